This is an optimization exercise on Yosys and OpenROAD, whose aim is small area, not a production implementation.
RTL that was checked went through simulation tests only; none was proved equivalent to the original.
The runs stand in the order in which they began. Some may have run side by side, so a run need not build on the results above it, and the first need not be the original design.
Some runs may be left out. An edit can pass the tests and still lose a function that they never use.
Function not checked in runs 3 and 4: the RTL went through the layout flow alone.
Power and IR drop assume default switching activity.

$ cat design/flow/run.sh
#!/bin/bash
# synth_recipe.tcl (not shown) runs the flow's synth.tcl, then flattens the netlist and writes it again
# the make line also repeats each setting of config.mk as NAME=value (left out here)
make -C /OpenROAD-flow-scripts/flow DESIGN_CONFIG=/design/flow/config.mk WORK_HOME=/design/flow/orfs CLKGATE_MAP_FILE= SYNTH_SCRIPT=/design/flow/synth_recipe.tcl finish
$ cat design/flow/config.mk
export PLATFORM = sky130hd
export DESIGN_NAME = top_module_x3
export DESIGN_NICKNAME = top_module_x3
export VERILOG_FILES = /design/flow/design.v
export SDC_FILE = /design/flow/constraint.sdc
export NUM_CORES = 4
export LEC_CHECK = 0
export CAP_MARGIN = 20
export CORE_MARGIN = 2
export CORE_UTILIZATION = 40
export SLEW_MARGIN = 20
$ cat design/flow/design.v
module i2c_ina219_x3 #(
    parameter [7:0] SENSOR_ADDR = 8'h80  
)(
    input wire clk,
    input wire reset,
    input wire sda_i,
    output reg sda_o,
    output reg sda_oe,
    output reg scl,
    output reg [15:0] data_out
);
    localparam TICK_DIV  = 2;    
    localparam IDLE_WAIT = 20;   
    reg [1:0] clk_div;
    reg tick;
    always @(posedge clk or negedge reset) begin
        if (!reset) begin tick <= 0; clk_div <= 0; end
        else if (clk_div == TICK_DIV) begin tick <= 1; clk_div <= 0; end
        else begin tick <= 0; clk_div <= clk_div + 1; end
    end
    reg [1:0] phase;
    reg [7:0] current_byte;
    localparam IDLE=0, START1=1, START2=2,
               WRITE_BIT=3, READ_ACK=4,
               READ_BIT=5, SEND_ACK=6, SEND_NACK=7,
               STOP1=8, STOP2=9, STOP3=10,
               WAIT_STEP=11, NEXT_PHASE=12;
    reg [4:0] state;
    reg [3:0] bit_cnt;
    reg [2:0] sub_step;
    reg [1:0] byte_idx;
    reg [15:0] read_buffer;
    reg [4:0] long_timer;
    always @(posedge clk or negedge reset) begin
        if (!reset) begin
            state <= IDLE; scl <= 1; sda_oe <= 0; sda_o <= 1;
            phase <= 0; byte_idx <= 0; data_out <= 0;
            current_byte <= 0; bit_cnt <= 0; sub_step <= 0;
            read_buffer <= 0; long_timer <= 0;
        end else if (tick) begin
            case (state)
                IDLE: begin
                    scl <= 1; sda_oe <= 1; sda_o <= 1;
                    if (long_timer == IDLE_WAIT) begin
                        long_timer <= 0;
                        state <= START1;
                    end else long_timer <= long_timer + 1;
                end
                START1: begin scl <= 1; sda_o <= 0; state <= START2; end
                START2: begin
                    scl <= 0;
                    state <= WRITE_BIT;
                    bit_cnt <= 7;
                    sub_step <= 0;
                    if (phase == 0) begin  
                        if (byte_idx == 0) current_byte <= SENSOR_ADDR;
                        else if (byte_idx == 1) current_byte <= 8'h05;
                        else if (byte_idx == 2) current_byte <= 8'h10;
                        else current_byte <= 8'h00;
                    end else if (phase == 1) begin  
                        if (byte_idx == 0) current_byte <= SENSOR_ADDR;
                        else current_byte <= 8'h04;
                    end else begin  
                        current_byte <= SENSOR_ADDR | 8'h01;
                    end
                end
                WRITE_BIT: begin
                    case (sub_step)
                        0: begin scl<=0; sda_oe<=1; sda_o<=current_byte[bit_cnt]; sub_step<=1; end
                        1: begin scl<=1; sub_step<=2; end
                        2: begin scl<=1; sub_step<=3; end
                        3: begin
                            scl<=0;
                            if (bit_cnt==0) begin state<=READ_ACK; sub_step<=0; end
                            else begin bit_cnt<=bit_cnt-1; sub_step<=0; end
                        end
                    endcase
                end
                READ_ACK: begin
                    case (sub_step)
                        0: begin scl<=0; sda_oe<=0; sub_step<=1; end  
                        1: begin scl<=1; sub_step<=2; end
                        2: begin scl<=1; sub_step<=3; end
                        3: begin
                            scl<=0;
                            if (phase == 2 && byte_idx == 0) begin
                                state <= READ_BIT; bit_cnt <= 7; byte_idx <= 1; sub_step <= 0;
                            end else begin
                                if (phase == 0 && byte_idx < 3) begin
                                    byte_idx <= byte_idx + 1;
                                    state <= WRITE_BIT;
                                    bit_cnt <= 7;
                                    if (byte_idx == 0) current_byte <= 8'h05;
                                    else if (byte_idx == 1) current_byte <= 8'h10;
                                    else current_byte <= 8'h00;
                                end else if (phase == 1 && byte_idx < 1) begin
                                    byte_idx <= byte_idx + 1;
                                    state <= WRITE_BIT;
                                    bit_cnt <= 7;
                                    current_byte <= 8'h04;
                                end else begin
                                    state <= STOP1;
                                end
                            end
                        end
                    endcase
                end
                READ_BIT: begin
                    case (sub_step)
                        0: begin scl<=0; sda_oe<=0; sub_step<=1; end
                        1: begin scl<=1; sub_step<=2; end
                        2: begin
                            scl<=1;
                            if (byte_idx == 1) read_buffer[bit_cnt + 8] <= sda_i;  
                            else read_buffer[bit_cnt] <= sda_i;  
                            sub_step<=3;
                        end
                        3: begin
                            scl<=0;
                            if (bit_cnt==0) begin
                                if (byte_idx == 1) state<=SEND_ACK;
                                else state<=SEND_NACK;
                                sub_step<=0;
                            end else begin bit_cnt<=bit_cnt-1; sub_step<=0; end
                        end
                    endcase
                end
                SEND_ACK: begin
                    case (sub_step)
                        0: begin scl<=0; sda_oe<=1; sda_o<=0; sub_step<=1; end
                        1: begin scl<=1; sub_step<=2; end
                        2: begin scl<=1; sub_step<=3; end
                        3: begin
                            scl<=0;
                            byte_idx <= 2;
                            state <= READ_BIT; bit_cnt <= 7; sub_step <= 0;
                        end
                    endcase
                end
                SEND_NACK: begin
                    case (sub_step)
                        0: begin scl<=0; sda_oe<=1; sda_o<=1; sub_step<=1; end
                        1: begin scl<=1; sub_step<=2; end
                        2: begin scl<=1; sub_step<=3; end
                        3: begin scl<=0; state <= STOP1; end
                    endcase
                end
                STOP1: begin scl<=0; sda_oe<=1; sda_o<=0; state<=STOP2; end
                STOP2: begin scl<=1; state<=STOP3; end
                STOP3: begin
                    sda_o<=1;
                    state <= NEXT_PHASE;
                end
                NEXT_PHASE: begin
                    if (phase == 0) phase <= 1;       
                    else if (phase == 1) phase <= 2;  
                    else begin
                        phase <= 1;  
                        data_out <= read_buffer;  
                    end
                    byte_idx <= 0;
                    state <= IDLE;
                end
            endcase
        end
    end
endmodule
module lcd_controller_x3 (
    input clk,
    input reset,
    input [15:0] val1,  
    input [15:0] val2,  
    input [15:0] val3,  
    output reg rs,
    output reg rw,
    output reg enable,
    output reg [7:0] data
);
    localparam TICK_DIV = 9;  
    reg [3:0] count_tick;
    reg lcd_tick;  
    always @(posedge clk or negedge reset) begin
        if (!reset) begin
            lcd_tick <= 0;
            count_tick <= 0;
        end else if (count_tick == TICK_DIV) begin  
            lcd_tick <= 1;
            count_tick <= 0;
        end else begin
            lcd_tick <= 0;
            count_tick <= count_tick + 1;
        end
    end
    localparam PWR_ON = 0,
               FUNC_SET1 = 1, FUNC_SET2 = 2, FUNC_SET3 = 3,
               DISP_ON = 4, CLEAR = 5, ENTRY_MODE = 6,
               WR_S1_LABEL = 7, WR_S1_VAL = 8,
               WR_SPACE = 9,
               WR_S2_LABEL = 10, WR_S2_VAL = 11,
               NEXT_LINE = 12,
               WR_S3_LABEL = 13, WR_S3_VAL = 14,
               FINISH = 15;
    reg [4:0] state;
    reg [3:0] char_idx;
    reg [3:0] char_idx1;
    reg [2:0] sub_step;  
    always @(posedge clk or negedge reset) begin
        if (!reset) begin
            state <= PWR_ON; enable <= 0; rs <= 0; rw <= 0;
            data <= 0; char_idx <= 0; char_idx1 <= 0; sub_step <= 0;
        end else if (lcd_tick) begin
            case (sub_step)
                0: begin  
                    enable <= 0;
                    rw <= 0;  
                    case (state)
                        PWR_ON: begin rs<=0; data<=8'h38; end
                        FUNC_SET1: begin rs<=0; data<=8'h38; end
                        FUNC_SET2: begin rs<=0; data<=8'h38; end
                        FUNC_SET3: begin rs<=0; data<=8'h38; end
                        DISP_ON:   begin rs<=0; data<=8'h0C; end
                        CLEAR:     begin rs<=0; data<=8'h01; end
                        ENTRY_MODE:begin rs<=0; data<=8'h06; end
                        WR_S1_LABEL: begin 
                            rs<=1; 
                            case(char_idx) 0:data<="S"; 1:data<="1"; 2:data<=":"; endcase 
                        end
                        WR_S1_VAL: begin
                            rs<=1;
                            case(char_idx1)
                                0:data<=8'h30 + ((val1/100)%10);  
                                1:data<=8'h30 + ((val1/10)%10);   
										  2:data<=8'h2E;   
                                3:data<=8'h30 + (val1%10);        
                            endcase
                        end
                        WR_SPACE: begin rs<=1; data<=" "; end
                        WR_S2_LABEL: begin 
                            rs<=1; 
                            case(char_idx) 0:data<="S"; 1:data<="2"; 2:data<=":"; endcase 
                        end
                        WR_S2_VAL: begin
                            rs<=1;
                            case(char_idx1)
                                0:data<=8'h30 + ((val2/100)%10);
                                1:data<=8'h30 + ((val2/10)%10);
										  2:data<=8'h2E;   
                                3:data<=8'h30 + (val2%10);
                            endcase
                        end
                        NEXT_LINE: begin rs<=0; data<=8'hC0; end  
                        WR_S3_LABEL: begin 
                            rs<=1; 
                            case(char_idx) 0:data<="S"; 1:data<="3"; 2:data<=":"; endcase 
                        end
                        WR_S3_VAL: begin
                            rs<=1;
                            case(char_idx1)
                                0:data<=8'h30 + ((val3/100)%10);
                                1:data<=8'h30 + ((val3/10)%10);
										  2:data<=8'h2E;   
                                3:data<=8'h30 + (val3%10);
                            endcase
                        end
                        FINISH: begin rs<=0; data<=8'h80; end  
                    endcase
                    sub_step <= 1;
                end
                1: begin enable <= 1; sub_step <= 2; end  
                2: begin 
                    enable <= 0; sub_step <= 0;  
                    case (state)
                        PWR_ON: state <= FUNC_SET1;
                        FUNC_SET1: state <= FUNC_SET2;
                        FUNC_SET2: state <= FUNC_SET3;
                        FUNC_SET3: state <= DISP_ON;
                        DISP_ON: state <= CLEAR;
                        CLEAR: state <= ENTRY_MODE;
                        ENTRY_MODE: begin state <= WR_S1_LABEL; char_idx <= 0; char_idx1 <= 0; end
                        WR_S1_LABEL: if(char_idx==2) begin state<=WR_S1_VAL; char_idx<=0; end else char_idx<=char_idx+1;
                        WR_S1_VAL:   if(char_idx1==3) begin state<=WR_SPACE; char_idx1<=0; end else char_idx1<=char_idx1+1;
                        WR_SPACE:    begin state<=WR_S2_LABEL; char_idx<=0; char_idx1<=0; end
                        WR_S2_LABEL: if(char_idx==2) begin state<=WR_S2_VAL; char_idx<=0; end else char_idx<=char_idx+1;
                        WR_S2_VAL:   if(char_idx1==3) begin state<=NEXT_LINE; char_idx1<=0; end else char_idx1<=char_idx1+1;
                        NEXT_LINE:   begin state<=WR_S3_LABEL; char_idx<=0; char_idx1<=0; end
                        WR_S3_LABEL: if(char_idx==2) begin state<=WR_S3_VAL; char_idx<=0; end else char_idx<=char_idx+1;
                        WR_S3_VAL:   if(char_idx1==3) begin state<=FINISH; end else char_idx1<=char_idx1+1;
                        FINISH: begin state<=WR_S1_LABEL; char_idx<=0; char_idx1 <= 0; end  
                    endcase
                end
            endcase
        end
    end
endmodule
module top_module_x3 (
    input wire clk,
    input wire rst_n,
    output reg buzzer,
    input  wire sda1_i, output wire sda1_o, output wire sda1_oe, output wire scl1,
    input  wire sda2_i, output wire sda2_o, output wire sda2_oe, output wire scl2,
    input  wire sda3_i, output wire sda3_o, output wire sda3_oe, output wire scl3,
    output wire lcd_rs,
    output wire lcd_rw,
    output wire lcd_en,
    output wire [7:0] lcd_d,
    output reg relay1,
    output reg relay2,
    output reg relay3
);
    localparam STARTUP_CYCLES = 4000;
    localparam FILTER_CYCLES  = 1000;
    wire [15:0] w_s1;
    wire [15:0] w_s2;
    wire [15:0] w_s3;
    i2c_ina219_x3 #(.SENSOR_ADDR(8'h80)) U_SENSOR1 (.clk(clk),.reset(rst_n),.sda_i(sda1_i),.sda_o(sda1_o),.sda_oe(sda1_oe),.scl(scl1),.data_out(w_s1));
    i2c_ina219_x3 #(.SENSOR_ADDR(8'h82)) U_SENSOR2 (.clk(clk),.reset(rst_n),.sda_i(sda2_i),.sda_o(sda2_o),.sda_oe(sda2_oe),.scl(scl2),.data_out(w_s2));
    i2c_ina219_x3 #(.SENSOR_ADDR(8'h88)) U_SENSOR3 (.clk(clk),.reset(rst_n),.sda_i(sda3_i),.sda_o(sda3_o),.sda_oe(sda3_oe),.scl(scl3),.data_out(w_s3));
    reg [11:0] startup_timer;
    reg [10:0] f1;
    reg [10:0] f2;
    reg [10:0] f3;
    always @(posedge clk or negedge rst_n) begin
        if (!rst_n) begin
            relay1 <= 1;
            relay2 <= 1;
            relay3 <= 1;
            buzzer <= 1'b1;
            startup_timer <= 0;
            f1<=0; f2<=0; f3<=0;
        end else begin
            if (startup_timer < STARTUP_CYCLES) begin
                startup_timer <= startup_timer + 1;
                relay1 <= 1; relay2 <= 1; relay3 <= 1;  
            end
            else begin
                if (w_s1 > 16'd500 && w_s1 < 16'd32000) begin
                    buzzer <= 1'b0;
                    if (f1 < FILTER_CYCLES) f1 <= f1 + 1;
                    else relay1 <= 0;  
                end else begin
                    f1 <= 0;
                end
                if (w_s2 > 16'd500 && w_s2 < 16'd32000) begin
                    buzzer <= 1'b0;
                    if (f2 < FILTER_CYCLES) f2 <= f2 + 1;
                    else relay2 <= 0;
                end else f2 <= 0;
                if (w_s3 > 16'd500 && w_s3 < 16'd32000) begin
                    buzzer <= 1'b0;
                    if (f3 < FILTER_CYCLES) f3 <= f3 + 1;
                    else relay3 <= 0;
                end else f3 <= 0;
            end
        end
    end
    lcd_controller_x3 U_LCD (
        .clk(clk), .reset(rst_n),
        .val1(w_s1), .val2(w_s2), .val3(w_s3),
        .rs(lcd_rs), .rw(lcd_rw), .enable(lcd_en), .data(lcd_d)
    );
endmodule
$ cat design/flow/constraint.sdc
create_clock -name core_clock -period 20.0 [get_ports {clk}]
set_input_delay 4.0000 -clock core_clock [delete_from_list [all_inputs] [get_ports {clk}]]
set_output_delay 4.0000 -clock core_clock [all_outputs]
set_load 0.01 [all_outputs]
==> run summary, run 1 <==
most frequent cells in the layout nand2_1, nor2_1, o21ai_0; final WL 127000 um; Critical Path RT 20420 ps; H-tree depth 2; vias in the first global route 41100; Seq/Total Area, Yosys 15.8%; GPL Wtd Cong 0.915; Buf/Inv on CP 1; MaxCap Viol Count 0; Setup Viol. Count Final 0; Vias 45200; WP data arrival 14130 ps; CP dominant cell by count nor2_1; Final Hold Fails 0; initial core utilization 40.5%; Clk pin slew, worst setup/hold paths 60 ps; post-synthesis cell count 5937; Worst path slowest cell nor2_1; largest family of logic cells by synthesized area compound AO/OA/AOI/OAI gates; width of the chip 326 um; first-pass GRT wire length 210000 um; Routed Antenna Nets 0; DRT iter0 DRCs 4571; Root Driver clkbuf_16; worst slew pin tran 1140 ps; worst-case clock buffer depth 3; commonest non-fill, non-tap cell in the layout nand2_1; Net Count, Synth 6033; xor/xnor share of the synthesized area 5.60%; # clock sinks 261; Setup TNS Final 0 ps; Total Routing Usage GR 22.7%; vias per cell 6.37; number of synthesized register bits 261; Ys Warns 5; ys async rst share 100%; fmax 72.9 MHz; # DRC 0; I/O pin cnt 29; PortBufs 27; area grow syn2layout 4.94%; status complete, no violations; library cells used by synthesis 139; crit path launch type register; Worst Setup End Kind register; largest net degree at the start of global routing 88; cell family with most CP delay simple AND/OR/NAND/NOR gates; detailed placement HPWL 93900 um; drt pass-1 iters 9; cts bufs inserted 34; row count 117; Antenna Cells 0; area share of fa/ha/maj cells after synthesis 3.72%; clk_skew 32.8 ps; CTS Hold Bufs 0; crit path time final 13710 ps; Slew Limit Fails 0; critical path type register to register; post-cts sizing count 0; die height 326 um; setup bufs post-CTS 0; Most used DFF post-synth dfrtp_1; layout cells sized above 1 7.05%; synthesized cell area 0.0414 sq mm; Die Area 0.106 sq mm; syn_area_per_cell 6.97 sq um; CTS tree built; initial antenna violation count 0; Final nets 5786; RSZ-0062 raised after global routing no; crit share post-route 68.6%; post-synthesis mux area share 4.32%; wire per inst 18.0 um; CORE AREA 0.102 sq mm; Post-synth EDFFs 0; worst-skew pair later-pin latency 570 ps; Simple-Gate Fraction of Synth Area 28.8%; post-synthesis compound-gate area fraction 36.3%; worst min path class register to register; slowest stage delay, CP 750 ps; relative slew slack 24.1%; Max Fanout on Critical Path 30; total global routing overflow 0
-- worst paths after layout --
check                                        from                      to  cells past startpoint  slack (ps)
min in group asynchronous                   rst_n   U_SENSOR3.sub_step[0]                      1        3470
min reg2reg                  U_SENSOR3.clk_div[0]    U_SENSOR3.clk_div[0]                      1         430
max reg2reg                U_SENSOR3.data_out[14]           U_LCD.data[5]                     42        6290
max in group asynchronous                   rst_n  U_SENSOR2.data_out[11]                      3       14660
min                          U_SENSOR3.clk_div[0]    U_SENSOR3.clk_div[0]                      1         430
max                        U_SENSOR3.data_out[14]           U_LCD.data[5]                     42        6290
-- through the flow --
step                instance area (sq um)  cells  setup WS (ps)  hold slack, ps  util [%]
global placement                    42300   7020           6800             423      41.4
detailed placement                  42300   7020           6490             428      41.4
finish                              43400   7083           6290             434      42.5
CTS                                 43400   7081           6460             439      42.5
global route                        43400   7083           5140             462      42.5
floorplan                           41400   5937           9670             411         -
-- synth_stat cells, types with 54 or more instances --
cell	n	area (sq um)
nand3_1	246	1230
mux2_2	78	878
or3_1	64	400
xor2_1	57	499
nor2b_1	59	369
and3_1	86	538
a21oi_1	423	2120
dfrtp_1	251	6280
o31ai_1	75	563
and2_1	85	532
o21a_1	72	541
nor2_1	593	2230
buf_2	71	355
nand4_1	79	494
nor4_1	74	463
mux2i_1	86	861
inv_1	158	593
a31oi_1	128	801
clkbuf_1	263	987
nor3_1	229	1150
xnor2_1	204	1790
a211oi_1	84	631
ha_1	91	1140
o22ai_1	54	338
nand2b_1	74	463
o21ai_0	424	2120
o211ai_1	116	871
nand2_1	602	2260
-- area by class of cell --
class | instances | area, sq um
clock buffers | 48 | 933
clock inverters | 13 | 169
fillers | 10600 | 58800
inverters | 176 | 661
multi-input cells | 5128 | 32700
flip-flops and latches | 261 | 6540
well taps | 1368 | 1710
repair buffers | 89 | 741
-- logic make-up after synthesis --
logic type | after synthesis
compound gates | 2150
xor+xnor | 263
fa+ha+maj | 131
buf+inv | 548
flops | 261
mux | 167
other cells | 1
simple gates | 2416
-- registers in the layout (all words and copies together) (netlist names), 5 cells and up --
register	flops
U_SENSOR1.data_out	16
U_SENSOR1.read_buffer	16
U_SENSOR2.data_out	16
U_SENSOR2.read_buffer	16
U_SENSOR3.data_out	16
U_SENSOR3.read_buffer	16
startup_timer	12
f1	11
f2	11
f3	11
U_LCD.data	8
U_SENSOR1.long_timer	5
U_SENSOR2.long_timer	5
U_SENSOR3.long_timer	5
-- metal layers --
layer	share of wire, %	track usage [%]
met2	45	36.5
met5	0	0
met3	5.8	2.81
met4	1.9	5.34
met1	47	32.3
Power of run 1 is not shown: the default activity estimate is doubtful for this run.
==> inputs of run 2 (changes only) <==
==> design/flow/design.v (replaced) <==
module ina_chan (
    input  wire        clk,
    input  wire        rst_n,
    input  wire        samp,     
    input  wire        first,    
    input  wire [3:0]  k,        
    input  wire        sda,
    input  wire        upd,
    output reg  [11:0] bcd,      
    output reg         inr       
);
    localparam HI = 2'd0,    
               LO = 2'd1,    
               IN = 2'd2,
               OUT = 2'd3;
    reg [11:0] acc;
    reg [1:0]  cs;
    wire c32 = (k == 4'd14) | (k == 4'd13) | (k == 4'd12) | (k == 4'd11) | (k == 4'd10) | (k == 4'd8);
    wire c5  = (k == 4'd8) | (k == 4'd7) | (k == 4'd6) | (k == 4'd5) | (k == 4'd4) | (k == 4'd2);
    wire [1:0] cs0 = first ? HI : cs;
    reg  [1:0] cs_n;
    always @(*) begin
        case (cs0)
            HI: cs_n = (sda == c32) ? HI : (sda ? OUT : ((k == 4'd14) ? LO : IN));
            LO: cs_n = (sda == c5)  ? LO : (sda ? IN : OUT);
            default: cs_n = cs0;
        endcase
    end
    wire [11:0] a0 = first ? 12'd0 : acc;
    wire [3:0] h = a0[11:8], t = a0[7:4], u = a0[3:0];
    wire cu = (u >= 4'd5), ct = (t >= 4'd5);
    wire [3:0] u2 = (cu ? u - 4'd5 : u);
    wire [3:0] t2 = (ct ? t - 4'd5 : t);
    wire [3:0] h2 = (h >= 4'd5) ? h - 4'd5 : h;
    wire [11:0] acc_n = {h2[2:0], ct, t2[2:0], cu, u2[2:0], sda};
    always @(posedge clk or negedge rst_n) begin
        if (!rst_n) begin
            acc <= 12'd0; cs <= OUT; bcd <= 12'd0; inr <= 1'b0;
        end else begin
            if (samp) begin acc <= acc_n; cs <= cs_n; end
            if (upd) begin bcd <= acc; inr <= (cs == IN); end
        end
    end
endmodule
module lcd_controller_x3 (
    input clk,
    input reset,
    input [11:0] val1,
    input [11:0] val2,
    input [11:0] val3,
    output rs,
    output rw,
    output enable,
    output [7:0] data
);
    reg [4:0] e;
    reg [4:0] p;
    reg [3:0] dlo;       
    wire setup = (e == 5'd20);
    wire [4:0] pn = (p == 5'd31) ? 5'd8 : p + 5'd1;
    wire [11:0] vsel = (pn[4:3] == 2'd1) ? val1 : (pn[4:3] == 2'd2) ? val2 : val3;
    reg [3:0] lo_n;
    always @(*) begin
        if (pn[4:3] == 2'd0) begin
            case (pn[2:0])
                3'd5: lo_n = 4'hC;
                3'd6: lo_n = 4'h1;
                3'd7: lo_n = 4'h6;
                default: lo_n = 4'h8;
            endcase
        end else begin
            case (pn[2:0])
                3'd0: lo_n = 4'h3;
                3'd1: lo_n = {2'b00, pn[4:3]};
                3'd2: lo_n = 4'hA;
                3'd3: lo_n = vsel[11:8];
                3'd4: lo_n = vsel[7:4];
                3'd5: lo_n = 4'hE;
                3'd6: lo_n = vsel[3:0];
                default: lo_n = 4'h0;
            endcase
        end
    end
    reg [3:0] hi;
    always @(*) begin
        if (p[4:3] == 2'd0) hi = (p == 5'd0 || p[2:0] >= 3'd5) ? 4'h0 : 4'h3;
        else case (p[2:0])
            3'd0: hi = 4'h5;
            3'd5: hi = 4'h2;
            3'd7: hi = (p[4:3] == 2'd1) ? 4'h2 : (p[4:3] == 2'd2) ? 4'hC : 4'h8;
            default: hi = 4'h3;
        endcase
    end
    always @(posedge clk or negedge reset) begin
        if (!reset) begin
            e <= 5'd30; p <= 5'd0; dlo <= 4'd0;
        end else begin
            e <= (e == 5'd0) ? 5'd29 : e - 5'd1;
            if (setup) begin p <= pn; dlo <= lo_n; end
        end
    end
    assign data = {hi, dlo};
    assign rs = (p[4:3] != 2'd0) & ~((p[2:0] == 3'd7) & p[4]);
    assign rw = 1'b0;
    assign enable = (e <= 5'd9);
endmodule
module top_module_x3 (
    input wire clk,
    input wire rst_n,
    output reg buzzer,
    input  wire sda1_i, output wire sda1_o, output wire sda1_oe, output wire scl1,
    input  wire sda2_i, output wire sda2_o, output wire sda2_oe, output wire scl2,
    input  wire sda3_i, output wire sda3_o, output wire sda3_oe, output wire scl3,
    output wire lcd_rs,
    output wire lcd_rw,
    output wire lcd_en,
    output wire [7:0] lcd_d,
    output reg relay1,
    output reg relay2,
    output reg relay3
);
    reg [1:0] q;
    wire tick = q[1] & q[0];
    reg       inbyte;
    reg [5:0] ss;
    reg [3:0] bidx;
    reg [3:0] ucnt;      
    wire [4:0] g    = ss[4:0];
    wire [3:0] slot = ss[5:2];
    wire [1:0] sub  = ss[1:0];
    wire b_last  = (bidx == 4'd3) | (bidx == 4'd5) | (bidx == 4'd8);
    wire b_read  = (bidx == 4'd7) | (bidx == 4'd8);
    wire gap4    = ~inbyte & (bidx == 4'd4);
    wire upd     = tick & gap4 & (g == 5'd31);    
    always @(posedge clk or negedge rst_n) begin
        if (!rst_n) begin
            q <= 2'd0;
            inbyte <= 1'b0; ss <= 6'd0; bidx <= 4'd0; ucnt <= 4'd0;
        end else begin
            q <= {q[0] ^ q[1], ~q[0] | q[1]};
            if (tick) begin
                if (!inbyte) begin
                    if (g == 5'd23) begin inbyte <= 1'b1; ss <= 6'd0; end
                    else ss <= {1'b0, g + 5'd1};
                    if (g == 5'd31 && bidx == 4'd4 && !ucnt[3]) ucnt <= ucnt + 4'd1;
                end else if (ss == 6'd35) begin
                    if (b_last) begin
                        inbyte <= 1'b0; ss <= 6'd29;
                        bidx <= (bidx == 4'd8) ? 4'd4 : bidx + 4'd1;
                    end else begin
                        bidx <= bidx + 4'd1;
                        ss <= (bidx == 4'd6 || bidx == 4'd7) ? 6'd0 : 6'd3;
                    end
                end else ss <= ss + 6'd1;
            end
        end
    end
    wire scl_c = inbyte ? (sub[1] ^ sub[0]) : ~(g == 5'd29 || g == 5'd23);
    wire oe_c  = inbyte ? ((slot == 4'd8) ? b_read
                                          : ~b_read & ~(slot == 4'd0 & ~(bidx == 4'd0 | bidx == 4'd4 | bidx == 4'd6)))
                        : ~(g == 5'd0 && bidx == 4'd0);
    wire [2:0] bitn = ~slot[2:0];             
    wire is_addr = (bidx == 4'd0) | (bidx == 4'd4) | (bidx == 4'd6);
    reg cbit;                                  
    always @(*) begin
        case (bidx)
            4'd1: cbit = (bitn == 3'd0) | (bitn == 3'd2);      
            4'd2: cbit = (bitn == 3'd4);                       
            4'd5: cbit = (bitn == 3'd2);                       
            4'd6: cbit = (bitn == 3'd7) | (bitn == 3'd0);      
            4'd8: cbit = 1'b1;                                 
            4'd0, 4'd4: cbit = (bitn == 3'd7);                 
            default: cbit = 1'b0;                              
        endcase
    end
    wire o_gap = ~(g == 5'd29 || g == 5'd30 || g == 5'd22 || g == 5'd23);
    wire o1 = inbyte ? cbit : o_gap;
    wire o2 = inbyte ? (cbit | (is_addr & bitn == 3'd1 & ~slot[3])) : o_gap;
    wire o3 = inbyte ? (cbit | (is_addr & bitn == 3'd3 & ~slot[3])) : o_gap;
    assign scl1 = scl_c; assign scl2 = scl_c; assign scl3 = scl_c;
    assign sda1_oe = oe_c; assign sda2_oe = oe_c; assign sda3_oe = oe_c;
    assign sda1_o = o1; assign sda2_o = o2; assign sda3_o = o3;
    wire samp  = tick & inbyte & b_read & ~slot[3] & (sub == 2'd1);
    wire first = (bidx == 4'd7) & (slot == 4'd0);
    wire [3:0] kbit = {~bidx[3], bitn};       
    wire [11:0] v1, v2, v3;
    wire c1, c2, c3;
    ina_chan U_C1 (.clk(clk), .rst_n(rst_n), .samp(samp), .first(first), .k(kbit), .sda(sda1_i), .upd(upd), .bcd(v1), .inr(c1));
    ina_chan U_C2 (.clk(clk), .rst_n(rst_n), .samp(samp), .first(first), .k(kbit), .sda(sda2_i), .upd(upd), .bcd(v2), .inr(c2));
    ina_chan U_C3 (.clk(clk), .rst_n(rst_n), .samp(samp), .first(first), .k(kbit), .sda(sda3_i), .upd(upd), .bcd(v3), .inr(c3));
    wire prot = ucnt[3] | (ucnt == 4'd7) | ((ucnt == 4'd6) & ~(gap4 & ~g[4]));
    wire rel_pt = (q == 2'd2) & ~inbyte & (bidx == 4'd6) &
                  ((ucnt == 4'd7) ? (g == 5'd22) : (g == 5'd6));
    reg a1, a2, a3;
    always @(posedge clk or negedge rst_n) begin
        if (!rst_n) begin
            relay1 <= 1'b1; relay2 <= 1'b1; relay3 <= 1'b1;
            buzzer <= 1'b1;
            a1 <= 1'b0; a2 <= 1'b0; a3 <= 1'b0;
        end else begin
            if (prot & (c1 | c2 | c3)) buzzer <= 1'b0;
            if (upd) begin a1 <= prot & c1; a2 <= prot & c2; a3 <= prot & c3; end
            if (rel_pt & a1 & c1) relay1 <= 1'b0;
            if (rel_pt & a2 & c2) relay2 <= 1'b0;
            if (rel_pt & a3 & c3) relay3 <= 1'b0;
        end
    end
    lcd_controller_x3 U_LCD (
        .clk(clk), .reset(rst_n),
        .val1(v1), .val2(v2), .val3(v3),
        .rs(lcd_rs), .rw(lcd_rw), .enable(lcd_en), .data(lcd_d)
    );
endmodule
==> run summary, run 2 <==
Worst Setup End Kind output port; Most used DFF post-synth dfrtp_1; detailed placement HPWL 11000 um; worst-case clock buffer depth 2; Antenna Cells 0; # DRC 0; post-synth top area share 36.7%; gr busiest metal met2; H-tree depth 4; commonest non-fill, non-tap cell in the layout nand2_1; fillcell total 1677; worst min path class register to register; initial antenna violation count 0; MaxCap Viol Count 0; clk_skew 15.1 ps; Reg-to-Reg End U_LCD.dlo[0]; critical path depth 7; crit share post-route 34.1%; WP data arrival 2820 ps; Net Count, Synth 859; Vias 5738; synthesized cell area 0.00715 sq mm; CTS Hold Bufs 0; most common cell in the netlist nand2_1; Post-synth EDFFs 0; cell family with most CP delay adder cells; total global routing overflow 0; syn_area_per_cell 8.87 sq um; status complete, no violations; DRT iter0 DRCs 290; Final Hold Fails 0; PortBufs 27; critical path type register to output port; initial core utilization 41.1%; row count 48; library cells used by synthesis 77; Setup TNS Final 0 ps; Post-synth top cells nand2_1, dfrtp_1, ha_1; number of synthesized register bits 119; largest cells by area after synthesis dfrtp_1, nand2_1, ha_1, dfstp_2, a21oi_1; GRT met2 Usage 28.7%; post-synth top area cell dfrtp_1; Die Area 0.0190 sq mm; Worst Setup EP lcd_d[5]; drt pass-1 iters 5; hold slack 419 ps; layout cells sized above 1 8.37%; largest net degree at the start of global routing 62; worst-skew pair later-pin latency 420 ps; crit path launch type register; Total Routing Usage GR 18.8%; Max Fanout on Critical Path 15; CP Cell Sequence ha_1 > ha_1 > inv_1 > a21oi_1 > o22ai_1 > o21ai_0 > clkdlybuf4s50_1; die height 138 um; relative slew slack 47.4%; Buf/Inv on CP 2; Setup Viol. Count Final 0; CP dominant cell by count ha_1; Seq/Total Area, Yosys 41.9%; post-cts sizing count 0; final WL 16500 um; most frequent cells in the layout nand2_1, dfrtp_1, ha_1; # clock sinks 119; setup bufs post-CTS 0; Worst path slowest cell ha_1; Setup crit start U_LCD.p[0]; Slew Limit Fails 0; I/O pin cnt 29; CTS tree built; met3 usage 4.42%; fmax 147 MHz; worst r2r src U_LCD.p[0]; first-pass GRT wire length 28000 um; worst reg2reg path depth 8; Critical Path RT 16000 ps; vias per cell 5.47; area grow syn2layout 12.0%; GPL Wtd Cong 0.847; Final nets 863; slowest stage delay, CP 560 ps; met1 Track Usage GR 26.7%; CORE AREA 0.0174 sq mm; crit path time final 6820 ps; width of the chip 138 um; wire per inst 15.7 um; RSZ-0062 raised after global routing no; Routed Antenna Nets 0; Clk pin slew, worst setup/hold paths 50 ps; fin util 46.0%; reg-to-reg slack, setup 16620 ps; Root Driver clkbuf_16; Ys Warns 3; ys async rst share 100%; worst slew pin tran 787 ps; cts bufs inserted 17; post-synthesis cell count 807; vias in the first global route 5393
run 2: logic make-up (layout without fill, tap and decap cells):
family	Yosys count	after routing	share of synthesized area (%)
buf+inv	91	108	6.19
other cells	1	1	0.0524
xor+xnor	16	16	1.96
compound gates	200	200	18.4
flops	119	119	41.9
mux	12	12	1.70
fa+ha+maj	47	47	8.22
simple gates	321	321	21.6
run 2: worst register-to-register path, delay by kind of cell (launching register included):
| family | cells | cell delay, ps |
|---|---|---|
| DFF | 1 | 500 |
| adders and majority gates | 2 | 800 |
| AOI/OAI and AO/OA | 4 | 1110 |
| and+or+nand+nor | 2 | 840 |
run 2: final cells by class:
class / count / area (sq um) / area share, %
Tap cell: 225 / 282 / 3.51
Multi-Input combinational cell: 597 / 3720 / 46.4
Inverter: 44 / 165 / 2.06
Clock inverter: 4 / 45.0 / 0.562
Clock buffer: 28 / 507 / 6.32
Timing Repair Buffer: 32 / 305 / 3.81
Sequential cell: 119 / 3000 / 37.4
run 2: how the worst min path moves through the flow:
stage	from	endpoint	cells after the start
6_report	a2	relay2	1
5_1_grt	a2	relay2	1
4_1_cts	a2	relay2	1
3_5_place_dp	a3	relay3	1
3_3_place_gp	a2	relay2	1
2_1_floorplan	a1	relay1	1
run 2: metal layers:
layer / share of wire (%) / vias up
li1: - / 2829
met1: 49 / 2770
met2: 45 / 120
met3: 4.4 / 19
met4: 1.2 / 0
met5: 0 / -
run 2: metrics by stage:
stage | cell area [sq um] | setup WS [ps] | cells
floorplan | 7150 | 14230 | 807
global placement | 7460 | 13650 | 1017
detailed placement | 7460 | 13640 | 1017
CTS | 8020 | 13180 | 1049
global route | 8020 | 12970 | 1049
finish | 8020 | 13180 | 1049
Power of run 2 is not shown: the default activity estimate is doubtful for this run.
==> inputs of run 3 (changes only) <==
==> design/flow/design.v (replaced) <==
module ina_chan (
    input  wire        clk,
    input  wire        rst_n,
    input  wire        samp,     
    input  wire        first,    
    input  wire        c32,      
    input  wire        c5,       
    input  wire        k14,      
    input  wire        sda,
    input  wire        upd,
    output reg  [11:0] bcd,      
    output reg         inr       
);
    reg [11:0] acc;
    reg [1:0]  cs;
    wire [1:0] c0 = first ? 2'b10 : cs;
    wire lim = c0[0] ? c5 : c32;
    wire [1:0] cs_n = (~c0[1] | (sda == lim)) ? c0 :
                      (c0[0] ? {1'b0, sda} : ((k14 & ~sda) ? 2'b11 : {1'b0, ~sda}));
    function [3:0] dbl;    
        input [3:0] d;
        dbl = {d[3] | d[2] & (d[1] | d[0]),
               d[3] & d[0] | d[2] & ~d[1] & ~d[0],
               ~d[3] & ~d[2] & d[1] | d[2] & d[1] & d[0] | d[3] & ~d[0],
               ~d[3] & ~d[2] & d[0] | d[2] & d[1] & ~d[0] | d[3] & ~d[0]};
    endfunction
    wire [11:0] a0 = first ? 12'd0 : acc;
    wire [3:0] dh = dbl(a0[11:8]), dt = dbl(a0[7:4]), du = dbl(a0[3:0]);
    wire [11:0] acc_n = {dh[2:0], dt[3], dt[2:0], du[3], du[2:0], sda};
    always @(posedge clk or negedge rst_n) begin
        if (!rst_n) begin
            acc <= 12'd0; cs <= 2'b00; bcd <= 12'd0; inr <= 1'b0;
        end else begin
            if (samp) begin acc <= acc_n; cs <= cs_n; end
            if (upd) begin bcd <= acc; inr <= ~cs[1] & cs[0]; end
        end
    end
endmodule
module lcd_controller_x3 (
    input clk,
    input reset,
    input [11:0] val1,
    input [11:0] val2,
    input [11:0] val3,
    output rs,
    output rw,
    output enable,
    output [7:0] data
);
    reg [4:0] e;
    reg [4:0] p;
    reg [3:0] dlo;       
    wire setup = (e == 5'd10);
    wire [4:0] pn = (&p) ? 5'd8 : p + 5'd1;
    wire [11:0] vsel = pn[4] ? (pn[3] ? val3 : val2) : val1;
    reg [3:0] lo_n;
    always @(*) begin
        if (pn[4:3] == 2'd0) begin
            case (pn[2:0])
                3'd5: lo_n = 4'hC;
                3'd6: lo_n = 4'h1;
                3'd7: lo_n = 4'h6;
                default: lo_n = 4'h8;
            endcase
        end else begin
            case (pn[2:0])
                3'd0: lo_n = 4'h3;
                3'd1: lo_n = {2'b00, pn[4:3]};
                3'd2: lo_n = 4'hA;
                3'd3: lo_n = vsel[11:8];
                3'd4: lo_n = vsel[7:4];
                3'd5: lo_n = 4'hE;
                3'd6: lo_n = vsel[3:0];
                default: lo_n = 4'h0;
            endcase
        end
    end
    reg [3:0] hi;
    always @(*) begin
        if (p[4:3] == 2'd0) hi = (p == 5'd0 || p[2:0] >= 3'd5) ? 4'h0 : 4'h3;
        else case (p[2:0])
            3'd0: hi = 4'h5;
            3'd5: hi = 4'h2;
            3'd7: hi = (p[4:3] == 2'd1) ? 4'h2 : (p[4:3] == 2'd2) ? 4'hC : 4'h8;
            default: hi = 4'h3;
        endcase
    end
    always @(posedge clk or negedge reset) begin
        if (!reset) begin
            e <= 5'd0; p <= 5'd0; dlo <= 4'd0;
        end else begin
            e <= (e == 5'd30) ? 5'd1 : e + 5'd1;
            if (setup) begin p <= pn; dlo <= lo_n; end
        end
    end
    assign data = {hi, dlo};
    assign rs = (p[4:3] != 2'd0) & ~((p[2:0] == 3'd7) & p[4]);
    assign rw = 1'b0;
    assign enable = e[4] & (e[3] | e[2] & (e[1] | e[0]));    
endmodule
module top_module_x3 (
    input wire clk,
    input wire rst_n,
    output reg buzzer,
    input  wire sda1_i, output wire sda1_o, output wire sda1_oe, output wire scl1,
    input  wire sda2_i, output wire sda2_o, output wire sda2_oe, output wire scl2,
    input  wire sda3_i, output wire sda3_o, output wire sda3_oe, output wire scl3,
    output wire lcd_rs,
    output wire lcd_rw,
    output wire lcd_en,
    output wire [7:0] lcd_d,
    output reg relay1,
    output reg relay2,
    output reg relay3
);
    reg [1:0] q;
    wire tick = q[1] & q[0];
    reg [5:0] ss;
    reg [3:0] bidx;
    reg [3:0] ucnt;      
    wire inbyte = ~(ss[5] & (ss[4] | ss[3] | ss[2]));
    wire [3:0] slot = ss[5:2];
    wire [1:0] sub  = ss[1:0];
    wire b_last  = (bidx == 4'd3) | (bidx == 4'd5) | bidx[3];
    wire b_read  = (bidx == 4'd7) | bidx[3];
    wire b4      = (bidx == 4'd4);
    wire upd     = tick & b4 & (ss == 6'd39);    
    always @(posedge clk or negedge rst_n) begin
        if (!rst_n) begin
            q <= 2'd0;
            ss <= 6'd40; bidx <= 4'd0; ucnt <= 4'd0;
        end else begin
            q <= {q[0] ^ q[1], ~q[0] | q[1]};
            if (tick) begin
                if (ss == 6'd35) begin
                    if (b_last) begin
                        ss <= 6'd37;
                        bidx <= bidx[3] ? 4'd4 : bidx + 4'd1;
                    end else begin
                        bidx <= bidx + 4'd1;
                        ss <= (bidx[2] & bidx[1]) ? 6'd0 : 6'd3;
                    end
                end else ss <= ss + 6'd1;
                if (ss == 6'd39 && b4 && !ucnt[3]) ucnt <= ucnt + 4'd1;
            end
        end
    end
    wire g_scl_lo = (ss == 6'd37) | (ss == 6'd63);
    wire g_o_lo   = g_scl_lo | (ss == 6'd38) | (ss == 6'd62);
    wire scl_c = inbyte ? (sub[1] ^ sub[0]) : ~g_scl_lo;
    wire is_addr = (bidx == 4'd0) | b4 | (bidx == 4'd6);
    wire oe_c  = inbyte ? (slot[3] ? b_read : ~b_read & ~(slot == 4'd0 & ~is_addr))
                        : ~(ss == 6'd40 && bidx == 4'd0);
    wire [2:0] bitn = ~slot[2:0];             
    reg cbit;                                  
    always @(*) begin
        case (bidx)
            4'd1: cbit = (bitn == 3'd0) | (bitn == 3'd2);      
            4'd2: cbit = (bitn == 3'd4);                       
            4'd5: cbit = (bitn == 3'd2);                       
            4'd6: cbit = (bitn == 3'd7) | (bitn == 3'd0);      
            4'd8: cbit = 1'b1;                                 
            4'd0, 4'd4: cbit = (bitn == 3'd7);                 
            default: cbit = 1'b0;                              
        endcase
    end
    wire o1 = inbyte ? cbit : ~g_o_lo;
    wire o2 = inbyte ? (cbit | (is_addr & bitn == 3'd1 & ~slot[3])) : ~g_o_lo;
    wire o3 = inbyte ? (cbit | (is_addr & bitn == 3'd3 & ~slot[3])) : ~g_o_lo;
    assign scl1 = scl_c; assign scl2 = scl_c; assign scl3 = scl_c;
    assign sda1_oe = oe_c; assign sda2_oe = oe_c; assign sda3_oe = oe_c;
    assign sda1_o = o1; assign sda2_o = o2; assign sda3_o = o3;
    wire samp  = tick & inbyte & b_read & ~slot[3] & ~sub[1] & sub[0];
    wire first = (bidx == 4'd7) & (slot[2:0] == 3'd0);
    wire msb = ~bidx[3];
    wire c32 = msb & (bitn == 3'd6 | bitn == 3'd5 | bitn == 3'd4 | bitn == 3'd3 | bitn == 3'd2 | bitn == 3'd0);
    wire c5  = msb ? (bitn == 3'd0) : (bitn == 3'd7 | bitn == 3'd6 | bitn == 3'd5 | bitn == 3'd4 | bitn == 3'd2);
    wire k14 = msb & (bitn == 3'd6);
    wire [11:0] v1, v2, v3;
    wire c1, c2, c3;
    ina_chan U_C1 (.clk(clk), .rst_n(rst_n), .samp(samp), .first(first), .c32(c32), .c5(c5), .k14(k14), .sda(sda1_i), .upd(upd), .bcd(v1), .inr(c1));
    ina_chan U_C2 (.clk(clk), .rst_n(rst_n), .samp(samp), .first(first), .c32(c32), .c5(c5), .k14(k14), .sda(sda2_i), .upd(upd), .bcd(v2), .inr(c2));
    ina_chan U_C3 (.clk(clk), .rst_n(rst_n), .samp(samp), .first(first), .c32(c32), .c5(c5), .k14(k14), .sda(sda3_i), .upd(upd), .bcd(v3), .inr(c3));
    wire u7 = (ucnt == 4'd7);
    wire prot = ucnt[3] | u7 | ((ucnt == 4'd6) & ~(b4 & ss[5] & (ss[4] ^ ss[3])));    
    wire rel_pt = q[1] & ~q[0] & (bidx == 4'd6) & (u7 ? (ss == 6'd62) : (ss == 6'd46));
    reg a1, a2, a3;
    always @(posedge clk or negedge rst_n) begin
        if (!rst_n) begin
            relay1 <= 1'b1; relay2 <= 1'b1; relay3 <= 1'b1;
            buzzer <= 1'b1;
            a1 <= 1'b0; a2 <= 1'b0; a3 <= 1'b0;
        end else begin
            if (prot & (c1 | c2 | c3)) buzzer <= 1'b0;
            if (upd) begin a1 <= prot & c1; a2 <= prot & c2; a3 <= prot & c3; end
            if (rel_pt & a1 & c1) relay1 <= 1'b0;
            if (rel_pt & a2 & c2) relay2 <= 1'b0;
            if (rel_pt & a3 & c3) relay3 <= 1'b0;
        end
    end
    lcd_controller_x3 U_LCD (
        .clk(clk), .reset(rst_n),
        .val1(v1), .val2(v2), .val3(v3),
        .rs(lcd_rs), .rw(lcd_rw), .enable(lcd_en), .data(lcd_d)
    );
endmodule
==> run summary, run 3 <==
setup bufs post-CTS 0; ys async rst share 100%; most frequent cells in the layout nand2_1, dfrtp_1, o21ai_0; first-pass GRT wire length 27200 um; xor/xnor share of the synthesized area 1.73%; I/O pin cnt 29; wire per inst 16.0 um; synthesized cell area 0.00659 sq mm; Routed Antenna Nets 0; Worst Setup End Kind output port; largest family of logic cells by synthesized area simple AND/OR/NAND/NOR gates; area share of fa/ha/maj cells after synthesis 4.75%; H-tree depth 4; initial antenna violation count 0; Clk pin slew, worst setup/hold paths 60 ps; DRT iter0 DRCs 363; slowest stage delay, CP 710 ps; relative slew slack 42.1%; area grow syn2layout 15.3%; total global routing overflow 0; worst slew pin tran 868 ps; status complete, no violations; Seq/Total Area, Yosys 45.0%; Critical Path RT 16000 ps; most common cell in the netlist nand2_1; vias per cell 5.61; Pleak 0.00345 uW; GPL Wtd Cong 0.904; fillcell total 1568; Vias 5662; largest net degree at the start of global routing 81; Most used DFF post-synth dfrtp_1; Final Hold Fails 0; Slew Limit Fails 0; CTS Hold Bufs 0; post-cts sizing count 0; worst min path class register to register; crit path time final 7050 ps; Post-synth EDFFs 0; post-synth top area share 42.6%; layout cells sized above 1 6.68%; Total Routing Usage GR 19.0%; Post-synth top cells nand2_1, dfrtp_1, o21ai_0; worst-case clock buffer depth 2; Root Driver clkbuf_16; CORE AREA 0.0160 sq mm; power density over the cells 77.6 mW/mm^2; crit share post-route 35.3%; Antenna Cells 0; pre-CTS setup slack 13410 ps; # clock sinks 118; Die Area 0.0175 sq mm; number of synthesized register bits 118; Net Count, Synth 812; Worst path slowest cell dfrtp_1; Ys Warns 3; clk_skew 14.4 ps; Final nets 811; reg-to-reg slack, setup 16620 ps; cts bufs inserted 17; fmax 142 MHz; library cells used by synthesis 59; PortBufs 27; final worst slack 12950 ps; post-synth top area cell dfrtp_1; vias in the first global route 5609; crit path launch type register; post-synthesis compound-gate area fraction 20.9%; total power 589 uW; WP data arrival 3050 ps; hold slack 422 ps; syn_area_per_cell 8.42 sq um; # DRC 0; post-synthesis mux area share 0.627%; die height 132 um; MaxCap Viol Count 0; Setup TNS Final 0 ps; RSZ-0062 raised after global routing no; critical path type register to output port; drt pass-1 iters 5; largest cells by area after synthesis dfrtp_1, nand2_1, o21ai_0, ha_1, a21oi_1; initial core utilization 41.2%; VDD IR max 0.0564 mV; CTS tree built; Max Fanout on Critical Path 16; post-synthesis cell count 782; commonest non-fill, non-tap cell in the layout nand2_1; Simple-Gate Fraction of Synth Area 21.2%; worst-skew pair later-pin latency 410 ps; detailed placement HPWL 10700 um; row count 46; CP Cell Sequence inv_1 > ha_1 > a21oi_1 > nor3_1 > a211oi_1 > a21o_1 > clkdlybuf4s50_1; final WL 16200 um; Setup Viol. Count Final 0; width of the chip 132 um
==> run 3: cells by family (layout without fill, tap and decap cells) <==
group / Yosys count / count (layout)
AND/OR/NAND/NOR: 316 / 316
AO/OA/AOI/OAI: 215 / 215
flip-flops: 118 / 118
buffers and inverters: 90 / 102
adder cells (fa/ha/maj): 25 / 25
XOR/XNOR: 13 / 13
multiplexers: 4 / 4
other: 1 / 1
==> run 3: final timing paths <==
check | start | endpoint | cells after the start
min in group asynchronous | rst_n | U_LCD.e[3] | 1
worst max register to register | U_LCD.p[0] | U_LCD.dlo[2] | 8
worst min-delay path | a3 | relay3 | 1
worst min register to register | a3 | relay3 | 1
worst max-delay path | ss[4] | sda2_o | 7
max in group asynchronous | rst_n | U_C1.acc[2] | 2
==> run 3: stage by stage <==
step | cells | cell area, sq um | utilization [%]
after floorplan | 782 | 6590 | -
after global placement | 978 | 6930 | 43.3
after detailed placement | 978 | 6930 | 43.3
after CTS | 1010 | 7590 | 47.4
after global routing | 1010 | 7590 | 47.5
final | 1010 | 7590 | 47.5
==> run 3: critical path, delay by kind of cell, from the launching register on <==
| family | cells | cell delay, ps |
|---|---|---|
| DFF | 1 | 710 |
| and+or+nand+nor | 1 | 80 |
| adders and majority gates | 1 | 290 |
| buffers and inverters | 2 | 750 |
| AOI/OAI and AO/OA | 3 | 810 |
==> run 3: cell type report <==
class	instances	area (sq um)	area share [%]
Clock buffer	18	439	5.78
Clock inverter	14	223	2.93
Inverter	37	139	1.83
Multi-Input combinational cell	574	3250	42.8
Sequential cell	118	2960	39.0
Tap cell	216	270	3.56
Timing Repair Buffer	33	317	4.17
==> run 3: per-layer routing <==
| metal | up-vias | GRT usage [%] | wire (um) |
|---|---|---|---|
| li1 | 2732 | - | - |
| met1 | 2754 | 25.1 | 7680 |
| met2 | 152 | 30.5 | 7560 |
| met3 | 24 | 4.92 | 752 |
| met4 | 0 | 6.33 | 195 |
| met5 | - | 0 | 0 |
==> run 3: power breakdown <==
part           internal, uW  switching [uW]  leakage (uW)
Clock                   226             116      0.000317
Sequential              239           0.673       0.00157
Combinational          1.87            6.05       0.00157
==> inputs of run 4 (changes only) <==
--- a/design/flow/config.mk
+++ b/design/flow/config.mk
@@ -5,7 +5,9 @@
 export SDC_FILE = /design/flow/constraint.sdc
 export NUM_CORES = 4
 export LEC_CHECK = 0
+export ABC_CLOCK_PERIOD_IN_PS = 20000
 export CAP_MARGIN = 20
 export CORE_MARGIN = 2
-export CORE_UTILIZATION = 40
+export CORE_UTILIZATION = 75
+export CTS_BUF_LIST = sky130_fd_sc_hd__clkbuf_4
 export SLEW_MARGIN = 20
==> run summary, run 4 <==
detailed placement HPWL 10300 um; Final nets 811; status complete, no violations; GPL Wtd Cong 0.952; wire per inst 17.0 um; first-pass GRT wire length 26400 um; Pleak 0.00328 uW; fmax 140 MHz; power density over the cells 60.2 mW/mm^2; Final Hold Fails 0; clk_skew 16.7 ps; Root Driver clkbuf_4; post-synth top area share 42.6%; CTS Hold Bufs 0; vias per cell 6.54; area grow syn2layout 7.64%; Max Fanout on Critical Path 17; drt pass-1 iters 6; # DRC 0; Post-synth top cells nand2_1, dfrtp_1, o21ai_0; die height 97.7 um; crit path time final 7150 ps; H-tree depth 4; CP Cell Sequence inv_1 > ha_1 > a21oi_1 > nor3_1 > a211oi_1 > a21o_1 > clkdlybuf4s50_1; Critical Path RT 16000 ps; worst-case clock buffer depth 2; worst-skew pair later-pin latency 550 ps; reg-to-reg slack, setup 16570 ps; most common cell in the netlist nand2_1; DR top layer met4; synthesized cell area 0.00659 sq mm; Total Routing Usage GR 34.2%; Seq/Total Area, Yosys 45.0%; Net Count, Synth 812; number of synthesized register bits 118; VDD IR max 0.0449 mV; WL met1 6250 um; Antenna Cells 0; Worst Setup End Kind output port; Routed Antenna Nets 0; final worst slack 12850 ps; total global routing overflow 0; Die Area 0.00955 sq mm; critical path type register to output port; commonest non-fill, non-tap cell in the layout nand2_1; row count 34; worst min path class register to register; post-synth top area cell dfrtp_1; initial antenna violation count 0; layout cells sized above 1 6.68%; area of the multi-input gates 0.00325 sq mm; Ys Warns 3; metal2 WL 7440 um; crit share post-route 35.8%; DRT iter0 DRCs 539; register area 0.00296 sq mm; Most used DFF post-synth dfrtp_1; # clock sinks 118; cts bufs inserted 17; fillcell total 554; largest cells by area after synthesis dfrtp_1, nand2_1, o21ai_0, ha_1, a21oi_1; post-cts sizing count 0; I/O pin cnt 29; Vias 5901; ys async rst share 100%; vias in the first global route 5670; RSZ-0062 raised after global routing no; pre-CTS setup slack 13440 ps; Post-synth EDFFs 0; setup bufs post-CTS 0; worst slew pin tran 815 ps; CORE AREA 0.00864 sq mm; library cells used by synthesis 59; Clk pin slew, worst setup/hold paths 120 ps; PortBufs 27; Setup TNS Final 0 ps; CTS tree built; largest net degree at the start of global routing 68; met3 WL 1310 um; initial core utilization 76.3%; WP data arrival 3150 ps; most frequent cells in the layout nand2_1, dfrtp_1, o21ai_0; Worst path slowest cell dfstp_2; crit path launch type register; MaxCap Viol Count 0; syn_area_per_cell 8.42 sq um; Setup Viol. Count Final 0; slowest stage delay, CP 730 ps; final WL 15400 um; width of the chip 97.7 um; Slew Limit Fails 0; post-synthesis cell count 782; relative slew slack 45.7%
## run 4: changes by cell type in the layout (fill, tap and decap cells not counted), sizes merged
| cell | previous run | this run |
|---|---|---|
| clkbuf | 18 | 17 |
| clkinv | 6 | 3 |
| inv | 38 | 44 |
| bufinv | 5 | 2 |
| clkinvlp | 2 | 3 |
## run 4: power breakdown
group	internal [uW]	switching, uW
Sequential	239	0.651
Clock	77.0	103
Combinational	1.80	5.76
## run 4: final timing paths
path	start	end	cells after the start
worst max register to register	U_LCD.p[0]	U_LCD.dlo[2]	8
max in group asynchronous	rst_n	U_C3.cs[1]	2
min in group asynchronous	rst_n	U_LCD.e[3]	1
worst max-delay path	ss[3]	sda2_o	7
worst min register to register	a2	relay2	1
worst min-delay path	a2	relay2	1
## run 4: per-stage QoR
stage | area, sq um | utilization [%] | hold slack (ps) | instances | total power [uW]
floorplan | 6590 | - | 399 | 782 | 246
global placement | 6790 | 78.7 | 408 | 870 | 252
detailed placement | 6790 | 78.7 | 419 | 870 | 252
CTS | 7090 | 82.1 | 435 | 902 | 428
global route | 7090 | 82.1 | 449 | 902 | 440
finish | 7090 | 82.1 | 429 | 902 | 427
## run 4: layout make-up
type	count	share of cell area, %
Clock buffer	17	1.80
Timing Repair Buffer	33	4.41
Multi-Input combinational cell	574	45.8
Inverter	37	1.96
Tap cell	108	1.91
Sequential cell	118	41.8
Clock inverter	15	2.35
## run 4: critical path: cells and delay by family, from the launching register on
family / cells / cell delay (ps)
AO/OA/AOI/OAI: 3 / 800
adder cells (fa/ha/maj): 1 / 290
buffers and inverters: 2 / 710
flip-flops: 1 / 730
AND/OR/NAND/NOR: 1 / 90
## run 4: kinds of logic (layout without fill, tap and decap cells)
| kind of cell | after synthesis | count (layout) | synth area share, % |
|---|---|---|---|
| buffers and inverters | 90 | 102 | 5.81 |
| and+or+nand+nor | 316 | 316 | 21.2 |
| other | 1 | 1 | 0.0569 |
| xor gates and xnor gates | 13 | 13 | 1.73 |
| muxes | 4 | 4 | 0.627 |
| AOI/OAI and AO/OA | 215 | 215 | 20.9 |
| DFF | 118 | 118 | 45.0 |
| adders and majority gates | 25 | 25 | 4.75 |
## run 4: routing by layer
layer	global-route usage (%)	vias up
met5	0	-
met4	13.6	0
met3	7.77	52
met2	54.2	316
met1	46.3	2803
li1	-	2730
==> inputs of run 5 (changes only) <==
--- a/design/flow/design.v
+++ b/design/flow/design.v
@@ -117,31 +117,33 @@
     wire tick = q[1] & q[0];
     reg [5:0] ss;
     reg [3:0] bidx;
-    reg [3:0] ucnt;      
+    reg [2:0] ucnt;      
     wire inbyte = ~(ss[5] & (ss[4] | ss[3] | ss[2]));
     wire [3:0] slot = ss[5:2];
     wire [1:0] sub  = ss[1:0];
     wire b_last  = (bidx == 4'd3) | (bidx == 4'd5) | bidx[3];
     wire b_read  = (bidx == 4'd7) | bidx[3];
     wire b4      = (bidx == 4'd4);
-    wire upd     = tick & b4 & (ss == 6'd39);    
+    wire nxt     = tick & (ss == 6'd39);
+    wire upd     = nxt & bidx[3];    
     always @(posedge clk or negedge rst_n) begin
         if (!rst_n) begin
             q <= 2'd0;
-            ss <= 6'd40; bidx <= 4'd0; ucnt <= 4'd0;
+            ss <= 6'd40; bidx <= 4'd0; ucnt <= 3'd0;
         end else begin
             q <= {q[0] ^ q[1], ~q[0] | q[1]};
             if (tick) begin
                 if (ss == 6'd35) begin
-                    if (b_last) begin
-                        ss <= 6'd37;
-                        bidx <= bidx[3] ? 4'd4 : bidx + 4'd1;
-                    end else begin
+                    if (b_last) ss <= 6'd37;
+                    else begin
                         bidx <= bidx + 4'd1;
                         ss <= (bidx[2] & bidx[1]) ? 6'd0 : 6'd3;
                     end
                 end else ss <= ss + 6'd1;
-                if (ss == 6'd39 && b4 && !ucnt[3]) ucnt <= ucnt + 4'd1;
+                if (ss == 6'd39) begin
+                    bidx <= bidx[3] ? 4'd4 : bidx + 4'd1;
+                    if (bidx[3] && !(&ucnt)) ucnt <= ucnt + 3'd1;
+                end
             end
         end
     end
@@ -181,9 +183,9 @@
     ina_chan U_C1 (.clk(clk), .rst_n(rst_n), .samp(samp), .first(first), .c32(c32), .c5(c5), .k14(k14), .sda(sda1_i), .upd(upd), .bcd(v1), .inr(c1));
     ina_chan U_C2 (.clk(clk), .rst_n(rst_n), .samp(samp), .first(first), .c32(c32), .c5(c5), .k14(k14), .sda(sda2_i), .upd(upd), .bcd(v2), .inr(c2));
     ina_chan U_C3 (.clk(clk), .rst_n(rst_n), .samp(samp), .first(first), .c32(c32), .c5(c5), .k14(k14), .sda(sda3_i), .upd(upd), .bcd(v3), .inr(c3));
-    wire u7 = (ucnt == 4'd7);
-    wire prot = ucnt[3] | u7 | ((ucnt == 4'd6) & ~(b4 & ss[5] & (ss[4] ^ ss[3])));    
-    wire rel_pt = q[1] & ~q[0] & (bidx == 4'd6) & (u7 ? (ss == 6'd62) : (ss == 6'd46));
+    wire u6 = (ucnt == 3'd6);
+    wire prot = (&ucnt) | u6 | ((ucnt == 3'd5) & ~(b4 & ss[5] & (ss[4] ^ ss[3])));    
+    wire rel_pt = q[1] & ~q[0] & (bidx == 4'd6) & (u6 ? (ss == 6'd62) : (ss == 6'd46));
     reg a1, a2, a3;
     always @(posedge clk or negedge rst_n) begin
         if (!rst_n) begin
==> design/flow/config.mk (replaced) <==
export PLATFORM = sky130hd
export DESIGN_NAME = top_module_x3
export DESIGN_NICKNAME = top_module_x3
export VERILOG_FILES = /design/flow/design.v
export SDC_FILE = /design/flow/constraint.sdc
export NUM_CORES = 4
export LEC_CHECK = 0
export CAP_MARGIN = 20
export CORE_MARGIN = 2
export CORE_UTILIZATION = 60
export CTS_BUF_LIST = sky130_fd_sc_hd__clkbuf_8
export SLEW_MARGIN = 20
==> run summary, run 5 <==
status complete, no violations; final WL 15300 um; Post-synth EDFFs 0; total global routing overflow 0; PortBufs 27; worst min path class register to register; cell family with most CP delay buffers and inverters; Logic pwr share 1.6%; Max Fanout on Critical Path 19; Net Count, Synth 758; setup bufs post-CTS 0; CORE AREA 0.0108 sq mm; syn_area_per_cell 9.15 sq um; Seq pwr share 52.7%; wire per inst 17.3 um; Final Cell Area 0.00725 sq mm; Post-synth top cells dfrtp_1, nand2_1, inv_1, o21ai_1, a21oi_1; CP Cell Sequence inv_1 > ha_1 > a21boi_0 > o21ai_0 > a21o_1 > o31ai_1 > clkdlybuf4s50_1; H-tree depth 4; post-synthesis cell count 727; vias per cell 6.18; vias in the first global route 5223; slowest stage delay, CP 750 ps; sw frac 24.0%; Area after DPL 0.00688 sq mm; Buf/Inv on CP 2; synthesized cell area 0.00665 sq mm; CTS tree built; drt pass-1 iters 5; number of synthesized register bits 117; Clk pin slew, worst setup/hold paths 70 ps; Root Driver clkbuf_8; largest cells by area after synthesis dfrtp_1, nand2_1, ha_1, mux2_1, o21ai_1; first-pass GRT wire length 25400 um; Worst path slowest cell dfstp_2; layout cells sized above 1 7.65%; row count 38; I/O pin cnt 29; Ys Warns 3; post-synth top area share 41.8%; cts bufs inserted 17; Critical Path RT 16000 ps; critical path depth 7; clock share of power 45.7%; library cells used by synthesis 75; critical path type register to output port; Routed Antenna Nets 0; relative slew slack 34.0%; worst-skew pair later-pin latency 450 ps; MaxCap Viol Count 0; crit path launch type register; worst reg2reg path depth 5; Setup Viol. Count Final 0; post-synth top area cell dfrtp_1; most frequent cells in the layout dfrtp_1, nand2_1, inv_1; Vias 5467; total power 449 uW; hold slack 423 ps; post-cts sizing count 0; worst slew pin tran 987 ps; Pleak 0.00328 uW; worst-case clock buffer depth 2; most common cell in the netlist dfrtp_1; fmax 145 MHz; width of the chip 109 um; crit share post-route 34.6%; Antenna Cells 0; die height 109 um; Slew Limit Fails 0; Final Hold Fails 0; initial core utilization 61.3%; power density over the cells 62.0 mW/mm^2; area grow syn2layout 9.01%; Most used DFF post-synth dfrtp_1; Final nets 763; ys async rst share 100%; hold depth 1; initial antenna violation count 0; crit path time final 6910 ps; sw power 108 uW; Die Area 0.0119 sq mm; Total Routing Usage GR 27.6%; Setup TNS Final 0 ps; WP data arrival 2910 ps; largest net degree at the start of global routing 77; Worst Setup End Kind output port; fillcell total 894; detailed placement HPWL 10300 um; Seq/Total Area, Yosys 44.1%; # clock sinks 117; internal power 342 uW; # DRC 0; clk_skew 9.77 ps; commonest non-fill, non-tap cell in the layout dfrtp_1; DRT iter0 DRCs 542; RSZ-0062 raised after global routing no; VDD IR max 0.0561 mV; CTS Hold Bufs 0; GPL Wtd Cong 0.905
run 5: cells by family after synthesis:
logic type	count (synthesis)	synth area share [%]
compound gates	225	21.5
flops	117	44.1
fa+ha+maj	26	4.89
mux	35	5.80
xor+xnor	11	1.45
simple gates	217	15.7
other cells	1	0.0564
buf+inv	95	6.49
run 5: metal layers:
layer | vias up | GRT usage [%] | share of wire [%]
met4 | 0 | 9.40 | 1.3
met5 | - | 0 | 0
met1 | 2701 | 38.4 | 47
li1 | 2610 | - | -
met2 | 134 | 42.2 | 47
met3 | 22 | 7.05 | 4.6
run 5: power groups by stage:
stage               clock [uW]  combinational (uW)  sequential [uW]
finish                     205                7.28              237
detailed placement           0                7.65              241
CTS                        207                7.65              237
global route               218                8.59              237
global placement             0                7.47              241
floorplan                    0                1.35              241
run 5: layout make-up:
class	count	area (sq um)	share of cell area, %
multi-input cells	515	3280	45.3
flip-flops and latches	117	2940	40.5
repair buffers	31	298	4.11
clock buffers	19	262	3.61
inverters	50	188	2.59
well taps	140	175	2.42
clock inverters	13	109	1.50
run 5: path summary, 6_finish.rpt:
check	start	to	slack, ps
setup reg to reg	q[0]	U_C3.acc[3]	16440
hold / removal	a1	relay1	420
hold reg to reg	a1	relay1	420
setup / recovery	ss[3]	sda3_o	13090
max in group asynchronous	rst_n	U_C1.inr	15070
min in group asynchronous	rst_n	U_LCD.e[3]	3540
run 5: per-stage QoR:
step           setup slack [ps]  util [%]  cells
2_1_floorplan             14220         -    727
3_3_place_gp              13640      63.4    853
3_5_place_dp              13590      63.4    853
4_1_cts                   13100      66.9    885
5_1_grt                   12920      66.9    885
6_report                  13090      66.9    885
==> inputs of run 6 (changes only) <==
==> design/flow/flow/run.sh (new file) <==
#!/bin/bash
# Own layout flow: the standard ORFS flow (standard.sh) with two changes
# to how the layout is made:
#  - the I/O port buffers are sky130_fd_sc_hd__buf_1 (the standard flow's
#    buffer_ports picks a larger cell; the ports see only 0.01 pF)
#  - clock tree synthesis uses clkbuf_8 and adds no dummy loads
# Everything else (synthesis, floorplan, placement, routing) is standard.sh.
set -e
cat >> config.mk <<'EOM'
export BUFFER_PORTS_ARGS = -buffer_cell sky130_fd_sc_hd__buf_1
export CTS_ARGS = -sink_clustering_enable -repair_clock_nets -dont_use_dummy_load -buf_list sky130_fd_sc_hd__clkbuf_8
EOM
bash standard.sh > standard.log 2>&1
==> design/flow/standard.sh (new file) <==
#!/bin/bash
# synth_recipe.tcl (not shown) runs the flow's synth.tcl, then flattens the netlist and writes it again
# the make line also repeats each setting of config.mk as NAME=value (left out here)
make -C /OpenROAD-flow-scripts/flow DESIGN_CONFIG=/design/flow/config.mk WORK_HOME=/design/flow/orfs CLKGATE_MAP_FILE= SYNTH_SCRIPT=/design/flow/synth_recipe.tcl "${@:-finish}"
--- a/design/flow/config.mk
+++ b/design/flow/config.mk
@@ -8,5 +8,6 @@
 export CAP_MARGIN = 20
 export CORE_MARGIN = 2
 export CORE_UTILIZATION = 60
-export CTS_BUF_LIST = sky130_fd_sc_hd__clkbuf_8
 export SLEW_MARGIN = 20
+export BUFFER_PORTS_ARGS = -buffer_cell sky130_fd_sc_hd__buf_1
+export CTS_ARGS = -sink_clustering_enable -repair_clock_nets -dont_use_dummy_load -buf_list sky130_fd_sc_hd__clkbuf_8
removed: design/flow/run.sh
==> run summary, run 6 <==
CP Cell Sequence inv_1 > ha_1 > a21boi_0 > o21ai_0 > a21o_1 > o31ai_1 > buf_1; Slew Limit Fails 0; Pleak 0.00316 uW; clk_skew 20.5 ps; GPL Wtd Cong 0.869; post-synth top area cell dfrtp_1; fmax 154 MHz; worst min path class register to register; CTS Hold Bufs 0; crit path time final 6510 ps; DRT iter0 DRCs 520; area grow syn2layout 4.52%; Setup crit start ss[3]; MaxCap Viol Count 0; cts bufs inserted 17; Clk pin slew, worst setup/hold paths 60 ps; Buf/Inv on CP 2; Worst Setup EP sda2_o; # DRC 0; relative slew slack 27.9%; power density over the cells 57.4 mW/mm^2; dpl cells 853; initial antenna violation count 0; Seq/Total Area, Yosys 44.1%; post-synthesis cell count 727; fin cells 870; critical path type register to output port; syn_area_per_cell 9.15 sq um; Net Count, Synth 758; worst-case clock buffer depth 2; Post-synth top cells dfrtp_1, nand2_1, inv_1, o21ai_1, a21oi_1; RSZ-0062 raised after global routing no; wire per inst 17.3 um; fillcell total 925; row count 38; layout cells sized above 1 5.89%; Antenna Cells 0; crit share post-route 32.5%; # clock sinks 117; pre-CTS setup slack 13920 ps; setup bufs post-CTS 0; most common cell in the netlist dfrtp_1; Post-synth EDFFs 0; most frequent cells in the layout dfrtp_1, nand2_1, inv_1, o21ai_1, a21oi_1; slowest stage delay, CP 750 ps; width of the chip 109 um; post-cts sizing count 0; Max Fanout on Critical Path 19; initial core utilization 61.3%; Worst Setup End Kind output port; Critical Path RT 16000 ps; crit path launch type register; Worst path slowest cell dfstp_2; largest cells by area after synthesis dfrtp_1, nand2_1, ha_1, mux2_1, o21ai_1; detailed placement HPWL 10200 um; Setup TNS Final 0 ps; status complete, no violations; vias per cell 6.21; CORE AREA 0.0108 sq mm; PortBufs 27; Die Area 0.0119 sq mm; H-tree depth 4; VDD IR max 0.0460 mV; worst reg2reg path depth 5; WP data arrival 2510 ps; reg-to-reg slack, setup 16330 ps; final WL 15100 um; Total Routing Usage GR 27.1%; commonest non-fill, non-tap cell in the layout dfrtp_1; synthesized cell area 0.00665 sq mm; Reg-to-Reg End U_C2.acc[7]; cell family with most CP delay flip-flops; worst-skew pair later-pin latency 420 ps; CTS tree built; hold slack 411 ps; total global routing overflow 0; drt pass-1 iters 6; Final nets 763; first-pass GRT wire length 24800 um; Final Hold Fails 0; final worst slack 13490 ps; Most used DFF post-synth dfrtp_1; die height 109 um; Vias 5405; number of synthesized register bits 117; Routed Antenna Nets 0; vias in the first global route 4966; I/O pin cnt 29; Ys Warns 3; library cells used by synthesis 75; Setup Viol. Count Final 0; critical path depth 7; worst slew pin tran 1080 ps; worst r2r src q[0]; largest net degree at the start of global routing 65; Root Driver clkbuf_8; ys async rst share 100%; post-synth top area share 41.8%
run 6: layer usage:
metal	GRT usage [%]	vias up	routed length, um
met3	6.04	16	945
li1	-	2598	-
met4	9.04	0	159
met2	40.9	174	6820
met5	0	-	0
met1	38.8	2617	7150
run 6: power breakdown:
part / leakage [uW] / switching (uW) / internal, uW / total, uW
sequential: 0.00155 / 0.0959 / 237 / 237
combinational: 0.00148 / 5.89 / 0.947 / 6.84
clock: 0.000122 / 80.4 / 74.5 / 155
total: 0.00316 / 86.4 / 312 / 399
run 6: worst min path at each step:
| stage | cells after the start | slack [ps] | endpoint | startpoint |
|---|---|---|---|---|
| 4_1_cts | 1 | 410 | relay2 | a2 |
| 3_3_place_gp | 1 | 410 | relay2 | a2 |
| 2_1_floorplan | 1 | 400 | relay1 | a1 |
| 3_5_place_dp | 1 | 410 | relay1 | a1 |
| 5_1_grt | 1 | 430 | relay2 | a2 |
| 6_report | 1 | 410 | relay2 | a2 |
run 6: cells by family (layout without fill, tap and decap cells):
logic type,after synthesis,count (layout),share of synthesized area [%]
mux,35,35,5.80
simple gates,217,217,15.7
flops,117,117,44.1
buf+inv,95,98,6.49
fa+ha+maj,26,26,4.89
xor+xnor,11,11,1.45
other cells,1,1,0.0564
compound gates,225,225,21.5
run 6: layout make-up:
class | count | area, sq um | share of cell area [%]
Inverter | 50 | 188 | 2.70
Multi-Input combinational cell | 515 | 3280 | 47.2
Clock buffer | 17 | 234 | 3.37
Timing Repair Buffer | 31 | 135 | 1.94
Sequential cell | 117 | 2940 | 42.2
Tap cell | 140 | 175 | 2.52
run 6: through the flow:
stage	utilization, %	power (uW)	instance area [sq um]
2_1_floorplan	-	243	6650
3_3_place_gp	61.9	248	6720
3_5_place_dp	61.9	248	6720
4_1_cts	64.1	403	6950
5_1_grt	64.1	416	6950
6_report	64.1	399	6950
==> inputs of run 7 (changes only) <==
--- a/design/flow/design.v
+++ b/design/flow/design.v
@@ -1,19 +1,13 @@
-module ina_chan (
-    input  wire        clk,
-    input  wire        rst_n,
-    input  wire        samp,     
+module ina_step (
+    input  wire [13:0] r,
     input  wire        first,    
     input  wire        c32,      
     input  wire        c5,       
     input  wire        k14,      
     input  wire        sda,
-    input  wire        upd,
-    output reg  [11:0] bcd,      
-    output reg         inr       
+    output wire [13:0] rn
 );
-    reg [11:0] acc;
-    reg [1:0]  cs;
-    wire [1:0] c0 = first ? 2'b10 : cs;
+    wire [1:0] c0 = first ? 2'b10 : r[1:0];
     wire lim = c0[0] ? c5 : c32;
     wire [1:0] cs_n = (~c0[1] | (sda == lim)) ? c0 :
                       (c0[0] ? {1'b0, sda} : ((k14 & ~sda) ? 2'b11 : {1'b0, ~sda}));
@@ -24,17 +18,9 @@
                ~d[3] & ~d[2] & d[1] | d[2] & d[1] & d[0] | d[3] & ~d[0],
                ~d[3] & ~d[2] & d[0] | d[2] & d[1] & ~d[0] | d[3] & ~d[0]};
     endfunction
-    wire [11:0] a0 = first ? 12'd0 : acc;
+    wire [11:0] a0 = first ? 12'd0 : r[13:2];
     wire [3:0] dh = dbl(a0[11:8]), dt = dbl(a0[7:4]), du = dbl(a0[3:0]);
-    wire [11:0] acc_n = {dh[2:0], dt[3], dt[2:0], du[3], du[2:0], sda};
-    always @(posedge clk or negedge rst_n) begin
-        if (!rst_n) begin
-            acc <= 12'd0; cs <= 2'b00; bcd <= 12'd0; inr <= 1'b0;
-        end else begin
-            if (samp) begin acc <= acc_n; cs <= cs_n; end
-            if (upd) begin bcd <= acc; inr <= ~cs[1] & cs[0]; end
-        end
-    end
+    assign rn = {dh[2:0], dt[3], dt[2:0], du[3], du[2:0], sda, cs_n};
 endmodule
 module lcd_controller_x3 (
     input clk,
@@ -51,27 +37,29 @@
     reg [4:0] p;
     reg [3:0] dlo;       
     wire setup = (e == 5'd10);
-    wire [4:0] pn = (&p) ? 5'd8 : p + 5'd1;
-    wire [11:0] vsel = pn[4] ? (pn[3] ? val3 : val2) : val1;
+    wire [1:0] ch = p[4:3];
+    wire [2:0] o  = p[2:0];
+    wire [11:0] vsel = ch[1] ? (ch[0] ? val3 : val2) : val1;
     reg [3:0] lo_n;
     always @(*) begin
-        if (pn[4:3] == 2'd0) begin
-            case (pn[2:0])
-                3'd5: lo_n = 4'hC;
-                3'd6: lo_n = 4'h1;
-                3'd7: lo_n = 4'h6;
-                default: lo_n = 4'h8;
+        if (ch == 2'd0) begin
+            case (o)
+                3'd4: lo_n = 4'hC;       
+                3'd5: lo_n = 4'h1;       
+                3'd6: lo_n = 4'h6;       
+                3'd7: lo_n = 4'h3;       
+                default: lo_n = 4'h8;    
             endcase
         end else begin
-            case (pn[2:0])
-                3'd0: lo_n = 4'h3;
-                3'd1: lo_n = {2'b00, pn[4:3]};
-                3'd2: lo_n = 4'hA;
-                3'd3: lo_n = vsel[11:8];
-                3'd4: lo_n = vsel[7:4];
-                3'd5: lo_n = 4'hE;
-                3'd6: lo_n = vsel[3:0];
-                default: lo_n = 4'h0;
+            case (o)
+                3'd0: lo_n = {2'b00, ch};        
+                3'd1: lo_n = 4'hA;               
+                3'd2: lo_n = vsel[11:8];         
+                3'd3: lo_n = vsel[7:4];          
+                3'd4: lo_n = 4'hE;               
+                3'd5: lo_n = vsel[3:0];          
+                3'd6: lo_n = 4'h0;               
+                default: lo_n = 4'h3;            
             endcase
         end
     end
@@ -90,7 +78,7 @@
             e <= 5'd0; p <= 5'd0; dlo <= 4'd0;
         end else begin
             e <= (e == 5'd30) ? 5'd1 : e + 5'd1;
-            if (setup) begin p <= pn; dlo <= lo_n; end
+            if (setup) begin p <= (&p) ? 5'd8 : p + 5'd1; dlo <= lo_n; end
         end
     end
     assign data = {hi, dlo};
@@ -172,17 +160,37 @@
     assign scl1 = scl_c; assign scl2 = scl_c; assign scl3 = scl_c;
     assign sda1_oe = oe_c; assign sda2_oe = oe_c; assign sda3_oe = oe_c;
     assign sda1_o = o1; assign sda2_o = o2; assign sda3_o = o3;
-    wire samp  = tick & inbyte & b_read & ~slot[3] & ~sub[1] & sub[0];
+    wire rd_slot = inbyte & b_read & ~slot[3];
+    wire proc  = rd_slot & (tick ? (~sub[1] & sub[0]) : ((q[1] ^ q[0]) & sub[1] & ~sub[0]));
     wire first = (bidx == 4'd7) & (slot[2:0] == 3'd0);
     wire msb = ~bidx[3];
     wire c32 = msb & (bitn == 3'd6 | bitn == 3'd5 | bitn == 3'd4 | bitn == 3'd3 | bitn == 3'd2 | bitn == 3'd0);
     wire c5  = msb ? (bitn == 3'd0) : (bitn == 3'd7 | bitn == 3'd6 | bitn == 3'd5 | bitn == 3'd4 | bitn == 3'd2);
     wire k14 = msb & (bitn == 3'd6);
-    wire [11:0] v1, v2, v3;
-    wire c1, c2, c3;
-    ina_chan U_C1 (.clk(clk), .rst_n(rst_n), .samp(samp), .first(first), .c32(c32), .c5(c5), .k14(k14), .sda(sda1_i), .upd(upd), .bcd(v1), .inr(c1));
-    ina_chan U_C2 (.clk(clk), .rst_n(rst_n), .samp(samp), .first(first), .c32(c32), .c5(c5), .k14(k14), .sda(sda2_i), .upd(upd), .bcd(v2), .inr(c2));
-    ina_chan U_C3 (.clk(clk), .rst_n(rst_n), .samp(samp), .first(first), .c32(c32), .c5(c5), .k14(k14), .sda(sda3_i), .upd(upd), .bcd(v3), .inr(c3));
+    reg d3, d2a, d2b;        
+    always @(posedge clk or negedge rst_n)
+        if (!rst_n) begin d3 <= 1'b0; d2a <= 1'b0; d2b <= 1'b0; end
+        else begin d3 <= sda3_i; d2a <= sda2_i; d2b <= d2a; end
+    wire sbit = tick ? sda1_i : (q[1] ? d2b : d3);
+    reg [13:0] ra, rb, rc;   
+    wire [13:0] rstep;
+    ina_step U_STEP (.r(ra), .first(first), .c32(c32), .c5(c5), .k14(k14), .sda(sbit), .rn(rstep));
+    always @(posedge clk or negedge rst_n)
+        if (!rst_n) begin ra <= 14'd0; rb <= 14'd0; rc <= 14'd0; end
+        else begin ra <= rc; rb <= proc ? rstep : ra; rc <= rb; end
+    wire dload = (ss == 6'd39) & bidx[3] & (q != 2'd0);
+    reg [11:0] da, db, dc;
+    always @(posedge clk or negedge rst_n)
+        if (!rst_n) begin da <= 12'd0; db <= 12'd0; dc <= 12'd0; end
+        else begin da <= dc; db <= dload ? ra[13:2] : da; dc <= db; end
+    wire [11:0] v1 = db, v2 = dc, v3 = da;
+    reg c1, c2, c3;
+    always @(posedge clk or negedge rst_n)
+        if (!rst_n) begin
+            c1 <= 1'b0; c2 <= 1'b0; c3 <= 1'b0;
+        end else if (upd) begin
+            c1 <= ~ra[1] & ra[0]; c2 <= ~rb[1] & rb[0]; c3 <= ~rc[1] & rc[0];
+        end
     wire u6 = (ucnt == 3'd6);
     wire prot = (&ucnt) | u6 | ((ucnt == 3'd5) & ~(b4 & ss[5] & (ss[4] ^ ss[3])));    
     wire rel_pt = q[1] & ~q[0] & (bidx == 4'd6) & (u6 ? (ss == 6'd62) : (ss == 6'd46));
==> run summary, run 7 <==
critical path type register to output port; area of the multi-input gates 0.00235 sq mm; final WL 11300 um; Largest regs ra: 14 flops, rb: 14 flops, rc: 14 flops; worst slew pin tran 841 ps; post-cts sizing count 0; slowest stage delay, CP 680 ps; setup bufs post-CTS 0; Post-synth EDFFs 0; relative slew slack 43.6%; largest cells by area after synthesis dfrtp_1, ha_1, dfstp_2, mux2_2, nand2_1; DRT iter0 DRCs 212; CP Cell Sequence inv_1 > ha_1 > a21boi_1 > nor3_1 > a41oi_1 > buf_1; Net Count, Synth 549; clock share of power 38.0%; synthesized cell area 0.00563 sq mm; ys async rst share 100%; # DRC 0; first-pass GRT wire length 19400 um; crit path launch type register; Routed Antenna Nets 0; worst-skew pair later-pin latency 410 ps; Antenna Cells 0; Ys Warns 3; post-synthesis cell count 515; clk_skew 24.7 ps; Seq/Total Area, Yosys 53.4%; GPL Wtd Cong 0.859; Total Routing Usage GR 24.7%; wire per inst 17.6 um; syn_area_per_cell 10.9 sq um; most common cell in the netlist dfrtp_1; Post-synth top cells dfrtp_1, nand2_1, inv_1; Worst Setup End Kind output port; layout cells sized above 1 9.04%; WP data arrival 2440 ps; width of the chip 101 um; area grow syn2layout 6.02%; Vias 3948; status complete, no violations; RSZ-0062 raised after global routing no; fmax 155 MHz; Setup Viol. Count Final 0; commonest non-fill, non-tap cell in the layout dfrtp_1; fillcell total 747; Critical Path RT 16000 ps; total global routing overflow 0; Final nets 567; worst-case clock buffer depth 2; sw power 82.5 uW; CTS tree built; worst min path class register to register; Root Driver clkbuf_8; Logic pwr share 1.3%; initial core utilization 61.3%; crit share post-route 32.2%; Clk pin slew, worst setup/hold paths 60 ps; post-synth top area cell dfrtp_1; I/O pin cnt 29; Final Hold Fails 0; die height 101 um; MaxCap Viol Count 0; register area 0.00301 sq mm; drt pass-1 iters 4; Die Area 0.0102 sq mm; crit path time final 6440 ps; PortBufs 27; Most used DFF post-synth dfrtp_1; Slew Limit Fails 0; CORE AREA 0.00920 sq mm; # clock sinks 120; detailed placement HPWL 7830 um; vias per cell 6.15; row count 35; CTS Hold Bufs 0; number of synthesized register bits 120; library cells used by synthesis 66; Setup TNS Final 0 ps; Pleak 0.00272 uW; largest net degree at the start of global routing 63; sw frac 20.6%; Worst path slowest cell dfstp_2; Seq pwr share 60.7%; initial antenna violation count 0; VDD IR max 0.0420 mV; power density over the cells 67.1 mW/mm^2; internal power 318 uW; most frequent cells in the layout dfrtp_1, nand2_1, inv_1; post-synth top area share 50.6%; vias in the first global route 3903; total power 401 uW; cts bufs inserted 17; H-tree depth 4; Max Fanout on Critical Path 14
run 7: cell count changes in the layout (fill, tap and decap cells not counted), moves of 8 or more:
cell	before	now
nand2_1	94	42
nor2_1	40	16
mux2_1	26	0
o21ai_1	49	0
inv_1	49	31
a21oi_1	46	21
mux2_2	2	14
o21ai_0	21	29
a31oi_1	23	10
run 7: critical path: cells and delay by family (launching register included):
kind / cells / cell delay [ps]
AO/OA/AOI/OAI: 2 / 700
flip-flops: 1 / 680
buffers and inverters: 2 / 320
adder cells (fa/ha/maj): 1 / 220
AND/OR/NAND/NOR: 1 / 120
run 7: metal layers:
metal / routed length, um / GRT usage [%]
met2: 5480 / 39.6
met1: 5360 / 34.0
met4: 127 / 8.42
met5: 0 / 0
met3: 333 / 4.99
run 7: final timing paths:
path                            startpoint  slack [ps]       to  depth (start not counted)
worst max-delay path                 ss[3]       13560  sda3_oe                          6
worst min-delay path                 rc[6]         340    ra[6]                          0
worst max register to register       ss[5]       17360    db[8]                          4
worst min register to register       rc[6]         340    ra[6]                          0
max in group asynchronous            rst_n       15040     q[0]                          2
min in group asynchronous            rst_n        3700    ra[8]                          1
run 7: cell families (layout without fill, tap and decap cells):
family	Yosys count	after routing	synth area share, %
AO/OA/AOI/OAI	141	141	17.5
XOR/XNOR	5	5	0.777
adder cells (fa/ha/maj)	29	29	6.44
buffers and inverters	61	77	4.80
flip-flops	120	120	53.4
multiplexers	23	23	4.40
other	1	1	0.0666
AND/OR/NAND/NOR	135	135	12.5
run 7: cell type report:
| cell class | instances | share of cell area, % |
|---|---|---|
| flip-flops and latches | 120 | 50.4 |
| multi-input cells | 334 | 39.4 |
| inverters | 31 | 1.95 |
| clock buffers | 17 | 3.92 |
| repair buffers | 29 | 2.01 |
| well taps | 111 | 2.33 |
run 7: power groups by stage:
stage / Clock (uW) / Sequential [uW] / Combinational, uW
6_report: 152 / 243 / 5.23
5_1_grt: 168 / 243 / 6.45
4_1_cts: 156 / 243 / 5.59
3_5_place_dp: 0 / 248 / 5.55
3_3_place_gp: 0 / 248 / 5.44
2_1_floorplan: 0 / 248 / 0.454
run 7: stage by stage:
step	cells	instance area (sq um)	util [%]	setup WS, ps	hold WS (ps)
2_1_floorplan	515	5630	-	14040	331
3_3_place_gp	625	5740	62.4	14030	331
3_5_place_dp	625	5740	62.4	14000	335
4_1_cts	642	5970	65.0	13550	338
5_1_grt	642	5970	65.0	13300	351
6_report	642	5970	65.0	13560	338
==> inputs of run 8 (changes only) <==
==> design/flow/flow/run.sh (replaced) <==
#!/bin/bash
# Own layout flow: the standard ORFS flow (standard.sh) with two changes
# to how the layout is made:
#  - the I/O port buffers are sky130_fd_sc_hd__buf_1 (the standard flow's
#    buffer_ports picks a larger cell; the ports see only 0.01 pF)
#  - clock tree synthesis uses clkbuf_4 and adds no dummy loads
# Everything else (synthesis, floorplan, placement, routing) is standard.sh.
set -e
cat >> config.mk <<'EOM'
export BUFFER_PORTS_ARGS = -buffer_cell sky130_fd_sc_hd__buf_1
export CTS_ARGS = -sink_clustering_enable -repair_clock_nets -dont_use_dummy_load -buf_list sky130_fd_sc_hd__clkbuf_4
EOM
bash standard.sh > standard.log 2>&1
--- a/design/flow/config.mk
+++ b/design/flow/config.mk
@@ -10,4 +10,4 @@
 export CORE_UTILIZATION = 60
 export SLEW_MARGIN = 20
 export BUFFER_PORTS_ARGS = -buffer_cell sky130_fd_sc_hd__buf_1
-export CTS_ARGS = -sink_clustering_enable -repair_clock_nets -dont_use_dummy_load -buf_list sky130_fd_sc_hd__clkbuf_8
+export CTS_ARGS = -sink_clustering_enable -repair_clock_nets -dont_use_dummy_load -buf_list sky130_fd_sc_hd__clkbuf_4
==> run summary, run 8 <==
status complete, no violations; worst-skew pair later-pin latency 510 ps; power density over the cells 61.4 mW/mm^2; Vias 3925; worst-case clock buffer depth 2; post-synth top area cell dfrtp_1; Ys Warns 3; Die Area 0.0102 sq mm; hold slack 333 ps; xor/xnor share of the synthesized area 0.777%; fin cells 642; Worst path slowest cell dfstp_2; CP Cell Sequence inv_1 > ha_1 > a21boi_1 > nand2_1 > o221ai_1 > buf_1; Final nets 567; largest net degree at the start of global routing 63; post-synthesis compound-gate area fraction 17.5%; width of the chip 101 um; # DRC 0; Setup TNS Final 0 ps; die height 101 um; Setup crit start ss[3]; first-pass GRT wire length 19300 um; CTS tree built; worst reg2reg path depth 4; initial antenna violation count 0; Setup Viol. Count Final 0; dpl cells 625; Net Count, Synth 549; Slew Limit Fails 0; GPL Wtd Cong 0.859; clock share of power 31.1%; I/O pin cnt 29; wire per inst 17.5 um; cell family with most CP delay flip-flops; syn_area_per_cell 10.9 sq um; min-delay src rc[6]; vias per cell 6.11; Simple-Gate Fraction of Synth Area 12.5%; fmax 153 MHz; post-cts sizing count 0; area grow syn2layout 4.13%; post-synthesis mux area share 4.40%; Buf/Inv on CP 2; H-tree depth 4; slowest stage delay, CP 690 ps; CORE AREA 0.00920 sq mm; Total Routing Usage GR 24.8%; area share of fa/ha/maj cells after synthesis 6.44%; crit share post-route 32.6%; Routed Antenna Nets 0; cts bufs inserted 17; most common cell in the netlist dfrtp_1; total power 360 uW; initial core utilization 61.3%; RSZ-0062 raised after global routing no; setup bufs post-CTS 0; sw power 78.0 uW; fillcell total 757; MaxCap Viol Count 0; layout cells sized above 1 9.04%; total global routing overflow 0; vias in the first global route 3886; WP data arrival 2530 ps; worst slew pin tran 838 ps; # clock sinks 120; library cells used by synthesis 66; Post-synth EDFFs 0; DRT iter0 DRCs 233; reg-to-reg slack, setup 17390 ps; Most used DFF post-synth dfrtp_1; final WL 11200 um; Post-synth top cells dfrtp_1, nand2_1, inv_1; Seq pwr share 67.4%; crit path time final 6530 ps; Largest regs ra: 14 flops, rb: 14 flops, rc: 14 flops; drt pass-1 iters 4; worst min path class register to register; sw frac 21.7%; post-synthesis cell count 515; crit path launch type register; ys async rst share 100%; Clk pin slew, worst setup/hold paths 100 ps; Pleak 0.00267 uW; detailed placement HPWL 7830 um; Critical Path RT 16000 ps; post-synth top area share 50.6%; relative slew slack 43.8%; Antenna Cells 0; Worst Setup End Kind output port; commonest non-fill, non-tap cell in the layout dfrtp_1; Root Driver clkbuf_4; Logic pwr share 1.5%; Reg-to-Reg End db[8]; worst r2r src ss[5]; Hold Path End ra[6]; Seq/Total Area, Yosys 53.4%; row count 35; Max Fanout on Critical Path 14; clk_skew 42.6 ps; critical path type register to output port; synthesized cell area 0.00563 sq mm; internal power 282 uW; largest family of logic cells by synthesized area compound AO/OA/AOI/OAI gates; PortBufs 27; number of synthesized register bits 120; Final Hold Fails 0; largest cells by area after synthesis dfrtp_1, ha_1, dfstp_2, mux2_2, nand2_1; hold depth 0; CTS Hold Bufs 0; most frequent cells in the layout dfrtp_1, nand2_1, inv_1; VDD IR max 0.0391 mV
## run 8: cell counts after synthesis
No cell type changed its count.
## run 8: metal layers
layer | wire (um) | share of wire (%) | track usage [%]
met3 | 427 | 3.8 | 6.66
met5 | 0 | 0 | 0
met2 | 5400 | 48 | 39.4
met1 | 5240 | 47 | 33.6
met4 | 138 | 1.2 | 7.48
## run 8: power groups by stage
stage	clock network, uW	registers (uW)	logic, uW
3_5_place_dp	0	248	5.55
3_3_place_gp	0	248	5.44
6_report	112	243	5.24
5_1_grt	127	243	6.45
4_1_cts	115	243	5.59
2_1_floorplan	0	248	0.454
## run 8: worst reg2reg max path: stages (launching register included)
cell and delay [ps]:
dfstp_2 650, nor3b_2 500, nand2_1 300, nor2_2 620, mux2_2 430
## run 8: how the worst max path moves through the flow
stage / slack, ps / cells after the start / end
finish: 13470 / 6 / sda3_o
global route: 13170 / 6 / sda3_o
CTS: 13450 / 6 / sda3_oe
detailed placement: 14000 / 6 / sda3_oe
global placement: 14030 / 6 / sda2_oe
floorplan: 14040 / 7 / sda2_oe
## run 8: cell type report
class                   instances  area [sq um]  area share, %
inverters                      31           116           1.98
multi-input cells             334          2350           40.1
well taps                     111           139           2.37
clock buffers                  17           128           2.18
flip-flops and latches        120          3010           51.3
repair buffers                 29           120           2.05
## run 8: cells by family (layout without fill, tap and decap cells)
group	Yosys count	after routing
AOI/OAI and AO/OA	141	141
xor gates and xnor gates	5	5
adders and majority gates	29	29
buffers and inverters	61	77
DFF	120	120
muxes	23	23
other	1	1
and+or+nand+nor	135	135
## run 8: per-stage QoR
| stage | worst slack, ps | instance area [sq um] | utilization [%] |
|---|---|---|---|
| 2_1_floorplan | 14040 | 5630 | - |
| 3_3_place_gp | 14030 | 5740 | 62.4 |
| 3_5_place_dp | 14000 | 5740 | 62.4 |
| 4_1_cts | 13450 | 5870 | 63.8 |
| 5_1_grt | 13170 | 5870 | 63.8 |
| 6_report | 13470 | 5870 | 63.8 |
==> inputs of run 9 (changes only) <==
==> design/flow/flow/run.sh (replaced) <==
#!/bin/bash
# Own layout flow: the standard ORFS flow (standard.sh) with three
# changes to how the layout is made:
#  - synthesis leaves adders to abc as plain logic instead of mapping them to
#    half/full-adder cells (ADDER_MAP_FILE empty); the registers, their names
#    and cell types are exactly the standard synthesis's
#  - the I/O port buffers are sky130_fd_sc_hd__buf_1 (the standard flow's
#    buffer_ports picks a larger cell; the ports see only 0.01 pF)
#  - clock tree synthesis uses clkbuf_4 and adds no dummy loads
# Everything else (floorplan, placement, routing) is standard.sh.
# The ORFS logs of every step are in orfs/logs; make's output is in
# standard.log.
set -e
cat >> config.mk <<'EOM'
export ADDER_MAP_FILE =
export BUFFER_PORTS_ARGS = -buffer_cell sky130_fd_sc_hd__buf_1
export CTS_ARGS = -sink_clustering_enable -repair_clock_nets -dont_use_dummy_load -buf_list sky130_fd_sc_hd__clkbuf_4
EOM
bash standard.sh > standard.log 2>&1
--- a/design/flow/config.mk
+++ b/design/flow/config.mk
@@ -9,5 +9,6 @@
 export CORE_MARGIN = 2
 export CORE_UTILIZATION = 60
 export SLEW_MARGIN = 20
+export ADDER_MAP_FILE =
 export BUFFER_PORTS_ARGS = -buffer_cell sky130_fd_sc_hd__buf_1
 export CTS_ARGS = -sink_clustering_enable -repair_clock_nets -dont_use_dummy_load -buf_list sky130_fd_sc_hd__clkbuf_4
==> run summary, run 9 <==
status complete, no violations; vias in the first global route 3631; worst min path class register to register; Worst Setup End Kind output port; power density over the cells 64.5 mW/mm^2; fillcell total 727; layout cells sized above 1 9.60%; post-cts sizing count 0; width of the chip 99.2 um; WP data arrival 2400 ps; Vias 3737; fmax 156 MHz; worst slew pin tran 830 ps; I/O pin cnt 29; VDD IR max 0.0402 mV; Max Fanout on Critical Path 17; number of synthesized register bits 120; MaxCap Viol Count 0; commonest non-fill, non-tap cell in the layout dfrtp_1; clk_skew 45.8 ps; Final Hold Fails 0; Post-synth top cells dfrtp_1, nand2_1, nor2_1; total global routing overflow 0; Final nets 528; pre-CTS setup slack 14060 ps; worst r2r src ss[5]; Antenna Cells 0; wire per inst 16.4 um; most frequent cells in the layout dfrtp_1, nand2_1, nor2_1; Ys Warns 3; post-synthesis cell count 517; Setup TNS Final 0 ps; library cells used by synthesis 66; most common cell in the netlist dfrtp_1; post-synth top area share 52.5%; # DRC 0; crit path time final 6400 ps; worst-skew pair later-pin latency 490 ps; CTS tree built; PortBufs 27; setup bufs post-CTS 0; initial core utilization 62.0%; Critical Path RT 16000 ps; row count 34; CTS Hold Bufs 0; post-synth top area cell dfrtp_1; vias per cell 5.94; crit share post-route 32.0%; ys async rst share 100%; cts bufs inserted 17; Setup Viol. Count Final 0; largest net degree at the start of global routing 68; Most used DFF post-synth dfrtp_1; critical path type register to output port; Slew Limit Fails 0; Routed Antenna Nets 0; Total Routing Usage GR 22.9%; relative slew slack 44.7%; Clk pin slew, worst setup/hold paths 120 ps; worst-case clock buffer depth 2; synthesized cell area 0.00543 sq mm; Root Driver clkbuf_4; crit path launch type register; final WL 10300 um; RSZ-0062 raised after global routing no; # clock sinks 120; area grow syn2layout 2.60%; Worst path slowest cell dfrtp_1; CORE AREA 0.00876 sq mm; first-pass GRT wire length 17800 um; detailed placement HPWL 6920 um; Setup crit start ss[2]; largest cells by area after synthesis dfrtp_1, nand2_1, o21ai_0, nor2_1, a21oi_1; slowest stage delay, CP 550 ps; Die Area 0.00983 sq mm; Pleak 0.00245 uW; GPL Wtd Cong 0.873; drt pass-1 iters 5; Net Count, Synth 522; hold slack 316 ps; syn_area_per_cell 10.5 sq um; initial antenna violation count 0; DRT iter0 DRCs 177; min-delay src rc[10]; die height 99.2 um; CP Cell Sequence or2_2 > nor2_1 > a22oi_1 > or4_1 > nand2_1 > buf_1; Post-synth EDFFs 0; H-tree depth 4; Largest regs ra: 14 flops, rb: 14 flops, rc: 14 flops; final worst slack 13600 ps; Seq/Total Area, Yosys 55.4%
==> run 9: cell count changes after synthesis, moves of 6 or more <==
cell	before	now
nor2_1	16	44
inv_1	31	12
buf_2	3	12
nand4_1	7	1
ha_1	29	0
a21oi_1	21	32
nor2b_1	12	5
o21ai_0	29	36
mux2i_1	9	15
nand2_1	42	53
==> run 9: layout make-up <==
class	count	area (sq um)	share of cell area [%]
sequential	120	3010	54.0
multi-input combinational	344	2140	38.5
tap	108	135	2.42
clock buffer	17	128	2.29
timing repair buffer	28	113	2.02
inverter	12	45.0	0.808
==> run 9: worst paths after layout <==
| check | end | cells after the start | slack (ps) |
|---|---|---|---|
| worst max-delay path | sda3_o | 6 | 13600 |
| worst min-delay path | ra[10] | 0 | 320 |
| worst max register to register | ucnt[1] | 5 | 17600 |
| worst min register to register | ra[10] | 0 | 320 |
| max in group asynchronous | c2 | 2 | 15110 |
| min in group asynchronous | da[10] | 1 | 3570 |
==> run 9: cell families (layout without fill, tap and decap cells) <==
| logic type | Yosys count | count (layout) | synth area share (%) |
|---|---|---|---|
| AND/OR/NAND/NOR | 174 | 174 | 16.5 |
| XOR/XNOR | 13 | 13 | 2.23 |
| flip-flops | 120 | 120 | 55.4 |
| AO/OA/AOI/OAI | 130 | 130 | 15.7 |
| other | 1 | 1 | 0.0690 |
| buffers and inverters | 53 | 57 | 5.13 |
| multiplexers | 26 | 26 | 5.04 |
==> run 9: worst max-delay path, delay by kind of cell (launching register included) <==
kind            cells  cell delay [ps]
compound gates      1              130
buf+inv             1              140
flops               1              550
simple gates        4             1130
==> run 9: per-stage QoR <==
| step | utilization (%) | power (uW) | instance area (sq um) | instances |
|---|---|---|---|---|
| after floorplan | - | 248 | 5430 | 517 |
| after global routing | 63.6 | 375 | 5580 | 629 |
| final | 63.6 | 360 | 5580 | 629 |
| after detailed placement | 62.2 | 253 | 5450 | 612 |
| after CTS | 63.6 | 364 | 5580 | 629 |
| after global placement | 62.2 | 253 | 5450 | 612 |
==> run 9: report_power, final <==
| part | total, uW | switching (uW) | internal [uW] |
|---|---|---|---|
| registers | 243 | 0.0874 | 243 |
| clock network | 111 | 72.4 | 38.9 |
| logic | 5.39 | 4.86 | 0.527 |
| total | 360 | 77.3 | 282 |
==> run 9: layer usage <==
layer | up-vias | global-route usage (%) | share of wire [%]
met5 | - | 0 | 0
met4 | 0 | 7.69 | 1.4
met3 | 12 | 4.64 | 3.3
met2 | 87 | 35.7 | 48
met1 | 1811 | 32.5 | 48
li1 | 1827 | - | -
==> inputs of run 10 (changes only) <==
--- a/design/flow/design.v
+++ b/design/flow/design.v
@@ -167,11 +167,11 @@
     wire c32 = msb & (bitn == 3'd6 | bitn == 3'd5 | bitn == 3'd4 | bitn == 3'd3 | bitn == 3'd2 | bitn == 3'd0);
     wire c5  = msb ? (bitn == 3'd0) : (bitn == 3'd7 | bitn == 3'd6 | bitn == 3'd5 | bitn == 3'd4 | bitn == 3'd2);
     wire k14 = msb & (bitn == 3'd6);
-    reg d3, d2a, d2b;        
-    always @(posedge clk or negedge rst_n)
-        if (!rst_n) begin d3 <= 1'b0; d2a <= 1'b0; d2b <= 1'b0; end
-        else begin d3 <= sda3_i; d2a <= sda2_i; d2b <= d2a; end
-    wire sbit = tick ? sda1_i : (q[1] ? d2b : d3);
+    reg d3, d2;              
+    always @(posedge clk or negedge rst_n)
+        if (!rst_n) begin d3 <= 1'b0; d2 <= 1'b0; end
+        else begin d3 <= sda3_i; if (tick) d2 <= sda2_i; end
+    wire sbit = tick ? sda1_i : (q[1] ? d2 : d3);
     reg [13:0] ra, rb, rc;   
     wire [13:0] rstep;
     ina_step U_STEP (.r(ra), .first(first), .c32(c32), .c5(c5), .k14(k14), .sda(sbit), .rn(rstep));
==> run summary, run 10 <==
final WL 10000 um; initial core utilization 61.1%; most common cell in the netlist dfrtp_1; Vias 3646; GPL Wtd Cong 0.823; first-pass GRT wire length 17500 um; crit path time final 6290 ps; initial antenna violation count 0; worst slew pin tran 953 ps; clk_skew 32.3 ps; Total Routing Usage GR 23.1%; largest cells by area after synthesis dfrtp_1, nand2_1, mux2_2, o21ai_0, dfstp_2; H-tree depth 4; Post-synth EDFFs 0; commonest non-fill, non-tap cell in the layout dfrtp_1; library cells used by synthesis 61; Largest regs ra: 14 flops, rb: 14 flops, rc: 14 flops; RSZ-0062 raised after global routing no; fmax 159 MHz; worst reg2reg path depth 5; Routed Antenna Nets 0; cts bufs inserted 17; critical path type register to output port; row count 34; post-synth top area share 53.9%; ys async rst share 100%; WP data arrival 2290 ps; Clk pin slew, worst setup/hold paths 110 ps; number of synthesized register bits 119; Logic pwr share 1.5%; worst-skew pair later-pin latency 460 ps; post-synthesis cell count 498; # clock sinks 119; Most used DFF post-synth dfrtp_1; Setup TNS Final 0 ps; sw power 74.9 uW; Root Driver clkbuf_4; Ys Warns 3; CORE AREA 0.00859 sq mm; internal power 280 uW; area of the multi-input gates 0.00203 sq mm; drt pass-1 iters 4; Post-synth top cells dfrtp_1, nand2_1, nor2_1; total global routing overflow 0; CTS Hold Bufs 0; Die Area 0.00951 sq mm; Worst Setup End Kind output port; hold slack 314 ps; worst min path class register to register; most frequent cells in the layout dfrtp_1, nand2_1, nor2_1; Seq/Total Area, Yosys 56.9%; # DRC 0; CTS tree built; largest net degree at the start of global routing 81; reg-to-reg slack, setup 17760 ps; crit share post-route 31.4%; Setup Viol. Count Final 0; hold depth 0; setup bufs post-CTS 0; fillcell total 723; I/O pin cnt 29; Reg-to-Reg End a3; relative slew slack 36.5%; PortBufs 27; sw frac 21.1%; fin util 63.5%; crit path launch type register; Final Hold Fails 0; Slew Limit Fails 0; Seq pwr share 67.8%; Net Count, Synth 503; Final nets 518; synthesized cell area 0.00525 sq mm; die height 97.5 um; detailed placement HPWL 6730 um; MaxCap Viol Count 0; VDD IR max 0.0469 mV; power density over the cells 65.1 mW/mm^2; Hold Path End rc[13]; vias per cell 5.89; area grow syn2layout 4.03%; Pleak 0.00238 uW; Critical Path RT 16000 ps; clock share of power 30.7%; worst r2r src ss[4]; Max Fanout on Critical Path 22; Antenna Cells 0; post-cts sizing count 0; status complete, no violations; layout cells sized above 1 11.4%; syn_area_per_cell 10.5 sq um; total power 355 uW; min-delay src rb[13]; vias in the first global route 3610; width of the chip 97.5 um; wire per inst 16.2 um; DRT iter0 DRCs 201; register area 0.00299 sq mm; post-synth top area cell dfrtp_1; worst-case clock buffer depth 2
-- run 10: logic make-up (layout without fill, tap and decap cells) --
| group | Yosys count | in the layout | share of synthesized area (%) |
|---|---|---|---|
| and+or+nand+nor | 166 | 166 | 15.8 |
| AOI/OAI and AO/OA | 128 | 128 | 15.5 |
| DFF | 119 | 119 | 56.9 |
| buffers and inverters | 48 | 61 | 4.46 |
| muxes | 25 | 25 | 5.39 |
| xor gates and xnor gates | 11 | 11 | 1.84 |
| other | 1 | 1 | 0.0715 |
-- run 10: critical path: stages (launching register included) --
cell	delay (ps)
dfrtp_1	800
nor2_1	320
a21o_1	230
a22o_1	170
a21oi_1	140
buf_1	160
-- run 10: power by group through the flow --
stage	logic, uW	registers (uW)	clock network [uW]
detailed placement	5.74	245	0
floorplan	0.535	245	0
global placement	5.53	245	0
CTS	5.73	241	114
finish	5.31	241	109
global route	6.41	241	125
-- run 10: layout make-up --
type | count | area share (%)
Tap cell | 108 | 2.48
Clock buffer | 17 | 2.34
Timing Repair Buffer | 29 | 2.20
Inverter | 15 | 1.03
Sequential cell | 119 | 54.7
Multi-Input combinational cell | 331 | 37.3
-- run 10: worst max path at each step --
| stage | to | start | slack, ps |
|---|---|---|---|
| 2_1_floorplan | sda2_oe | ss[3] | 14390 |
| 3_5_place_dp | lcd_d[5] | U_LCD.p[3] | 14170 |
| 4_1_cts | lcd_d[5] | U_LCD.p[4] | 13660 |
| 5_1_grt | lcd_d[5] | U_LCD.p[3] | 13410 |
| 3_3_place_gp | lcd_d[5] | U_LCD.p[3] | 14230 |
| 6_report | lcd_d[5] | U_LCD.p[4] | 13710 |
-- run 10: through the flow --
step           instances  worst slack [ps]  instance area (sq um)
6_report             619             13710                   5460
5_1_grt              619             13410                   5460
4_1_cts              619             13660                   5460
3_5_place_dp         602             14170                   5330
3_3_place_gp         602             14230                   5330
2_1_floorplan        498             14390                   5250
-- run 10: metal layers --
metal	share of wire, %	global-route usage, %	up-vias
met5	0	0	-
met4	1.1	6.52	0
met3	3.1	6.55	8
met2	51	37.9	75
met1	45	30.2	1797
li1	-	-	1766

[re-timing with driven ports]
The flow's constraints put no driver on any port. The routed layouts listed below were extracted and timed again, unchanged, in two steps. Step 1 sets driving cells, clkbuf_16 on the clock port and buf_2 on the other inputs (assumed; they add their load-dependent delay and slew). Step 2, shift: input delay + t, output delay - t, t = (earliest + latest rising clock arrival at the registers) / 2. This alone moves slack from input paths to output paths. a / b / c = no drivers / after step 1 / after step 2; a / b = the first two.
| run | t, ns | setup WS [ns] | worst hold slack (ns) | worst slew at a driven data input, ns | cell pins on the clock port's net |
|---|---|---|---|---|---|
| run 1 | 0.615 | 6.287 / 6.287 / 6.287 | 0.434 / 0.434 / 0.434 | 0.06 | 1 |
| run 2 | 0.456 | 13.181 / 13.139 / 13.594 | 0.419 / 0.419 / 0.419 | 0.04 | 1 |
| run 3 | 0.450 | 12.947 / 12.902 / 13.352 | 0.422 / 0.422 / 0.422 | 0.03 | 1 |
| run 4 | 0.575 | 12.847 / 12.811 / 13.385 | 0.429 / 0.429 / 0.429 | 0.03 | 1 |
| run 5 | 0.483 | 13.087 / 13.049 / 13.532 | 0.423 / 0.423 / 0.423 | 0.03 | 1 |
| run 6 | 0.455 | 13.495 / 13.457 / 13.911 | 0.411 / 0.411 / 0.411 | 0.03 | 1 |
| run 7 | 0.434 | 13.561 / 13.528 / 13.962 | 0.338 / 0.338 / 0.338 | 0.03 | 1 |
| run 8 | 0.518 | 13.471 / 13.439 / 13.957 | 0.333 / 0.333 / 0.333 | 0.03 | 1 |
| run 9 | 0.500 | 13.600 / 13.567 / 14.067 | 0.316 / 0.316 / 0.316 | 0.03 | 1 |
| run 10 | 0.482 | 13.712 / 13.681 / 14.162 | 0.314 / 0.314 / 0.314 | 0.03 | 1 |
After both steps every run listed still meets setup and hold.
